This design comes from an exercise in tuning for small area on the open sky130 flow, not from production work. At most, simulation tests tie the RTL to the original design; equivalence was not proved. Runs are listed by start time; runs that overlapped did not see each other's results, and the first one shown may already differ from the original design. The series may have gaps, and a smaller design here may also do less where the tests do not look. For run 2, only the layout was checked, not whether the RTL still works. Power figures rest on the tool's default switching activity, not on a simulated workload.

--- flow/run.sh ---
#!/bin/bash
# synth_recipe.tcl (not shown) runs the flow's synth.tcl, then flattens the netlist and writes it again
# the make line also repeats each setting of config.mk as NAME=value (left out here)
make -C /OpenROAD-flow-scripts/flow DESIGN_CONFIG=/design/flow/config.mk WORK_HOME=/design/flow/orfs CLKGATE_MAP_FILE= SYNTH_SCRIPT=/design/flow/synth_recipe.tcl finish
--- flow/design.v ---
module nbyn #(parameter x_coord ='d0,parameter y_coord='d0,X=2,Y=2,data_width=32, x_size=1, y_size=1,total_width=(x_size+y_size+data_width),sw_no=X*Y)  
(
input wire clk,
input wire rstn,
input wire i_ready_r,
input wire i_ready_t,
input wire i_valid_l,
input wire i_valid_b,
input wire i_valid_pe,
output wire o_ready_l,
output wire o_ready_b,
output reg  o_ready_pe,
output reg o_valid_r,
output reg o_valid_t,
output reg o_valid_pe,
input wire [total_width-1:0] i_data_l,
input wire [total_width-1:0] i_data_b,
input wire [total_width-1:0] i_data_pe,
output reg [total_width-1:0] o_data_r,
output reg [total_width-1:0] o_data_t,
output reg [total_width-1:0] o_data_pe
);
wire leftToPe;
wire bottomToPe;
wire peTope;
reg  leftToRight;
reg leftToTop;
reg bottomToRight;
reg bottomToTop;
wire peToTop;
wire peToRight;
assign  o_ready_l = 1'b1;
assign  o_ready_b = 1'b1;
assign leftToPe = ((i_data_l[x_size-1:0]==x_coord) & (i_data_l[x_size+y_size-1:x_size]==y_coord) & i_valid_l);
always @(*)
begin
    if(i_valid_l)
    begin
        if(i_data_l[x_size-1:0]!=x_coord)
        begin
            leftToTop = 1'b0;
            leftToRight = 1'b1;
        end
        else if(i_data_l[x_size+y_size-1:x_size]!=y_coord)
        begin
            leftToTop   = 1'b1;
            leftToRight = 1'b0;
        end
        else
        begin
            leftToTop   = 1'b0;
            leftToRight = 1'b0;
        end
    end
    else
    begin
         leftToTop = 1'b0;
         leftToRight = 1'b0;
    end
end
always @(*)
begin
    if(i_valid_b)
    begin
        if(i_data_b[x_size+y_size-1:x_size]!=y_coord)
        begin
            bottomToTop   = 1'b1;
            bottomToRight = 1'b0;
        end
        else if(i_data_b[x_size-1:0]!=x_coord)
        begin
            bottomToTop = 1'b0;
            bottomToRight = 1'b1;
        end
        else
        begin
            bottomToTop   = 1'b0;
            bottomToRight = 1'b0;
        end
    end
    else
    begin
         bottomToTop = 1'b0;
         bottomToRight = 1'b0;
    end
end
assign bottomToPe = ((i_data_b[x_size-1:0]==x_coord) & (i_data_b[x_size+y_size-1:x_size]==y_coord) & i_valid_b);
assign peTope = ((i_data_pe[x_size-1:0]==x_coord) & (i_data_pe[x_size+y_size-1:x_size]==y_coord) & i_valid_pe & o_ready_pe);
assign peToRight = ((i_data_pe[x_size-1:0]!=x_coord) & i_valid_pe & o_ready_pe);
assign peToTop = (~peToRight & (i_data_pe[x_size+y_size-1:x_size]!=y_coord) & i_valid_pe & o_ready_pe);
always @(*)
begin
	if((~leftToRight & ~leftToTop) | (~bottomToTop & ~bottomToRight))
	begin
		o_ready_pe = 1'b1;
	end
	else
	begin
		o_ready_pe = 1'b0;
	end
end
always @(posedge clk)
begin
	if(!rstn)
		o_valid_r <=1'b0;
	if(bottomToRight) 
	begin
		o_data_r  <= i_data_b;
		o_valid_r <= 1'b1;
	end
	else if(leftToTop)
	begin
		if(bottomToTop)
		begin
			o_data_r <= i_data_b;
			o_valid_r <= 1'b1;
		end
		else if(peToTop|peToRight)
		begin
			o_data_r <= i_data_pe;
			o_valid_r <= 1'b1;
		end
		else if(bottomToPe & peTope)
		begin
			o_data_r <= i_data_b;
			o_valid_r <= 1'b1;
		end
		else
			o_valid_r <= 1'b0;
	end
	else if(peToTop)
	begin
		if(bottomToTop)
		begin
			o_data_r  <= i_data_b;
			o_valid_r <= 1'b1;
		end
		else if(leftToRight)
		begin
			o_data_r  <= i_data_l;
			o_valid_r <= 1'b1;
		end
		else if(bottomToPe & leftToPe)
		begin
			o_data_r  <= i_data_l;
			o_valid_r <= 1'b1;
		end
		else
			o_valid_r <= 1'b0;
	end
	else if(leftToPe & bottomToPe)
	begin
		o_data_r  <= i_data_l;
		o_valid_r <= 1'b1;
	end
	else if(leftToPe & peTope)
	begin
		o_data_r <= i_data_l;
		o_valid_r <= 1'b1;
	end
	else if(leftToRight)
	begin
		o_data_r  <= i_data_l;
		o_valid_r <= 1'b1;
	end
	else if(peToRight)
	begin
		o_data_r <=i_data_pe;
		o_valid_r <=1'b1;
	end
	else
	begin
		o_valid_r <=1'b0;
	end
end
always @(posedge clk)
begin
	if(!rstn)
		o_valid_t <= 1'b0;
	else if(bottomToRight) 
	begin
		if(leftToRight|leftToTop)
		begin
			o_data_t <= i_data_l;
			o_valid_t <= 1'b1;
		end
		else if(peToRight|peToTop)  
		begin
			o_data_t <= i_data_pe;
			o_valid_t <= 1'b1;
		end
		else if(leftToPe & peTope)
		begin
			o_data_t <= i_data_l;
			o_valid_t <= 1'b1;
		end
		else
			o_valid_t <= 1'b0;
	end
	else if(leftToTop)
	begin
		o_data_t <= i_data_l;
		o_valid_t <= 1'b1;
	end
	else if(peToTop)
	begin
		o_data_t  <= i_data_pe;
		o_valid_t <= 1'b1;
	end
	else if(leftToRight)
	begin
		if(bottomToTop)
		begin
			o_data_t <= i_data_b;
			o_valid_t <= 1'b1;
		end
		else if(peToRight)
		begin
			o_data_t <= i_data_pe;
			o_valid_t <= 1'b1;
		end
		else if(bottomToPe & peTope)
		begin
			o_data_t <= i_data_b;
			o_valid_t <= 1'b1;
		end
		else
			o_valid_t <= 1'b0;
	end
	else if(leftToPe & bottomToPe) 
	begin
		if(peToRight|peToTop)
		begin
			o_data_t <= i_data_pe;
			o_valid_t <= 1'b1;
		end
		else if(peTope)
		begin
			o_data_t <= i_data_b;
			o_valid_t <= 1'b1;
		end
		else
			o_valid_t <= 1'b0;
	end
	else if(bottomToPe & peTope)
	begin
		o_data_t <= i_data_b;
		o_valid_t <= 1'b1;
	end
	else if(bottomToTop)
	begin
		o_data_t <=i_data_b;
		o_valid_t <=1'b1;
	end
	else if(peToTop)
	begin
		o_data_t <= i_data_pe;
		o_valid_t <= 1'b1;
	end
	else
		o_valid_t <= 1'b0;
end
always @(posedge clk)
begin
	if(!rstn)
		o_valid_pe <= 1'b0; 
	else if(peTope)
	begin
		o_data_pe <= i_data_pe;
		o_valid_pe <=1'b1;
	end
	else if(bottomToPe)
	begin
		o_data_pe  <= i_data_b;
		o_valid_pe <= 1'b1;
	end
	else if(leftToPe)
	begin
		o_data_pe <= i_data_l;
		o_valid_pe <= 1'b1;
	end
	else
		o_valid_pe <=1'b0;
end
endmodule
module openNocTop #(parameter X=2,Y=2,data_width=32, x_size=1, y_size=1,total_width=(x_size+y_size+data_width),sw_no=X*Y)
(
input wire clk,
input wire rstn,
input wire [(X*Y)-1:0] r_valid_pe,
input wire [(total_width*X*Y)-1:0] r_data_pe,
output wire [(X*Y)-1:0] r_ready_pe,
output wire [(X*Y)-1:0] w_valid_pe,
output wire [(total_width*X*Y)-1:0] w_data_pe
);
wire  r_ready_r[X*Y-1:0];
wire  r_ready_t[X*Y-1:0];
wire  r_valid_l[X*Y-1:0];
wire  r_valid_b[X*Y-1:0];
wire  w_ready_l[X*Y-1:0];
wire  w_ready_b[X*Y-1:0];
wire  w_valid_r[X*Y-1:0];
wire  w_valid_t[X*Y-1:0];
wire [total_width-1:0]  w_data_r[X*Y-1:0];
wire [total_width-1:0]  w_data_t[X*Y-1:0];
generate
genvar x, y; 
for (x=0;x<X;x=x+1) begin:xs
   for (y=0; y<Y; y=y+1) begin:ys
      if(x==0 & y==0)
	     begin: instnce
		     nbyn #(.x_coord(x),.y_coord(y),.X(X),.Y(Y),.data_width(data_width), .x_size(x_size), .y_size(y_size),.total_width(total_width))
			   nbyn_instance(
			         .clk(clk), 
			         .rstn(rstn),     
                     .i_ready_r(r_ready_r[(y*X)+x]),    
			         .i_ready_t(r_ready_t[(y*X)+x]), 
					 .i_valid_l(w_valid_r[(y*X)+x+X-1]),
					 .i_valid_b(w_valid_t[(y*X)+x+(Y-1)*X]), 
					 .i_valid_pe(r_valid_pe[x+X*y:x+X*y]),
					 .o_ready_l(r_ready_r[(y*X)+x+X-1]),	 
					 .o_ready_b(r_ready_t[(y*X)+x+(Y-1)*X]), 
                     .o_ready_pe(r_ready_pe[x+X*y:x+X*y]),					 
					 .o_valid_r(w_valid_r[y*X+x]),
					 .o_valid_t(w_valid_t[y*X+x]), 
					 .o_valid_pe(w_valid_pe[x+X*y:x+X*y]),
					 .i_data_l(w_data_r[(y*X)+x+X-1]),	
                     .i_data_b(w_data_t[(y*X)+x+(Y-1)*X]), 
                     .o_data_r(w_data_r[y*X+x]),
                     .o_data_t(w_data_t[y*X+x]), 
					 .i_data_pe(r_data_pe[(total_width*x)+(total_width*X*y)+:total_width]),
					 .o_data_pe(w_data_pe[(total_width*x)+(total_width*X*y)+:total_width])
					 );
		 end
       else if(x!=0 & y==0)
	     begin: instnce
              nbyn #(.x_coord(x),.y_coord(y),.X(X),.Y(Y),.data_width(data_width), .x_size(x_size), .y_size(y_size),.total_width(total_width))
			     nbyn_instance(		  
			         .clk(clk), 
			         .rstn(rstn),     
                     .i_ready_r(r_ready_r[(y*X)+x]),     
			         .i_ready_t(r_ready_t[(y*X)+x]),
					 .i_valid_l(w_valid_r[(y*X)+x-1]),		
					 .i_valid_b(w_valid_t[(y*X)+x+(Y-1)*X]),
					 .i_valid_pe(r_valid_pe[x+X*y:x+X*y]),
					 .o_ready_l(r_ready_r[(y*X)+x-1]),		
					 .o_ready_b(r_ready_t[(y*X)+x+(Y-1)*X]),
					 .o_ready_pe(r_ready_pe[x+X*y:x+X*y]),
					 .o_valid_r(w_valid_r[(y*X)+x]),					  
					 .o_valid_t(w_valid_t[(y*X)+x]),
                     .o_valid_pe(w_valid_pe[x+X*y:x+X*y]),					 
					 .i_data_l(w_data_r[(y*X)+x-1]),			
                     .i_data_b(w_data_t[(y*X)+x+(Y-1)*X]),
                     .o_data_r(w_data_r[(y*X)+x]),
                     .o_data_t(w_data_t[(y*X)+x]),
					 .i_data_pe(r_data_pe[(total_width*x)+(total_width*X*y)+:total_width]),
					 .o_data_pe(w_data_pe[(total_width*x)+(total_width*X*y)+:total_width]));
		 end
      else if(x==0 & y!=0 )
	     begin: instnce
		     nbyn #(.x_coord(x),.y_coord(y),.X(X),.Y(Y),.data_width(data_width), .x_size(x_size), .y_size(y_size),.total_width(total_width))
			    nbyn_instance(
			         .clk(clk),   
			         .rstn(rstn),   
                     .i_ready_r(r_ready_r[(y*X)+x]),     
			         .i_ready_t(r_ready_t[(y*X)+x]),
					 .i_valid_l(w_valid_r[(y*X)+x+X-1]),						  
					 .i_valid_b(w_valid_t[(y*X)+x-X]),
                     .i_valid_pe(r_valid_pe[x+X*y:x+X*y]),					 
					 .o_ready_l(r_ready_r[(y*X)+x+X-1]),						  
					 .o_ready_b(r_ready_t[(y*X)+x-X]),
					 .o_ready_pe(r_ready_pe[x+X*y:x+X*y]),
					 .o_valid_r(w_valid_r[(y*X)+x]),						  
					 .o_valid_t(w_valid_t[(y*X)+x]),
					   .o_valid_pe(w_valid_pe[x+X*y:x+X*y]),	
					 .i_data_l(w_data_r[(y*X)+x+X-1]),						 
                     .i_data_b(w_data_t[(y*X)+x-X]),
                     .o_data_r(w_data_r[(y*X)+x]),
                     .o_data_t(w_data_t[(y*X)+x]),
					 .i_data_pe(r_data_pe[(total_width*x)+(total_width*X*y)+:total_width]),
					 .o_data_pe(w_data_pe[(total_width*x)+(total_width*X*y)+:total_width]))
					 ;
		 end		 
      else if(x!=0 & y!=0)
	     begin: instnce
		     nbyn #(.x_coord(x),.y_coord(y),.X(X),.Y(Y),.data_width(data_width), .x_size(x_size), .y_size(y_size),.total_width(total_width))
			    nbyn_instance(
			         .clk(clk),
			         .rstn(rstn),      
                     .i_ready_r(r_ready_r[(y*X)+x]),     
			         .i_ready_t(r_ready_t[(y*X)+x]),
					 .i_valid_l(w_valid_r[(y*X)+x-1]),						  
					 .i_valid_b(w_valid_t[(y*X)+x-X]),
					 .i_valid_pe(r_valid_pe[x+X*y:x+X*y]),	
					 .o_ready_l(r_ready_r[(y*X)+x-1]),						  
					 .o_ready_b(r_ready_t[(y*X)+x-X]),
					 .o_ready_pe(r_ready_pe[x+X*y:x+X*y]),
					 .o_valid_r(w_valid_r[(y*X)+x]),						  
					 .o_valid_t(w_valid_t[(y*X)+x]),
				     .o_valid_pe(w_valid_pe[x+X*y:x+X*y]),
					 .i_data_l(w_data_r[(y*X)+x-1]),						 
                     .i_data_b(w_data_t[(y*X)+x-X]),
                     .o_data_r(w_data_r[(y*X)+x]),
                     .o_data_t(w_data_t[(y*X)+x]),
					 .i_data_pe(r_data_pe[(total_width*x)+(total_width*X*y)+:total_width]),
					 .o_data_pe(w_data_pe[(total_width*x)+(total_width*X*y)+:total_width]));
		    end
	    end
      end			
endgenerate 
endmodule
--- flow/constraint.sdc ---
create_clock -name core_clock -period 5.0 [get_ports {clk}]
set_input_delay 1.0000 -clock core_clock [delete_from_list [all_inputs] [get_ports {clk}]]
set_output_delay 1.0000 -clock core_clock [all_outputs]
set_load 0.01 [all_outputs]
--- flow/config.mk ---
export PLATFORM = sky130hd
export DESIGN_NAME = openNocTop
export DESIGN_NICKNAME = openNocTop
export VERILOG_FILES = /design/flow/design.v
export SDC_FILE = /design/flow/constraint.sdc
export NUM_CORES = 4
export LEC_CHECK = 0
export CAP_MARGIN = 20
export CORE_MARGIN = 2
export CORE_UTILIZATION = 40
export SLEW_MARGIN = 20
==> results of run 1 <==
[area by class of cell]
cell class                 instances  area, um2
timing repair buffer             373       3550
tap                              873       1090
clock buffer                      67       1380
inverter                          28        105
sequential                       420      12500
fill                            6180      34500
multi-input combinational       2146      13600
antenna                            1       2.50
clock inverter                    27        367
[Yosys cell counts (63+ instances only)]
master     instances
nand2_1          360
nor2_1           280
o221ai_1          98
edfxtp_1         408
a2bb2oi_1         63
o21ai_0          205
clkbuf_1         202
a221o_1           64
a22o_1            75
mux2i_1           94
a22oi_1           98
a21oi_1          111
a31oi_1           83
[power breakdown]
group,leakage (nW),switching [mW],internal [mW]
registers,3.98,2.91,6.69
logic,6.66,7.25,4.61
clock network,0.847,1.61,2.40
total,11.5,11.8,13.7
[logic make-up (layout without fill, tap and decap cells)]
family,count (synthesis),count (layout),share of synthesized area [%]
simple gates,931,931,15.6
other cells,0,1,0
mux,94,94,3.49
flops,420,420,46.3
buf+inv,303,495,4.72
compound gates,1121,1121,29.9
[critical path, cell delays in order, from the launching register on]
cell and delay (ns):
edfxtp_1 0.84, nor2b_1 0.29, or3_1 0.60, clkdlybuf4s50_1 0.55
[per-layer routing]
layer	track usage, %	share of wire [%]	vias up
met2	50.3	43	1964
met3	5.23	11	312
met5	0	0.0073	-
li1	-	-	11500
met1	47.9	40	13000
met4	18.5	6.4	2
[final timing paths]
path,start,endpoint,cells after the start
setup / recovery,flip-flop,r_ready_pe[1],3
hold reg to reg,xs[0].ys[0].instnce.nbyn_instance.o_data_t[22]$_DFFE_PP_,flip-flop,2
hold / removal,xs[0].ys[0].instnce.nbyn_instance.o_data_t[22]$_DFFE_PP_,flip-flop,2
setup reg to reg,flip-flop,xs[0].ys[0].instnce.nbyn_instance.o_data_r[18]$_DFFE_PP_,6
==> flow_metrics.env, run 1 <==
export IMPL_yosysTopAreaCellShare_pct=45.4
export IMPL_synth_top_area_cell="edfxtp_1"
export IMPL_first_pass_iters=7
export IMPL_port_buffers=285
export IMPL_cp_max_fo=14
export IMPL_grt_max_degree=66
export IMPL_cap_violations=0
export IMPL_die_w_um=264
export IMPL_wirelength_mm=123
export IMPL_timing_final_crit_share_pct=78.3
export IMPL_p_leak_nw=11.5
export IMPL_hpwl_mm=85.8
export IMPL_required_ns=4.00
export IMPL_async_flop_share_pct=0
export IMPL_grt_overflow=0
export IMPL_nets=3163
export IMPL_max_freq_mhz=256
export IMPL_dp_slack_ns=0.985
export IMPL_rows=95
export IMPL_design_core_area_um2=67000
export IMPL_drive_gt1_share_pct=7.48
export IMPL_wl_per_cell_um=31.3
export IMPL_cts_sinks=420
export IMPL_vdd_drop_max_uv=360
export IMPL_yosys_top_cells_area="edfxtp_1, nand2_1, nor2_1, o21ai_0, mux2i_1"
export IMPL_synthCells=2869
export IMPL_drtIter0Drc=4401
export IMPL_ant_nets=0
export IMPL_final_cell_mix="edfxtp_1, nand2_1, clkdlybuf4s50_1"
export IMPL_hold_viol_final=0
export IMPL_synth_edff_count=408
export IMPL_slew_headroom_pct=20.0
export IMPL_grt_util_all_layers_pct=34.0
export IMPL_die_y_um=264
export IMPL_crit_type="flip-flop to output port"
export IMPL_antenna_found_initial=3
export IMPL_post_cts_resized=0
export IMPL_cp_arrival_ns=2.91
export IMPL_grt_pass1_wl_mm=175
export IMPL_synth_avg_cell_area_um2=9.41
export IMPL_finalInstanceArea_um2=32600
export IMPL_die_area_um2=69600
export IMPL_postCtsSetupRepairBufs=0
export IMPL_clk_insertion_delay_late_ns=0.62
export IMPL_fin_tns_setup_ns=0
export IMPL_worst_pin_slew_ns=1.20
export IMPL_final_cells=3935
export IMPL_routabilityCongestion=0.949
export IMPL_synthFlopType="edfxtp_1"
export IMPL_final_util_pct=48.6
export IMPL_finalPower_mw=25.5
export IMPL_io_pins=286
export IMPL_h_tree_depth=2
export IMPL_synth_warnings=5
export IMPL_ys_ff_latch=420
export IMPL_synth_distinct_cells=76
export IMPL_p_per_area_nw_per_um2=782
export IMPL_dp_cells=3839
export IMPL_maxSlewViolCount=0
export IMPL_seq_area_frac_synth_pct=46.3
export IMPL_areaGrowthSynthToFinish_pct=20.7
export IMPL_hold_class="flip-flop to flip-flop"
export IMPL_dpl_cell_area_um2=30800
export IMPL_cts_buffer_depth=3
export IMPL_finalSetupViolations=0
export IMPL_ctsHoldBuffers=0
export IMPL_via_count=26800
export IMPL_syn_area_um2=27000
export IMPL_fin_ws_ns=1.09
export IMPL_clock_root_buffer="clkbuf_16"
export IMPL_clk_pin_slew_ns=0.06
export IMPL_rsz0062_at_grt="no"
export IMPL_cts_made_buffers=52
export IMPL_layout_commonest_cell="edfxtp_1"
export IMPL_drcViolationCount=0
export IMPL_outcome="timing/DRC/antenna clean"
export IMPL_end_kind="output port"
export IMPL_r2r_slack_ns=1.45
export IMPL_cts_tree="done"
export IMPL_startpoint_type="flip-flop"
export IMPL_skew_ns=0.0253
export IMPL_vias_per_cell=6.82
export IMPL_holdWs_ns=0.648
export IMPL_start_util_pct=40.3
export IMPL_period_needed_ns=3.91
export IMPL_grt_pass1_vias=24100
==> run 2, diff against run 1 <==
==> flow/design.v (replaced) <==
module nbyn #(parameter x_coord = 0, y_coord = 0, INV_IN = 0, INV_OUT = 0,
              data_width = 32, total_width = data_width + 2)
(
input  wire clk,
input  wire rstn,
input  wire i_valid_l,
input  wire i_valid_b,
input  wire i_valid_pe,
output wire o_ready_pe,
output reg  o_valid_r,
output reg  o_valid_t,
output reg  o_valid_pe,
input  wire [total_width-1:0] i_data_l,
input  wire [total_width-1:0] i_data_b,
input  wire [total_width-1:0] i_data_pe,
output reg  [total_width-1:0] o_data_r,
output reg  [total_width-1:0] o_data_t,
output wire [total_width-1:0] o_data_pe
);
wire [total_width-1:0] dl = INV_IN ? ~i_data_l : i_data_l;
wire [total_width-1:0] db = INV_IN ? ~i_data_b : i_data_b;
wire [total_width-1:0] dp = i_data_pe;
wire lx = dl[0] == x_coord[0];
wire ly = dl[1] == y_coord[0];
wire bx = db[0] == x_coord[0];
wire by = db[1] == y_coord[0];
wire px = dp[0] == x_coord[0];
wire py = dp[1] == y_coord[0];
wire LR = i_valid_l & ~lx;
wire LT = i_valid_l & lx & ~ly;
wire LP = i_valid_l & lx & ly;
wire BT = i_valid_b & ~by;
wire BR = i_valid_b & by & ~bx;
wire BP = i_valid_b & by & bx;
assign o_ready_pe = ~(LR | LT) | ~(BT | BR);
wire pv = i_valid_pe & o_ready_pe;
wire PR = pv & ~px;
wire PT = pv & px & ~py;
wire PP = pv & px & py;
reg [2:0] sr, st, sp;
always @(*) begin
    sr = 3'b000;
    if (BR)
        sr = 3'b001;
    else if (LT) begin
        if (BT)            sr = 3'b001;
        else if (PT | PR)  sr = 3'b100;
        else if (BP & PP)  sr = 3'b001;
    end
    else if (PT) begin
        if (BT)            sr = 3'b001;
        else if (LR)       sr = 3'b010;
        else if (BP & LP)  sr = 3'b010;
    end
    else if (LP & BP)      sr = 3'b010;
    else if (LP & PP)      sr = 3'b010;
    else if (LR)           sr = 3'b010;
    else if (PR)           sr = 3'b100;
end
always @(*) begin
    st = 3'b000;
    if (BR) begin
        if (LR | LT)       st = 3'b010;
        else if (PR | PT)  st = 3'b100;
        else if (LP & PP)  st = 3'b010;
    end
    else if (LT)           st = 3'b010;
    else if (PT)           st = 3'b100;
    else if (LR) begin
        if (BT)            st = 3'b001;
        else if (PR)       st = 3'b100;
        else if (BP & PP)  st = 3'b001;
    end
    else if (LP & BP) begin
        if (PR | PT)       st = 3'b100;
        else if (PP)       st = 3'b001;
    end
    else if (BP & PP)      st = 3'b001;
    else if (BT)           st = 3'b001;
end
always @(*) begin
    sp = 3'b000;
    if (PP)      sp = 3'b100;
    else if (BP) sp = 3'b001;
    else if (LP) sp = 3'b010;
end
wire [total_width-1:0] nr = ({total_width{sr[0]}} & db) | ({total_width{sr[1]}} & dl) | ({total_width{sr[2]}} & dp);
wire [total_width-1:0] nt = ({total_width{st[0]}} & db) | ({total_width{st[1]}} & dl) | ({total_width{st[2]}} & dp);
wire [data_width-1:0]  np = ({data_width{sp[0]}} & db[total_width-1:2]) | ({data_width{sp[1]}} & dl[total_width-1:2]) | ({data_width{sp[2]}} & dp[total_width-1:2]);
reg [data_width-1:0] pe_payload;
assign o_data_pe = {pe_payload, y_coord[0], x_coord[0]};
always @(posedge clk) begin
    o_valid_r  <= |sr;
    o_valid_t  <= rstn & (|st);
    o_valid_pe <= rstn & (|sp);
    o_data_r   <= INV_OUT ? ~nr : nr;
    o_data_t   <= INV_OUT ? ~nt : nt;
    pe_payload <= np;
end
endmodule
module openNocTop #(parameter X=2,Y=2,data_width=32, x_size=1, y_size=1,total_width=(x_size+y_size+data_width),sw_no=X*Y)
(
input wire clk,
input wire rstn,
input wire [(X*Y)-1:0] r_valid_pe,
input wire [(total_width*X*Y)-1:0] r_data_pe,
output wire [(X*Y)-1:0] r_ready_pe,
output wire [(X*Y)-1:0] w_valid_pe,
output wire [(total_width*X*Y)-1:0] w_data_pe
);
wire                   w_valid_r[3:0];
wire                   w_valid_t[3:0];
wire [total_width-1:0] w_data_r[3:0];
wire [total_width-1:0] w_data_t[3:0];
genvar p;
generate
for (p = 0; p < 4; p = p + 1) begin : node
    localparam xc = p % 2;
    localparam yc = p / 2;
    localparam pl = (1 - xc) + 2 * yc;    
    localparam pb = xc + 2 * (1 - yc);    
    localparam inv = (xc + yc) % 2;
    nbyn #(.x_coord(xc), .y_coord(yc), .INV_IN(1 - inv), .INV_OUT(inv),
           .data_width(data_width), .total_width(total_width))
    nbyn_instance (
        .clk(clk),
        .rstn(rstn),
        .i_valid_l(w_valid_r[pl]),
        .i_valid_b(w_valid_t[pb]),
        .i_valid_pe(r_valid_pe[p]),
        .o_ready_pe(r_ready_pe[p]),
        .o_valid_r(w_valid_r[p]),
        .o_valid_t(w_valid_t[p]),
        .o_valid_pe(w_valid_pe[p]),
        .i_data_l(w_data_r[pl]),
        .i_data_b(w_data_t[pb]),
        .i_data_pe(r_data_pe[total_width*p +: total_width]),
        .o_data_r(w_data_r[p]),
        .o_data_t(w_data_t[p]),
        .o_data_pe(w_data_pe[total_width*p +: total_width])
    );
end
endgenerate
endmodule
==> run 2 against run 1 <==
  * Still clean
  * Clock power decreased by 14%
  * Core utilization is 3.2 points higher
  * Fmax up 17%
  * Synthesized area down 40%
  * Via count decreased by 43%
  * Synthesized cell count decreased by 45%
  * Clock-buffer cell count shrank 7
  * Largest cell class is now sequential cells
  * Highest routed layer unchanged
==> flow_metrics.env, run 2 <==
export IMPL_outcome="timing/DRC/antenna clean"
export IMPL_drive_gt1_share_pct=10.2
export IMPL_startpoint_type="flip-flop"
export IMPL_port_buffers=277
export IMPL_routabilityCongestion=0.896
export IMPL_postCtsSetupRepairBufs=0
export IMPL_cts_buffer_depth=3
export IMPL_yosysTopAreaCellShare_pct=50.8
export IMPL_cp_slowest_cell="dfxtp_1"
export IMPL_layout_commonest_cell="dfxtp_1"
export IMPL_maxSlewViolCount=0
export IMPL_final_cell_mix="dfxtp_1, clkdlybuf4s50_1, a222oi_1"
export IMPL_fin_tns_setup_ns=0
export IMPL_skew_ns=0.0262
export IMPL_die_y_um=205
export IMPL_post_cts_resized=0
export IMPL_antenna_found_initial=6
export IMPL_wirelength_mm=66.4
export IMPL_synth_most_common_cell="dfxtp_1"
export IMPL_finalSetupViolations=0
export IMPL_crit_type="flip-flop to output port"
export IMPL_holdWs_ns=0.465
export IMPL_wl_per_cell_um=28.4
export IMPL_design_core_area_um2=39900
export IMPL_p_per_area_nw_per_um2=499
export IMPL_via_count=15200
export IMPL_die_w_um=205
export IMPL_synth_compound_area_share_pct=30.7
export IMPL_fill_cells=3570
export IMPL_clock_root_buffer="clkbuf_16"
export IMPL_synth_xor_area_share_pct=0
export IMPL_async_flop_share_pct=0
export IMPL_nets=1919
export IMPL_largest_registers="node.nbyn_instance.o_data_r x136, node.nbyn_instance.o_data_t x136, node.nbyn_instance.pe_payload x128"
export IMPL_synth_simple_gate_area_share_pct=8.23
export IMPL_finalInstanceArea_um2=20700
export IMPL_synth_avg_cell_area_um2=10.3
export IMPL_drcViolationCount=0
export IMPL_cts_sinks=412
export IMPL_slew_headroom_pct=26.9
export IMPL_ant_nets=0
export IMPL_hpwl_mm=41.6
export IMPL_max_stage_delay_ns=0.59
export IMPL_areaGrowthSynthToFinish_pct=27.4
export IMPL_finalPower_mw=10.3
export IMPL_seq_area_frac_synth_pct=50.8
export IMPL_cap_violations=0
export IMPL_yosys_top_cells_area="dfxtp_1, a222oi_1, a221o_1, o221ai_1, a22oi_1"
export IMPL_ys_ff_latch=412
export IMPL_start_util_pct=40.7
export IMPL_synth_common_cells="dfxtp_1, a222oi_1, nand2_1, nor2_1, inv_1"
export IMPL_end_kind="output port"
export IMPL_grt_max_degree=67
export IMPL_synthMuxAreaShare_pct=2.47
export IMPL_h_tree_depth=2
export IMPL_final_util_pct=51.8
export IMPL_synth_distinct_cells=76
export IMPL_grt_util_all_layers_pct=30.4
export IMPL_timing_final_crit_share_pct=67.1
export IMPL_io_pins=286
export IMPL_ctsHoldBuffers=0
export IMPL_synth_fa_ha_area_share_pct=0
export IMPL_clk_pin_slew_ns=0.07
export IMPL_crit_chain="o211ai_1, or2_2, clkdlybuf4s50_1"
export IMPL_grt_pass1_vias=14900
export IMPL_max_freq_mhz=298
export IMPL_required_ns=4.00
export IMPL_vdd_drop_max_uv=248
export IMPL_grt_overflow=0
export IMPL_dpl_cell_area_um2=19100
export IMPL_synth_top_area_cell="dfxtp_1"
export IMPL_synth_edff_count=0
export IMPL_hold_class="flip-flop to flip-flop"
export IMPL_p_leak_nw=8.03
export IMPL_synthCells=1576
export IMPL_cp_max_fo=10
export IMPL_cp_arrival_ns=2.36
export IMPL_hold_viol_final=0
export IMPL_syn_area_um2=16200
export IMPL_vias_per_cell=6.52
export IMPL_rsz0062_at_grt="no"
export IMPL_synth_top_family_by_area="compound AO/OA/AOI/OAI gates"
export IMPL_cts_tree="done"
export IMPL_rows=73
export IMPL_clk_insertion_delay_late_ns=0.60
export IMPL_worst_pin_slew_ns=1.10
export IMPL_die_area_um2=42200
export IMPL_period_needed_ns=3.36
export IMPL_drtIter0Drc=2644
export IMPL_grt_pass1_wl_mm=94.7
export IMPL_cts_made_buffers=44
export IMPL_synthFlopType="dfxtp_1"
export IMPL_first_pass_iters=9
export IMPL_synth_warnings=5
## run 2: cell count changes after synthesis, moves of 150 or more
cell,before,now
nor2_1,280,82
nand2_1,360,118
dfxtp_1,12,412
clkbuf_1,202,50
edfxtp_1,408,0
o21ai_0,205,55
## run 2: worst paths after layout
path / end / cells after the start / slack [ns] / start
setup reg to reg: node[3].nbyn_instance.o_data_t[16]$_DFF_P_ / 6 / 1.96 / node[2].nbyn_instance.o_valid_r$_DFF_P_
hold reg to reg: node[2].nbyn_instance.o_data_r[8]$_DFF_P_ / 1 / 0.47 / node[0].nbyn_instance.o_data_t[8]$_DFF_P_
setup / recovery: r_ready_pe[3] / 3 / 1.64 / node[2].nbyn_instance.o_valid_r$_DFF_P_
hold / removal: node[2].nbyn_instance.o_data_r[8]$_DFF_P_ / 1 / 0.47 / node[0].nbyn_instance.o_data_t[8]$_DFF_P_
## run 2: metal layers
metal | GRT usage [%] | up-vias | routed length, um
li1 | - | 6510 | -
met1 | 38.6 | 7361 | 25800
met2 | 47.6 | 1161 | 30100
met3 | 8.19 | 198 | 7700
met4 | 15.0 | 4 | 2770
met5 | 0 | - | 26
## run 2: critical path: cells and delay by family, from the launching register on
kind                   cells  cell delay, ns
AND/OR/NAND/NOR            1            0.38
flip-flops                 1            0.59
buffers and inverters      1            0.49
AO/OA/AOI/OAI              1            0.30
## run 2: logic make-up after synthesis
kind of cell	count (synthesis)
compound gates	606
flops	412
simple gates	276
mux	36
buf+inv	244
other cells	2
## run 2: report_power, final
| group | total (mW) | switching [mW] | leakage [nW] | internal (mW) |
|---|---|---|---|---|
| clock network | 3.43 | 1.41 | 0.746 | 2.02 |
| registers | 4.42 | 0.561 | 3.38 | 3.86 |
| logic | 2.46 | 1.52 | 3.90 | 0.943 |
| total | 10.3 | 3.49 | 8.03 | 6.82 |
## run 2: area by class of cell
type                            instances  area, um2  area share, %
Sequential cell                       412       8250           39.9
Tap cell                              525        657           3.18
Antenna cell                            3       7.51         0.0363
Timing Repair Buffer                  312       3070           14.9
Multi-Input combinational cell        926       6880           33.3
Inverter                               81        304           1.47
Clock inverter                         18        249           1.20
Clock buffer                           60       1250           6.05
## run 2: metrics by stage
stage	setup slack [ns]	instances
2_1_floorplan	2.57	1582
3_3_place_gp	1.34	2255
3_5_place_dp	1.26	2255
4_1_cts	1.65	2333
5_1_grt	1.60	2336
6_report	1.64	2337
==> run 3, diff against run 2 <==
--- a/flow/design.v
+++ b/flow/design.v
@@ -20,6 +20,7 @@
 wire [total_width-1:0] dl = INV_IN ? ~i_data_l : i_data_l;
 wire [total_width-1:0] db = INV_IN ? ~i_data_b : i_data_b;
 wire [total_width-1:0] dp = i_data_pe;
+wire [total_width-1:0] rp = INV_IN ? ~i_data_pe : i_data_pe;
 wire lx = dl[0] == x_coord[0];
 wire ly = dl[1] == y_coord[0];
 wire bx = db[0] == x_coord[0];
@@ -84,19 +85,31 @@
     else if (BP) sp = 3'b001;
     else if (LP) sp = 3'b010;
 end
-wire [total_width-1:0] nr = ({total_width{sr[0]}} & db) | ({total_width{sr[1]}} & dl) | ({total_width{sr[2]}} & dp);
-wire [total_width-1:0] nt = ({total_width{st[0]}} & db) | ({total_width{st[1]}} & dl) | ({total_width{st[2]}} & dp);
-wire [data_width-1:0]  np = ({data_width{sp[0]}} & db[total_width-1:2]) | ({data_width{sp[1]}} & dl[total_width-1:2]) | ({data_width{sp[2]}} & dp[total_width-1:2]);
+wire [total_width-1:0] nr, nt;
+wire [data_width-1:0]  np;
+sel3n #(total_width) mux_r (.s(sr), .a(i_data_b), .b(i_data_l), .c(rp), .y(nr));
+sel3n #(total_width) mux_t (.s(st), .a(i_data_b), .b(i_data_l), .c(rp), .y(nt));
+sel3n #(data_width)  mux_p (.s(sp), .a(i_data_b[total_width-1:2]), .b(i_data_l[total_width-1:2]), .c(rp[total_width-1:2]), .y(np));
 reg [data_width-1:0] pe_payload;
-assign o_data_pe = {pe_payload, y_coord[0], x_coord[0]};
+assign o_data_pe = {INV_IN ? pe_payload : ~pe_payload, y_coord[0], x_coord[0]};
 always @(posedge clk) begin
     o_valid_r  <= |sr;
     o_valid_t  <= rstn & (|st);
     o_valid_pe <= rstn & (|sp);
-    o_data_r   <= INV_OUT ? ~nr : nr;
-    o_data_t   <= INV_OUT ? ~nt : nt;
+    o_data_r   <= nr;
+    o_data_t   <= nt;
     pe_payload <= np;
 end
+endmodule
+module sel3n #(parameter W = 1)
+(
+input  wire [2:0]   s,
+input  wire [W-1:0] a,
+input  wire [W-1:0] b,
+input  wire [W-1:0] c,
+output wire [W-1:0] y
+);
+assign y = ~(({W{s[0]}} & a) | ({W{s[1]}} & b) | ({W{s[2]}} & c));
 endmodule
 module openNocTop #(parameter X=2,Y=2,data_width=32, x_size=1, y_size=1,total_width=(x_size+y_size+data_width),sw_no=X*Y)
 (
==> flow/flow/run.sh (new file) <==
#!/bin/bash
# Standard ORFS layout, with the ports buffered by the smallest buffer cell
# instead of ORFS's default choice. Each tool's full output stays in
# orfs/logs; the make output goes to flow_make.log.
set -euo pipefail
bash standard.sh \
  "BUFFER_PORTS_ARGS=-buffer_cell sky130_fd_sc_hd__buf_1" \
  REMOVE_ABC_BUFFERS=1 \
  finish > flow_make.log 2>&1
==> flow/standard.sh (new file) <==
#!/bin/bash
# synth_recipe.tcl (not shown) runs the flow's synth.tcl, then flattens the netlist and writes it again
# the make line also repeats each setting of config.mk as NAME=value (left out here)
make -C /OpenROAD-flow-scripts/flow DESIGN_CONFIG=/design/flow/config.mk WORK_HOME=/design/flow/orfs CLKGATE_MAP_FILE= SYNTH_SCRIPT=/design/flow/synth_recipe.tcl "${@:-finish}"
--- a/flow/config.mk
+++ b/flow/config.mk
@@ -7,5 +7,8 @@
 export LEC_CHECK = 0
 export CAP_MARGIN = 20
 export CORE_MARGIN = 2
-export CORE_UTILIZATION = 40
+export CORE_UTILIZATION = 60
+export CTS_BUF_LIST = sky130_fd_sc_hd__clkbuf_4 sky130_fd_sc_hd__clkbuf_8
 export SLEW_MARGIN = 20
+export SYNTH_HIERARCHICAL = 1
+export SYNTH_MINIMUM_KEEP_SIZE = 0
removed: flow/run.sh
==> run 3 against run 2 <==
  * Synthesized area fell by 6.1%
  * Global-route usage grew 8.3 points
  * First-iteration DRC count up 83%
  * Flip-flop and latch count is the same
  * Combinational power up 57%
  * Power grew 20%
  * Clock-buffer cell count is 33 higher
  * Non-clock buffer count is 6 lower
  * Still clean
  * Sequential share of layout area increased by 8.4 points
==> flow_metrics.env, run 3 <==
export IMPL_multiInputGateArea_um2=5300
export IMPL_period_needed_ns=2.98
export IMPL_holdWs_ns=0.476
export IMPL_fill_cells=2017
export IMPL_synth_avg_cell_area_um2=12.0
export IMPL_rsz0062_at_grt="no"
export IMPL_postCtsSetupRepairBufs=0
export IMPL_ctsHoldBuffers=0
export IMPL_cts_tree="done"
export IMPL_vdd_drop_max_uv=381
export IMPL_cp_num_buf_inv=1
export IMPL_routabilityCongestion=0.901
export IMPL_required_ns=4.00
export IMPL_fin_tns_setup_ns=0
export IMPL_cp_slowest_cell="or4_4"
export IMPL_final_cell_mix="dfxtp_1, a222oi_1, buf_1"
export IMPL_wirelength_mm=54.7
export IMPL_grt_pass1_vias=12900
export IMPL_synth_top_area_cell="dfxtp_1"
export IMPL_hpwl_mm=30.0
export IMPL_cap_violations=0
export IMPL_end_kind="output port"
export IMPL_clk_insertion_delay_late_ns=0.61
export IMPL_die_w_um=163
export IMPL_nets=1638
export IMPL_timing_final_crit_share_pct=59.6
export IMPL_rows=58
export IMPL_yosysTopAreaCellShare_pct=54.1
export IMPL_via_count=13900
export IMPL_largest_registers="node.nbyn_instance.o_data_r x136, node.nbyn_instance.o_data_t x136, node.nbyn_instance.pe_payload x128"
export IMPL_final_cells=1865
export IMPL_finalInstanceArea_um2=17100
export IMPL_synth_common_cells="dfxtp_1, a222oi_1, inv_1, buf_6, buf_2"
export IMPL_wl_per_cell_um=29.3
export IMPL_layout_commonest_cell="dfxtp_1"
export IMPL_slew_headroom_pct=16.7
export IMPL_async_flop_share_pct=0
export IMPL_drtIter0Drc=4826
export IMPL_seq_area_frac_synth_pct=54.1
export IMPL_ys_ff_latch=412
export IMPL_p_leak_nw=6.93
export IMPL_die_y_um=163
export IMPL_cts_sinks=412
export IMPL_clk_pin_slew_ns=0.07
export IMPL_drcViolationCount=0
export IMPL_ant_nets=0
export IMPL_max_stage_delay_ns=0.55
export IMPL_port_buffers=277
export IMPL_die_area_um2=26700
export IMPL_hold_class="flip-flop to flip-flop"
export IMPL_synthFlopType="dfxtp_1"
export IMPL_areaGrowthSynthToFinish_pct=12.1
export IMPL_grt_overflow=0
export IMPL_maxSlewViolCount=0
export IMPL_h_tree_depth=2
export IMPL_synth_edff_count=0
export IMPL_yosys_top_cells_area="dfxtp_1, a222oi_1, buf_6, inv_1, buf_2"
export IMPL_cp_top_family="simple AND/OR/NAND/NOR gates"
export IMPL_p_per_area_nw_per_um2=721
export IMPL_grt_util_all_layers_pct=38.7
export IMPL_max_freq_mhz=336
export IMPL_synth_distinct_cells=68
export IMPL_design_core_area_um2=25000
export IMPL_vias_per_cell=7.45
export IMPL_skew_ns=0.0313
export IMPL_first_pass_iters=14
export IMPL_dpl_cell_area_um2=15800
export IMPL_dp_cells=1761
export IMPL_synthCells=1267
export IMPL_outcome="timing/DRC/antenna clean"
export IMPL_hold_viol_final=0
export IMPL_antenna_found_initial=4
export IMPL_post_cts_resized=0
export IMPL_grt_pass1_wl_mm=77.2
export IMPL_syn_area_um2=15200
export IMPL_drive_gt1_share_pct=11.5
export IMPL_ff_latch_area_um2=8250
export IMPL_synth_most_common_cell="dfxtp_1"
export IMPL_io_pins=286
export IMPL_grt_max_degree=36
export IMPL_cts_made_buffers=61
export IMPL_startpoint_type="flip-flop"
export IMPL_cp_max_fo=8
export IMPL_start_util_pct=60.9
export IMPL_clock_root_buffer="clkbuf_8"
export IMPL_finalSetupViolations=0
export IMPL_cts_buffer_depth=3
export IMPL_finalPower_mw=12.3
export IMPL_worst_pin_slew_ns=1.25
export IMPL_crit_type="flip-flop to output port"
export IMPL_synth_warnings=11
export IMPL_cp_arrival_ns=1.98
export IMPL_crit_chain="nor2b_1, or4_4, buf_1"
[run 3: worst paths after layout]
path                                                     end                                        from  slack, ns  cells past startpoint
hold reg to reg   node[1].nbyn_instance.o_data_r[32]$_DFF_P_  node[0].nbyn_instance.o_data_r[32]$_DFF_P_       0.48                      1
hold / removal    node[1].nbyn_instance.o_data_r[32]$_DFF_P_  node[0].nbyn_instance.o_data_r[32]$_DFF_P_       0.48                      1
setup / recovery                               r_ready_pe[1]   node[3].nbyn_instance.o_data_t[1]$_DFF_P_       2.02                      3
setup reg to reg  node[1].nbyn_instance.o_data_t[32]$_DFF_P_   node[0].nbyn_instance.o_data_r[0]$_DFF_P_       2.17                      6
[run 3: logic make-up after synthesis]
group                  Yosys count  share of synthesized area, %
AOI/OAI and AO/OA              467                          29.9
buffers and inverters          293                          12.1
DFF                            412                          54.1
muxes                            1                        0.0657
other                            6                         0.148
and+or+nand+nor                 88                          3.65
[run 3: power breakdown]
part	total, mW	internal, mW	switching (mW)	leakage [nW]
Sequential	5.68	4.64	1.04	3.43
Combinational	3.85	1.54	2.31	2.84
Clock	2.79	1.53	1.26	0.664
Total	12.3	7.72	4.60	6.93
[run 3: layout make-up]
| type | count | share of cell area [%] |
|---|---|---|
| sequential | 412 | 48.3 |
| multi-input combinational | 564 | 31.0 |
| timing repair buffer | 306 | 7.71 |
| clock buffer | 93 | 6.87 |
| inverter | 151 | 3.32 |
| tap | 330 | 2.42 |
| clock inverter | 7 | 0.388 |
| antenna | 2 | 0.0293 |
[run 3: through the flow]
step	util, %	worst slack [ns]
2_1_floorplan	-	0.622
3_3_place_gp	62.9	1.62
3_5_place_dp	63.1	1.64
4_1_cts	68.0	2.02
5_1_grt	68.2	1.95
6_report	68.3	2.02
[run 3: worst reg2reg max path: stages (launching register included)]
cell and delay [ns]:
dfxtp_1 0.46, nor2b_1 0.37, or4_4 0.23, nand2_1 0.10, nor3_2 0.80, buf_4 0.53, a222oi_1 0.17
[run 3: layer usage]
metal | vias up | global-route usage [%] | part of all wire [%]
li1 | 5782 | - | -
met1 | 6518 | 49.8 | 36
met2 | 1368 | 59.3 | 43
met3 | 216 | 10.7 | 16
met4 | 4 | 20.4 | 5.0
met5 | - | 0.189 | 0.068
==> run 4, diff against run 3 <==
==> flow/flow/run.sh (replaced) <==
#!/bin/bash
# Standard ORFS layout with two changes: the ports are buffered by the
# smallest buffer cell, and the clock tree is built from small clock buffers
# in small clusters, without dummy loads; after global routing, gates off the
# critical paths are downsized (RECOVER_POWER). Each tool's full output stays in
# orfs/logs; the make output goes to flow_make.log.
set -euo pipefail
bash standard.sh \
  "BUFFER_PORTS_ARGS=-buffer_cell sky130_fd_sc_hd__buf_1" \
  REMOVE_ABC_BUFFERS=1 RECOVER_POWER=100 \
  "CTS_ARGS=-sink_clustering_enable -repair_clock_nets -dont_use_dummy_load -buf_list sky130_fd_sc_hd__clkbuf_4 -sink_clustering_size 10 -sink_clustering_max_diameter 50" \
  finish > flow_make.log 2>&1
--- a/flow/config.mk
+++ b/flow/config.mk
@@ -7,8 +7,7 @@
 export LEC_CHECK = 0
 export CAP_MARGIN = 20
 export CORE_MARGIN = 2
-export CORE_UTILIZATION = 60
-export CTS_BUF_LIST = sky130_fd_sc_hd__clkbuf_4 sky130_fd_sc_hd__clkbuf_8
+export CORE_UTILIZATION = 40
 export SLEW_MARGIN = 20
 export SYNTH_HIERARCHICAL = 1
 export SYNTH_MINIMUM_KEEP_SIZE = 0
==> run 4 against run 3 <==
  * The layout now fails its checks (max-capacitance violations, max-slew violations)
  * Clock skew is 0.025 ns higher
  * Clock-buffer cell count is 45 lower
  * Synthesized area stayed put
  * Setup slack worse by 1.2 ns
  * Critical path type is now flip-flop to flip-flop
  * Largest cell class unchanged
  * Largest power group unchanged
==> flow_metrics.env, run 4 <==
export IMPL_outcome="complete, but fails checks"
export IMPL_so_faults="max-capacitance violations, max-slew violations"
export IMPL_synth_fa_ha_area_share_pct=0
export IMPL_max_freq_mhz=240
export IMPL_cp_num_buf_inv=1
export IMPL_rows=71
export IMPL_cp_top_family="compound AO/OA/AOI/OAI gates"
export IMPL_synthMuxAreaShare_pct=0.0657
export IMPL_die_y_um=199
export IMPL_worst_pin_slew_ns=2.88
export IMPL_synth_avg_cell_area_um2=12.0
export IMPL_cap_violations=12
export IMPL_wirelength_mm=59.1
export IMPL_vias_per_cell=6.81
export IMPL_rr_worst_depth=6
export IMPL_synth_top_area_cell="dfxtp_1"
export IMPL_p_per_area_nw_per_um2=673
export IMPL_die_area_um2=39700
export IMPL_cts_sinks=412
export IMPL_skew_ns=0.0567
export IMPL_cts_buffer_depth=3
export IMPL_synth_warnings=11
export IMPL_grt_util_all_layers_pct=28.2
export IMPL_syn_area_um2=15200
export IMPL_ys_ff_latch=412
export IMPL_start_util_pct=40.5
export IMPL_crit_type="flip-flop to flip-flop"
export IMPL_slew_headroom_pct=-92.2
export IMPL_worstHoldPathCells=1
export IMPL_cts_tree="done"
export IMPL_synthFlopType="dfxtp_1"
export IMPL_layout_commonest_cell="dfxtp_1"
export IMPL_grt_pass1_vias=13000
export IMPL_end_kind="flip-flop"
export IMPL_grt_pass1_wl_mm=82.0
export IMPL_routabilityCongestion=0.834
export IMPL_p_leak_nw=6.47
export IMPL_hold_viol_final=0
export IMPL_synth_edff_count=0
export IMPL_maxSlewViolCount=395
export IMPL_largest_registers="node.nbyn_instance.o_data_r x136, node.nbyn_instance.o_data_t x136, node.nbyn_instance.pe_payload x128"
export IMPL_cp_arrival_ns=4.74
export IMPL_drcViolationCount=0
export IMPL_min_from="node[0].nbyn_instance.o_data_t[24]$_DFF_P_"
export IMPL_wl_per_cell_um=29.6
export IMPL_async_flop_share_pct=0
export IMPL_final_cells=1995
export IMPL_r2r_slack_ns=0.83
export IMPL_synth_xor_area_share_pct=0
export IMPL_timing_final_crit_share_pct=83.5
export IMPL_required_ns=5.56
export IMPL_vdd_drop_max_uv=219
export IMPL_design_core_area_um2=37600
export IMPL_synth_simple_gate_area_share_pct=3.65
export IMPL_rsz0062_at_grt="no"
export IMPL_port_buffers=277
export IMPL_finalSetupViolations=0
export IMPL_seq_area_frac_synth_pct=54.1
export IMPL_synth_distinct_cells=68
export IMPL_yosysTopAreaCellShare_pct=54.1
export IMPL_grt_overflow=0
export IMPL_h_tree_depth=2
export IMPL_io_pins=286
export IMPL_die_w_um=199
export IMPL_clk_pin_slew_ns=0.12
export IMPL_via_count=13600
export IMPL_synthCells=1267
export IMPL_areaGrowthSynthToFinish_pct=7.61
export IMPL_clock_root_buffer="clkbuf_4"
export IMPL_nets=1621
export IMPL_antenna_found_initial=7
export IMPL_drive_gt1_share_pct=7.11
export IMPL_synth_top_family_by_area="compound AO/OA/AOI/OAI gates"
export IMPL_drtIter0Drc=4242
export IMPL_startpoint_type="flip-flop"
export IMPL_r2r_end="node[1].nbyn_instance.o_data_r[21]$_DFF_P_"
export IMPL_first_pass_iters=14
export IMPL_final_cell_mix="dfxtp_1, a222oi_1, buf_1"
export IMPL_fin_tns_setup_ns=0
export IMPL_max_stage_delay_ns=2.15
export IMPL_cp_slowest_cell="a21oi_1"
export IMPL_postCtsSetupRepairBufs=0
export IMPL_synth_most_common_cell="dfxtp_1"
export IMPL_dp_cells=1936
export IMPL_holdPathEnd="node[2].nbyn_instance.o_data_r[24]$_DFF_P_"
export IMPL_r2r_start="node[0].nbyn_instance.o_data_r[0]$_DFF_P_"
export IMPL_cts_made_buffers=48
export IMPL_grt_max_degree=36
export IMPL_post_cts_resized=0
export IMPL_synth_common_cells="dfxtp_1, a222oi_1, inv_1, buf_6, buf_2"
export IMPL_clk_insertion_delay_late_ns=0.72
export IMPL_ant_nets=0
export IMPL_synth_compound_area_share_pct=29.9
export IMPL_hpwl_mm=34.0
export IMPL_cp_max_fo=22
export IMPL_yosys_top_cells_area="dfxtp_1, a222oi_1, buf_6, inv_1, buf_2"
export IMPL_hold_class="flip-flop to flip-flop"
export IMPL_ctsHoldBuffers=0
export IMPL_period_needed_ns=4.17
export IMPL_crit_chain="nor2b_1, or4_4, a21boi_0, a21oi_1, buf_4, a222oi_1"
==> run 4: changes by cell type in the layout (fill, tap and decap cells not counted), sizes merged <==
cell / change
bufinv: -1
buf: -9
inv: +2
diode: +5
clkinv: -8
clkbuf: -40
==> run 4: report_power, final <==
| group | leakage, nW | internal [mW] | switching, mW | total (mW) |
|---|---|---|---|---|
| Combinational | 2.82 | 1.54 | 2.31 | 3.86 |
| Sequential | 3.43 | 4.64 | 1.04 | 5.68 |
| Clock | 0.221 | 0.441 | 1.06 | 1.50 |
| Total | 6.47 | 6.62 | 4.42 | 11.0 |
==> run 4: cell type report <==
class                      instances  area (um2)
fill                            3681       21200
sequential                       412        8250
multi-input combinational        564        5240
timing repair buffer             302        1320
tap                              511         639
inverter                         151         567
clock buffer                      48         360
antenna                            7        17.5
==> run 4: worst max-delay path by stage <==
stage	slack [ns]	from	cells past startpoint	end
after detailed placement	1.45	r_data_pe[68]	6	node[2].nbyn_instance.pe_payload[25]$_DFF_P_
after floorplan	0.62	r_valid_pe[0]	4	node[0].nbyn_instance.pe_payload[0]$_DFF_P_
after CTS	1.87	node[3].nbyn_instance.o_data_t[1]$_DFF_P_	3	r_ready_pe[1]
after global placement	1.55	r_data_pe[68]	6	node[2].nbyn_instance.pe_payload[30]$_DFF_P_
final	0.83	node[0].nbyn_instance.o_data_r[0]$_DFF_P_	6	node[1].nbyn_instance.o_data_r[21]$_DFF_P_
after global routing	0.91	node[0].nbyn_instance.o_data_r[0]$_DFF_P_	6	node[1].nbyn_instance.o_data_r[21]$_DFF_P_
==> run 4: cell families after synthesis <==
| kind of cell | after synthesis |
|---|---|
| flops | 412 |
| mux | 1 |
| buf+inv | 293 |
| other cells | 6 |
| simple gates | 88 |
| compound gates | 467 |
==> run 4: metal layers <==
metal / up-vias / global-route usage, % / wire, um
li1: 5728 / - / -
met1: 6561 / 37.1 / 22400
met2: 1135 / 45.3 / 26800
met3: 153 / 5.28 / 7860
met4: 2 / 12.1 / 2010
met5: - / 0 / 9
==> run 4: metrics by stage <==
step / hold WS, ns / worst slack, ns / util [%] / cell area (um2) / power [mW]
floorplan: 0.444 / 0.622 / - / 14000 / 7.67
finish: 0.462 / 0.826 / 43.6 / 16400 / 11.0
CTS: 0.461 / 1.87 / 43.5 / 16400 / 10.9
global route: 0.460 / 0.913 / 43.6 / 16400 / 11.5
global placement: 0.455 / 1.55 / 42.4 / 15900 / 9.32
detailed placement: 0.463 / 1.45 / 42.6 / 16000 / 9.39
==> run 5, diff against run 4 <==
==> flow/flow/run.sh (replaced) <==
#!/bin/bash
# Standard ORFS layout with two changes: the ports are buffered by the
# smallest buffer cell, and the clock tree is built from small clock buffers
# in small clusters, without dummy loads. Each tool's full output stays in
# orfs/logs; the make output goes to flow_make.log.
set -euo pipefail
bash standard.sh \
  "BUFFER_PORTS_ARGS=-buffer_cell sky130_fd_sc_hd__buf_1" \
  REMOVE_ABC_BUFFERS=1 \
  "CTS_ARGS=-sink_clustering_enable -repair_clock_nets -dont_use_dummy_load -buf_list sky130_fd_sc_hd__clkbuf_4 -sink_clustering_size 10 -sink_clustering_max_diameter 50" \
  finish > flow_make.log 2>&1
--- a/flow/config.mk
+++ b/flow/config.mk
@@ -7,7 +7,7 @@
 export LEC_CHECK = 0
 export CAP_MARGIN = 20
 export CORE_MARGIN = 2
-export CORE_UTILIZATION = 40
+export CORE_UTILIZATION = 50
 export SLEW_MARGIN = 20
 export SYNTH_HIERARCHICAL = 1
 export SYNTH_MINIMUM_KEEP_SIZE = 0
==> run 5 against run 4 <==
  * The run now finishes clean
  * Core utilization is 11 points higher
  * Synthesized area stayed put
  * Power is 0.50% lower
  * Highest routed layer unchanged
==> flow_metrics.env, run 5 <==
export IMPL_die_y_um=179
export IMPL_areaGrowthSynthToFinish_pct=6.97
export IMPL_syn_area_um2=15200
export IMPL_clock_power_share_pct=13.5
export IMPL_r2r_start="node[3].nbyn_instance.o_data_r[0]$_DFF_P_"
export IMPL_final_cell_mix="dfxtp_1, a222oi_1, buf_1"
export IMPL_vdd_drop_max_uv=306
export IMPL_die_area_um2=31900
export IMPL_largest_registers="node.nbyn_instance.o_data_r x136, node.nbyn_instance.o_data_t x136, node.nbyn_instance.pe_payload x128"
export IMPL_clk_pin_slew_ns=0.10
export IMPL_postCtsSetupRepairBufs=0
export IMPL_wirelength_mm=55.7
export IMPL_timing_final_crit_share_pct=60.8
export IMPL_ant_nets=0
export IMPL_p_switching_mw=4.37
export IMPL_synth_common_cells="dfxtp_1, a222oi_1, inv_1, buf_6, buf_2"
export IMPL_synth_top_area_cell="dfxtp_1"
export IMPL_cp_max_fo=33
export IMPL_grt_max_degree=36
export IMPL_max_freq_mhz=329
export IMPL_wl_per_cell_um=29.8
export IMPL_slew_headroom_pct=17.0
export IMPL_worst_pin_slew_ns=1.24
export IMPL_finalPower_mw=11.0
export IMPL_dp_slack_ns=1.60
export IMPL_cp_arrival_ns=3.48
export IMPL_r2r_end="node[2].nbyn_instance.pe_payload[18]$_DFF_P_"
export IMPL_async_flop_share_pct=0
export IMPL_finalSetupViolations=0
export IMPL_dp_cells=1817
export IMPL_ctsHoldBuffers=0
export IMPL_cts_tree="done"
export IMPL_h_tree_depth=2
export IMPL_synth_most_common_cell="dfxtp_1"
export IMPL_finalInstanceArea_um2=16300
export IMPL_layout_commonest_cell="dfxtp_1"
export IMPL_end_kind="flip-flop"
export IMPL_cts_made_buffers=48
export IMPL_hold_class="flip-flop to flip-flop"
export IMPL_grt_overflow=0
export IMPL_via_count=13600
export IMPL_final_cells=1871
export IMPL_clk_insertion_delay_late_ns=0.73
export IMPL_seq_area_frac_synth_pct=54.1
export IMPL_drtIter0Drc=4105
export IMPL_vias_per_cell=7.28
export IMPL_crit_start="node[3].nbyn_instance.o_data_r[0]$_DFF_P_"
export IMPL_final_util_pct=54.7
export IMPL_synth_avg_cell_area_um2=12.0
export IMPL_comb_power_share_pct=34.9
export IMPL_synthCells=1267
export IMPL_drcViolationCount=0
export IMPL_internal_power_mw=6.61
export IMPL_rows=63
export IMPL_rr_worst_depth=6
export IMPL_synth_warnings=11
export IMPL_p_leak_nw=6.49
export IMPL_hpwl_mm=30.7
export IMPL_startpoint_type="flip-flop"
export IMPL_rsz0062_at_grt="no"
export IMPL_first_pass_iters=15
export IMPL_synth_distinct_cells=68
export IMPL_cts_buffer_depth=3
export IMPL_fin_tns_setup_ns=0
export IMPL_cts_sinks=412
export IMPL_maxSlewViolCount=0
export IMPL_ys_ff_latch=412
export IMPL_port_buffers=277
export IMPL_dpl_cell_area_um2=15800
export IMPL_synthFlopType="dfxtp_1"
export IMPL_grt_pass1_vias=12900
export IMPL_hold_viol_final=0
export IMPL_holdWs_ns=0.412
export IMPL_io_pins=286
export IMPL_required_ns=5.44
export IMPL_p_per_area_nw_per_um2=674
export IMPL_skew_ns=0.0996
export IMPL_r2r_slack_ns=1.96
export IMPL_endpoint="node[2].nbyn_instance.pe_payload[18]$_DFF_P_"
export IMPL_period_needed_ns=3.04
export IMPL_antenna_found_initial=4
export IMPL_outcome="timing/DRC/antenna clean"
export IMPL_start_util_pct=51.1
export IMPL_yosys_top_cells_area="dfxtp_1, a222oi_1, buf_6, inv_1, buf_2"
export IMPL_drive_gt1_share_pct=8.32
export IMPL_nets=1622
export IMPL_grt_util_all_layers_pct=33.4
export IMPL_synth_edff_count=0
export IMPL_routabilityCongestion=0.882
export IMPL_grt_pass1_wl_mm=78.8
export IMPL_sequentialPowerShare_pct=51.6
export IMPL_post_cts_resized=0
export IMPL_die_w_um=179
export IMPL_design_core_area_um2=29800
export IMPL_cap_violations=0
export IMPL_p_sw_share_pct=39.8
export IMPL_clock_root_buffer="clkbuf_4"
export IMPL_fin_ws_ns=1.96
export IMPL_yosysTopAreaCellShare_pct=54.1
export IMPL_crit_type="flip-flop to flip-flop"
export IMPL_fill_cells=2714
==> run 5: changes by cell type in the layout (fill, tap and decap cells not counted), sizes merged <==
cell / delta
buf: +6
clkbuf: -5
clkinv: +2
diode: -4
inv: -2
==> run 5: worst min-delay path by stage <==
stage,startpoint,endpoint,slack [ns],depth (start not counted)
after global placement,node[1].nbyn_instance.o_data_r[32]$_DFF_P_,node[0].nbyn_instance.pe_payload[30]$_DFF_P_,0.46,1
final,node[2].nbyn_instance.o_data_r[20]$_DFF_P_,node[3].nbyn_instance.o_data_t[20]$_DFF_P_,0.41,1
after global routing,node[2].nbyn_instance.o_data_r[20]$_DFF_P_,node[3].nbyn_instance.o_data_t[20]$_DFF_P_,0.45,1
after floorplan,node[1].nbyn_instance.o_data_r[32]$_DFF_P_,node[0].nbyn_instance.o_data_r[32]$_DFF_P_,0.44,1
after CTS,node[2].nbyn_instance.o_data_r[20]$_DFF_P_,node[3].nbyn_instance.o_data_t[20]$_DFF_P_,0.41,1
after detailed placement,node[3].nbyn_instance.o_data_r[32]$_DFF_P_,node[2].nbyn_instance.o_data_t[32]$_DFF_P_,0.46,1
==> run 5: power by group through the flow <==
stage          combinational, mW  sequential [mW]  clock, mW
6_report                    3.83             5.67       1.48
5_1_grt                     4.05             5.78       1.62
4_1_cts                     3.69             5.60       1.50
3_5_place_dp                3.67             5.65          0
3_3_place_gp                3.63             5.68          0
2_1_floorplan               2.23             5.44          0
==> run 5: cell families (layout without fill, tap and decap cells) <==
group	Yosys count	count (layout)	synth area share (%)
AOI/OAI and AO/OA	467	467	29.9
DFF	412	412	54.1
buffers and inverters	293	502	12.1
and+or+nand+nor	88	88	3.65
other	6	11	0.148
muxes	1	1	0.0657
==> run 5: layer usage <==
layer  share of wire, %  vias to the layer above  GRT usage, %
li1                   -                     5731             -
met2                 45                     1229          52.3
met3                 14                      144          7.74
met4                3.6                        2          15.4
met1                 37                     6515          43.8
met5              0.034                        -             0
==> run 5: cell type report <==
cell class	instances	area [um2]	area share, %
Sequential cell	412	8250	50.6
Multi-Input combinational cell	564	5310	32.6
Timing Repair Buffer	303	1320	8.07
Inverter	151	567	3.48
Tap cell	390	488	2.99
Clock buffer	48	360	2.21
Antenna cell	3	7.51	0.0461
==> run 5: critical path, cell delays in order, from the launching register on <==
cell and delay (ns):
dfxtp_1 0.52, nand2b_2 0.22, nand4_1 0.19, nand2_1 0.17
inv_2 0.37, nor2_4 1.08, a222oi_1 0.26
==> run 6, diff against run 5 <==
--- a/flow/design.v
+++ b/flow/design.v
@@ -1,4 +1,4 @@
-module nbyn #(parameter x_coord = 0, y_coord = 0, INV_IN = 0, INV_OUT = 0,
+module nbyn #(parameter x_coord = 0, y_coord = 0, INV_IN = 0,
               data_width = 32, total_width = data_width + 2)
 (
 input  wire clk,
@@ -38,58 +38,25 @@
 wire PR = pv & ~px;
 wire PT = pv & px & ~py;
 wire PP = pv & px & py;
-reg [2:0] sr, st, sp;
-always @(*) begin
-    sr = 3'b000;
-    if (BR)
-        sr = 3'b001;
-    else if (LT) begin
-        if (BT)            sr = 3'b001;
-        else if (PT | PR)  sr = 3'b100;
-        else if (BP & PP)  sr = 3'b001;
-    end
-    else if (PT) begin
-        if (BT)            sr = 3'b001;
-        else if (LR)       sr = 3'b010;
-        else if (BP & LP)  sr = 3'b010;
-    end
-    else if (LP & BP)      sr = 3'b010;
-    else if (LP & PP)      sr = 3'b010;
-    else if (LR)           sr = 3'b010;
-    else if (PR)           sr = 3'b100;
-end
-always @(*) begin
-    st = 3'b000;
-    if (BR) begin
-        if (LR | LT)       st = 3'b010;
-        else if (PR | PT)  st = 3'b100;
-        else if (LP & PP)  st = 3'b010;
-    end
-    else if (LT)           st = 3'b010;
-    else if (PT)           st = 3'b100;
-    else if (LR) begin
-        if (BT)            st = 3'b001;
-        else if (PR)       st = 3'b100;
-        else if (BP & PP)  st = 3'b001;
-    end
-    else if (LP & BP) begin
-        if (PR | PT)       st = 3'b100;
-        else if (PP)       st = 3'b001;
-    end
-    else if (BP & PP)      st = 3'b001;
-    else if (BT)           st = 3'b001;
-end
-always @(*) begin
-    sp = 3'b000;
-    if (PP)      sp = 3'b100;
-    else if (BP) sp = 3'b001;
-    else if (LP) sp = 3'b010;
-end
+wire lR = LR | (LP & (PP | BP));    
+wire bT = BT | (BP & PP);           
+wire r_b = BR | (bT & (LT | PT));
+wire r_l = ~BR & lR;
+wire r_p = (PR & ~BR & ~lR) | (PT & LT);
+wire t_l = LT | (lR & BR);
+wire t_p = (PT & ~LT) | (PR & (BR | lR));
+wire t_b = bT & ~LT & ~PT;
+wire [2:0] sr = {r_p, r_l, r_b};
+wire [2:0] st = {t_p, t_l, t_b};
+wire [2:0] sp = {PP, LP, BP};
+wire [2:0] dr = {~(r_b | r_l), r_l, r_b};
+wire [2:0] dt = {t_p, t_l, ~(t_l | t_p)};
+wire [2:0] dq = {PP, ~PP & ~BP, ~PP & BP};
 wire [total_width-1:0] nr, nt;
 wire [data_width-1:0]  np;
-sel3n #(total_width) mux_r (.s(sr), .a(i_data_b), .b(i_data_l), .c(rp), .y(nr));
-sel3n #(total_width) mux_t (.s(st), .a(i_data_b), .b(i_data_l), .c(rp), .y(nt));
-sel3n #(data_width)  mux_p (.s(sp), .a(i_data_b[total_width-1:2]), .b(i_data_l[total_width-1:2]), .c(rp[total_width-1:2]), .y(np));
+sel3n #(total_width) mux_r (.s(dr), .a(i_data_b), .b(i_data_l), .c(rp), .y(nr));
+sel3n #(total_width) mux_t (.s(dt), .a(i_data_b), .b(i_data_l), .c(rp), .y(nt));
+sel3n #(data_width)  mux_p (.s(dq), .a(i_data_b[total_width-1:2]), .b(i_data_l[total_width-1:2]), .c(rp[total_width-1:2]), .y(np));
 reg [data_width-1:0] pe_payload;
 assign o_data_pe = {INV_IN ? pe_payload : ~pe_payload, y_coord[0], x_coord[0]};
 always @(posedge clk) begin
@@ -133,7 +100,7 @@
     localparam pl = (1 - xc) + 2 * yc;    
     localparam pb = xc + 2 * (1 - yc);    
     localparam inv = (xc + yc) % 2;
-    nbyn #(.x_coord(xc), .y_coord(yc), .INV_IN(1 - inv), .INV_OUT(inv),
+    nbyn #(.x_coord(xc), .y_coord(yc), .INV_IN(1 - inv),
            .data_width(data_width), .total_width(total_width))
     nbyn_instance (
         .clk(clk),
==> flow/flow/run.sh (replaced) <==
#!/bin/bash
# Standard ORFS layout with three changes after the standard synthesis:
# the ports are buffered by the smallest buffer cell; the clock tree is built
# from small clock buffers in small clusters, without dummy loads; and the
# repair steps may not use the cells listed in flow/dont_use.txt (the
# platform's own don't-use cells plus the high-drive logic and buffer cells),
# so that they buffer heavy nets with small buffers instead of upsizing.
# Each tool's full output stays in orfs/logs; the make output goes to
# flow_synth.log and flow_make.log.
set -euo pipefail
bash standard.sh synth > flow_synth.log 2>&1
dont_use=$(grep -v '^#' flow/dont_use.txt | tr '\n' ' ')
bash standard.sh \
  "BUFFER_PORTS_ARGS=-buffer_cell sky130_fd_sc_hd__buf_1" \
  REMOVE_ABC_BUFFERS=1 \
  "DONT_USE_CELLS=$dont_use" \
  "CTS_ARGS=-sink_clustering_enable -repair_clock_nets -dont_use_dummy_load -buf_list sky130_fd_sc_hd__clkbuf_4 -sink_clustering_size 10 -sink_clustering_max_diameter 50" \
  finish > flow_make.log 2>&1
==> flow/flow/dont_use.txt (new file) <==
# Cells the layout steps after synthesis may not use: the platform's own
# don't-use list, then every logic and buffer cell of drive 2 or more
# except buf_2, buf_4 and the clock buffers and flip-flops.
sky130_fd_sc_hd__probe_p_8
sky130_fd_sc_hd__probec_p_8
sky130_fd_sc_hd__lpflow_bleeder_1
sky130_fd_sc_hd__lpflow_clkbufkapwr_1
sky130_fd_sc_hd__lpflow_clkbufkapwr_16
sky130_fd_sc_hd__lpflow_clkbufkapwr_2
sky130_fd_sc_hd__lpflow_clkbufkapwr_4
sky130_fd_sc_hd__lpflow_clkbufkapwr_8
sky130_fd_sc_hd__lpflow_clkinvkapwr_1
sky130_fd_sc_hd__lpflow_clkinvkapwr_16
sky130_fd_sc_hd__lpflow_clkinvkapwr_2
sky130_fd_sc_hd__lpflow_clkinvkapwr_4
sky130_fd_sc_hd__lpflow_clkinvkapwr_8
sky130_fd_sc_hd__lpflow_decapkapwr_12
sky130_fd_sc_hd__lpflow_decapkapwr_3
sky130_fd_sc_hd__lpflow_decapkapwr_4
sky130_fd_sc_hd__lpflow_decapkapwr_6
sky130_fd_sc_hd__lpflow_decapkapwr_8
sky130_fd_sc_hd__lpflow_inputiso0n_1
sky130_fd_sc_hd__lpflow_inputiso0p_1
sky130_fd_sc_hd__lpflow_inputiso1n_1
sky130_fd_sc_hd__lpflow_inputiso1p_1
sky130_fd_sc_hd__lpflow_inputisolatch_1
sky130_fd_sc_hd__lpflow_isobufsrc_1
sky130_fd_sc_hd__lpflow_isobufsrc_16
sky130_fd_sc_hd__lpflow_isobufsrc_2
sky130_fd_sc_hd__lpflow_isobufsrc_4
sky130_fd_sc_hd__lpflow_isobufsrc_8
sky130_fd_sc_hd__lpflow_isobufsrckapwr_16
sky130_fd_sc_hd__lpflow_lsbuf_lh_hl_isowell_tap_1
sky130_fd_sc_hd__lpflow_lsbuf_lh_hl_isowell_tap_2
sky130_fd_sc_hd__lpflow_lsbuf_lh_hl_isowell_tap_4
sky130_fd_sc_hd__lpflow_lsbuf_lh_isowell_4
sky130_fd_sc_hd__lpflow_lsbuf_lh_isowell_tap_1
sky130_fd_sc_hd__lpflow_lsbuf_lh_isowell_tap_2
sky130_fd_sc_hd__lpflow_lsbuf_lh_isowell_tap_4
sky130_fd_sc_hd__fill_1
sky130_fd_sc_hd__fill_2
sky130_fd_sc_hd__fill_4
sky130_fd_sc_hd__fill_8
sky130_fd_sc_hd__a2111o_4
sky130_fd_sc_hd__a2111oi_4
sky130_fd_sc_hd__a211o_4
sky130_fd_sc_hd__a211oi_4
sky130_fd_sc_hd__a21bo_4
sky130_fd_sc_hd__a21boi_4
sky130_fd_sc_hd__a21o_4
sky130_fd_sc_hd__a21oi_4
sky130_fd_sc_hd__a221o_4
sky130_fd_sc_hd__a221oi_4
sky130_fd_sc_hd__a22o_4
sky130_fd_sc_hd__a22oi_4
sky130_fd_sc_hd__a2bb2o_4
sky130_fd_sc_hd__a2bb2oi_4
sky130_fd_sc_hd__a311o_4
sky130_fd_sc_hd__a311oi_4
sky130_fd_sc_hd__a31o_4
sky130_fd_sc_hd__a31oi_4
sky130_fd_sc_hd__a32o_4
sky130_fd_sc_hd__a32oi_4
sky130_fd_sc_hd__a41o_4
sky130_fd_sc_hd__a41oi_4
sky130_fd_sc_hd__and2_4
sky130_fd_sc_hd__and2b_4
sky130_fd_sc_hd__and3_4
sky130_fd_sc_hd__and3b_4
sky130_fd_sc_hd__and4_4
sky130_fd_sc_hd__and4b_4
sky130_fd_sc_hd__and4bb_4
sky130_fd_sc_hd__buf_12
sky130_fd_sc_hd__buf_16
sky130_fd_sc_hd__buf_6
sky130_fd_sc_hd__buf_8
sky130_fd_sc_hd__bufbuf_16
sky130_fd_sc_hd__bufbuf_8
sky130_fd_sc_hd__bufinv_16
sky130_fd_sc_hd__bufinv_8
sky130_fd_sc_hd__clkinv_16
sky130_fd_sc_hd__clkinv_4
sky130_fd_sc_hd__clkinv_8
sky130_fd_sc_hd__clkinvlp_4
sky130_fd_sc_hd__dfrtp_4
sky130_fd_sc_hd__dfstp_4
sky130_fd_sc_hd__dlclkp_4
sky130_fd_sc_hd__dlrtn_4
sky130_fd_sc_hd__dlrtp_4
sky130_fd_sc_hd__dlxtn_4
sky130_fd_sc_hd__ebufn_4
sky130_fd_sc_hd__ebufn_8
sky130_fd_sc_hd__einvn_4
sky130_fd_sc_hd__einvn_8
sky130_fd_sc_hd__einvp_4
sky130_fd_sc_hd__einvp_8
sky130_fd_sc_hd__fa_4
sky130_fd_sc_hd__ha_4
sky130_fd_sc_hd__inv_12
sky130_fd_sc_hd__inv_16
sky130_fd_sc_hd__inv_4
sky130_fd_sc_hd__inv_6
sky130_fd_sc_hd__inv_8
sky130_fd_sc_hd__maj3_4
sky130_fd_sc_hd__mux2_4
sky130_fd_sc_hd__mux2_8
sky130_fd_sc_hd__mux2i_4
sky130_fd_sc_hd__mux4_4
sky130_fd_sc_hd__nand2_4
sky130_fd_sc_hd__nand2_8
sky130_fd_sc_hd__nand2b_4
sky130_fd_sc_hd__nand3_4
sky130_fd_sc_hd__nand3b_4
sky130_fd_sc_hd__nand4_4
sky130_fd_sc_hd__nand4b_4
sky130_fd_sc_hd__nand4bb_4
sky130_fd_sc_hd__nor2_4
sky130_fd_sc_hd__nor2_8
sky130_fd_sc_hd__nor2b_4
sky130_fd_sc_hd__nor3_4
sky130_fd_sc_hd__nor3b_4
sky130_fd_sc_hd__nor4_4
sky130_fd_sc_hd__nor4b_4
sky130_fd_sc_hd__nor4bb_4
sky130_fd_sc_hd__o2111a_4
sky130_fd_sc_hd__o2111ai_4
sky130_fd_sc_hd__o211a_4
sky130_fd_sc_hd__o211ai_4
sky130_fd_sc_hd__o21a_4
sky130_fd_sc_hd__o21ai_4
sky130_fd_sc_hd__o21ba_4
sky130_fd_sc_hd__o21bai_4
sky130_fd_sc_hd__o221a_4
sky130_fd_sc_hd__o221ai_4
sky130_fd_sc_hd__o22a_4
sky130_fd_sc_hd__o22ai_4
sky130_fd_sc_hd__o2bb2a_4
sky130_fd_sc_hd__o2bb2ai_4
sky130_fd_sc_hd__o311a_4
sky130_fd_sc_hd__o311ai_4
sky130_fd_sc_hd__o31a_4
sky130_fd_sc_hd__o31ai_4
sky130_fd_sc_hd__o32a_4
sky130_fd_sc_hd__o32ai_4
sky130_fd_sc_hd__o41a_4
sky130_fd_sc_hd__o41ai_4
sky130_fd_sc_hd__or2_4
sky130_fd_sc_hd__or2b_4
sky130_fd_sc_hd__or3_4
sky130_fd_sc_hd__or3b_4
sky130_fd_sc_hd__or4_4
sky130_fd_sc_hd__or4b_4
sky130_fd_sc_hd__or4bb_4
sky130_fd_sc_hd__probe_p_8
sky130_fd_sc_hd__probec_p_8
sky130_fd_sc_hd__sdfrtp_4
sky130_fd_sc_hd__sdfstp_4
sky130_fd_sc_hd__sdfxtp_4
sky130_fd_sc_hd__sdlclkp_4
sky130_fd_sc_hd__sedfxtp_4
sky130_fd_sc_hd__xnor2_4
sky130_fd_sc_hd__xnor3_4
sky130_fd_sc_hd__xor2_4
sky130_fd_sc_hd__xor3_4
sky130_fd_sc_hd__a2111o_2
sky130_fd_sc_hd__a2111oi_2
sky130_fd_sc_hd__a211o_2
sky130_fd_sc_hd__a211oi_2
sky130_fd_sc_hd__a21bo_2
sky130_fd_sc_hd__a21boi_2
sky130_fd_sc_hd__a21o_2
sky130_fd_sc_hd__a21oi_2
sky130_fd_sc_hd__a221o_2
sky130_fd_sc_hd__a221oi_2
sky130_fd_sc_hd__a22o_2
sky130_fd_sc_hd__a22oi_2
sky130_fd_sc_hd__a2bb2o_2
sky130_fd_sc_hd__a2bb2oi_2
sky130_fd_sc_hd__a311o_2
sky130_fd_sc_hd__a311oi_2
sky130_fd_sc_hd__a31o_2
sky130_fd_sc_hd__a31oi_2
sky130_fd_sc_hd__a32o_2
sky130_fd_sc_hd__a32oi_2
sky130_fd_sc_hd__a41o_2
sky130_fd_sc_hd__a41oi_2
sky130_fd_sc_hd__and2_2
sky130_fd_sc_hd__and2b_2
sky130_fd_sc_hd__and3_2
sky130_fd_sc_hd__and3b_2
sky130_fd_sc_hd__and4_2
sky130_fd_sc_hd__and4b_2
sky130_fd_sc_hd__and4bb_2
sky130_fd_sc_hd__clkdlybuf4s15_2
sky130_fd_sc_hd__clkdlybuf4s18_2
sky130_fd_sc_hd__clkdlybuf4s25_2
sky130_fd_sc_hd__clkdlybuf4s50_2
sky130_fd_sc_hd__clkinv_2
sky130_fd_sc_hd__clkinvlp_2
sky130_fd_sc_hd__dfbbn_2
sky130_fd_sc_hd__dfrbp_2
sky130_fd_sc_hd__dfrtp_2
sky130_fd_sc_hd__dfsbp_2
sky130_fd_sc_hd__dfstp_2
sky130_fd_sc_hd__dfxbp_2
sky130_fd_sc_hd__dlclkp_2
sky130_fd_sc_hd__dlrbn_2
sky130_fd_sc_hd__dlrbp_2
sky130_fd_sc_hd__dlrtn_2
sky130_fd_sc_hd__dlrtp_2
sky130_fd_sc_hd__dlxbn_2
sky130_fd_sc_hd__dlxtn_2
sky130_fd_sc_hd__ebufn_2
sky130_fd_sc_hd__einvn_2
sky130_fd_sc_hd__einvp_2
sky130_fd_sc_hd__fa_2
sky130_fd_sc_hd__ha_2
sky130_fd_sc_hd__inv_2
sky130_fd_sc_hd__maj3_2
sky130_fd_sc_hd__mux2_2
sky130_fd_sc_hd__mux2i_2
sky130_fd_sc_hd__mux4_2
sky130_fd_sc_hd__nand2_2
sky130_fd_sc_hd__nand2b_2
sky130_fd_sc_hd__nand3_2
sky130_fd_sc_hd__nand3b_2
sky130_fd_sc_hd__nand4_2
sky130_fd_sc_hd__nand4b_2
sky130_fd_sc_hd__nand4bb_2
sky130_fd_sc_hd__nor2_2
sky130_fd_sc_hd__nor2b_2
sky130_fd_sc_hd__nor3_2
sky130_fd_sc_hd__nor3b_2
sky130_fd_sc_hd__nor4_2
sky130_fd_sc_hd__nor4b_2
sky130_fd_sc_hd__nor4bb_2
sky130_fd_sc_hd__o2111a_2
sky130_fd_sc_hd__o2111ai_2
sky130_fd_sc_hd__o211a_2
sky130_fd_sc_hd__o211ai_2
sky130_fd_sc_hd__o21a_2
sky130_fd_sc_hd__o21ai_2
sky130_fd_sc_hd__o21ba_2
sky130_fd_sc_hd__o21bai_2
sky130_fd_sc_hd__o221a_2
sky130_fd_sc_hd__o221ai_2
sky130_fd_sc_hd__o22a_2
sky130_fd_sc_hd__o22ai_2
sky130_fd_sc_hd__o2bb2a_2
sky130_fd_sc_hd__o2bb2ai_2
sky130_fd_sc_hd__o311a_2
sky130_fd_sc_hd__o311ai_2
sky130_fd_sc_hd__o31a_2
sky130_fd_sc_hd__o31ai_2
sky130_fd_sc_hd__o32a_2
sky130_fd_sc_hd__o32ai_2
sky130_fd_sc_hd__o41a_2
sky130_fd_sc_hd__o41ai_2
sky130_fd_sc_hd__or2_2
sky130_fd_sc_hd__or2b_2
sky130_fd_sc_hd__or3_2
sky130_fd_sc_hd__or3b_2
sky130_fd_sc_hd__or4_2
sky130_fd_sc_hd__or4b_2
sky130_fd_sc_hd__or4bb_2
sky130_fd_sc_hd__sdfbbn_2
sky130_fd_sc_hd__sdfrbp_2
sky130_fd_sc_hd__sdfrtp_2
sky130_fd_sc_hd__sdfsbp_2
sky130_fd_sc_hd__sdfstp_2
sky130_fd_sc_hd__sdfxbp_2
sky130_fd_sc_hd__sdfxtp_2
sky130_fd_sc_hd__sdlclkp_2
sky130_fd_sc_hd__sedfxbp_2
sky130_fd_sc_hd__sedfxtp_2
sky130_fd_sc_hd__xnor2_2
sky130_fd_sc_hd__xnor3_2
sky130_fd_sc_hd__xor2_2
sky130_fd_sc_hd__xor3_2
--- a/flow/config.mk
+++ b/flow/config.mk
@@ -7,7 +7,7 @@
 export LEC_CHECK = 0
 export CAP_MARGIN = 20
 export CORE_MARGIN = 2
-export CORE_UTILIZATION = 50
+export CORE_UTILIZATION = 45
 export SLEW_MARGIN = 20
 export SYNTH_HIERARCHICAL = 1
 export SYNTH_MINIMUM_KEEP_SIZE = 0
==> run 6 against run 5 <==
  * Critical path depth up 1
  * Clock skew is 0.035 ns lower
  * Fmax fell by 4.3%
  * Final area decreased by 0.99%
  * Global-route usage decreased by 3.7 points
  * Clock-buffer cell count unchanged
  * Sequential share of layout area grew 0.51 points
  * Combinational power increased by 35%
  * Die area increased by 11%
  * Critical path type unchanged
  * Largest cell class unchanged
==> flow_metrics.env, run 6 <==
export IMPL_port_buffers=277
export IMPL_synth_top_area_cell="dfxtp_1"
export IMPL_yosys_top_cells_area="dfxtp_1, a222oi_1, buf_6, inv_1, buf_2"
export IMPL_crit_type="flip-flop to flip-flop"
export IMPL_r2r_slack_ns=1.82
export IMPL_synth_avg_cell_area_um2=12.0
export IMPL_grt_overflow=0
export IMPL_synth_common_cells="dfxtp_1, a222oi_1, inv_1, buf_6, buf_2"
export IMPL_antenna_found_initial=2
export IMPL_startpoint_type="flip-flop"
export IMPL_post_cts_resized=0
export IMPL_synth_most_common_cell="dfxtp_1"
export IMPL_postCtsSetupRepairBufs=0
export IMPL_via_count=13600
export IMPL_cts_buffer_depth=3
export IMPL_yosysTopAreaCellShare_pct=54.3
export IMPL_drive_gt1_share_pct=6.59
export IMPL_rsz0062_at_grt="no"
export IMPL_final_cell_mix="dfxtp_1, a222oi_1, buf_1"
export IMPL_rr_worst_depth=7
export IMPL_timing_final_crit_share_pct=63.5
export IMPL_required_ns=5.58
export IMPL_nets=1647
export IMPL_clock_root_buffer="clkbuf_4"
export IMPL_holdPathEnd="node[3].nbyn_instance.o_data_t[32]$_DFF_P_"
export IMPL_end_kind="flip-flop"
export IMPL_r2r_end="node[2].nbyn_instance.o_data_r[22]$_DFF_P_"
export IMPL_layout_commonest_cell="dfxtp_1"
export IMPL_vias_per_cell=6.94
export IMPL_fill_cells=3230
export IMPL_vdd_drop_max_uv=557
export IMPL_fin_tns_setup_ns=0
export IMPL_hold_class="flip-flop to flip-flop"
export IMPL_finalSetupViolations=0
export IMPL_ys_ff_latch=412
export IMPL_synthCells=1269
export IMPL_maxSlewViolCount=0
export IMPL_first_pass_iters=13
export IMPL_wl_per_cell_um=28.3
export IMPL_outcome="timing/DRC/antenna clean"
export IMPL_ff_latch_area_um2=8250
export IMPL_synth_warnings=11
export IMPL_routabilityCongestion=0.901
export IMPL_worstHoldPathCells=1
export IMPL_cp_max_fo=18
export IMPL_worst_pin_slew_ns=1.22
export IMPL_rows=67
export IMPL_largest_registers="node.nbyn_instance.o_data_r x136, node.nbyn_instance.o_data_t x136, node.nbyn_instance.pe_payload x128"
export IMPL_finalPower_mw=13.2
export IMPL_period_needed_ns=3.18
export IMPL_cts_sinks=412
export IMPL_h_tree_depth=2
export IMPL_synth_distinct_cells=65
export IMPL_clk_pin_slew_ns=0.11
export IMPL_grt_pass1_vias=13000
export IMPL_ctsHoldBuffers=0
export IMPL_synthFlopType="dfxtp_1"
export IMPL_syn_area_um2=15200
export IMPL_cts_tree="done"
export IMPL_start_util_pct=45.6
export IMPL_cts_made_buffers=48
export IMPL_async_flop_share_pct=0
export IMPL_die_y_um=188
export IMPL_design_core_area_um2=33400
export IMPL_synth_edff_count=0
export IMPL_areaGrowthSynthToFinish_pct=6.17
export IMPL_multiInputGateArea_um2=5130
export IMPL_min_from="node[2].nbyn_instance.o_data_r[32]$_DFF_P_"
export IMPL_die_area_um2=35300
export IMPL_die_w_um=188
export IMPL_io_pins=286
export IMPL_ant_nets=0
export IMPL_grt_max_degree=36
export IMPL_hpwl_mm=34.1
export IMPL_drtIter0Drc=4032
export IMPL_clk_insertion_delay_late_ns=0.72
export IMPL_skew_ns=0.0651
export IMPL_wirelength_mm=55.4
export IMPL_p_leak_nw=6.38
export IMPL_slew_headroom_pct=18.2
export IMPL_grt_pass1_wl_mm=79.9
export IMPL_cp_arrival_ns=3.76
export IMPL_p_per_area_nw_per_um2=816
export IMPL_drcViolationCount=0
export IMPL_max_freq_mhz=315
export IMPL_seq_area_frac_synth_pct=54.3
export IMPL_r2r_start="node[0].nbyn_instance.o_data_t[0]$_DFF_P_"
export IMPL_grt_util_all_layers_pct=29.7
export IMPL_hold_viol_final=0
export IMPL_cap_violations=0
export IMPL_holdWs_ns=0.478
-- run 6: layout make-up --
| type | instances | share of cell area [%] |
|---|---|---|
| antenna | 2 | 0.0310 |
| clock buffer | 48 | 2.23 |
| inverter | 145 | 3.37 |
| multi-input combinational | 571 | 31.8 |
| sequential | 412 | 51.1 |
| tap | 448 | 3.47 |
| timing repair buffer | 327 | 7.97 |
-- run 6: per-layer routing --
| metal | global-route usage, % | up-vias | wire [um] |
|---|---|---|---|
| met1 | 40.1 | 6457 | 21100 |
| met4 | 12.2 | 0 | 1930 |
| met3 | 6.79 | 153 | 7760 |
| met2 | 46.1 | 1184 | 24600 |
| met5 | 0 | - | 0 |
| li1 | - | 5765 | - |
-- run 6: worst max-delay path by stage --
stage	startpoint	to	slack, ns	depth (start not counted)
detailed placement	r_data_pe[68]	node[2].nbyn_instance.o_data_t[10]$_DFF_P_	1.45	8
global route	node[0].nbyn_instance.o_data_t[0]$_DFF_P_	node[2].nbyn_instance.o_data_r[13]$_DFF_P_	1.68	7
CTS	node[0].nbyn_instance.o_data_t[0]$_DFF_P_	node[2].nbyn_instance.o_data_r[22]$_DFF_P_	1.96	7
floorplan	r_data_pe[68]	node[2].nbyn_instance.o_data_t[32]$_DFF_P_	0.87	6
global placement	r_data_pe[68]	node[2].nbyn_instance.o_data_t[10]$_DFF_P_	1.46	8
finish	node[0].nbyn_instance.o_data_t[0]$_DFF_P_	node[2].nbyn_instance.o_data_r[22]$_DFF_P_	1.82	7
-- run 6: power breakdown --
| group | internal [mW] | leakage (nW) | total, mW | switching [mW] |
|---|---|---|---|---|
| clock network | 0.441 | 0.221 | 1.49 | 1.05 |
| logic | 1.99 | 2.68 | 5.18 | 3.19 |
| registers | 5.14 | 3.48 | 6.51 | 1.37 |
| total | 7.57 | 6.38 | 13.2 | 5.61 |
-- run 6: critical path, cell delays in order, from the launching register on --
cell and delay, ns:
dfxtp_1 0.56, nor2b_4 0.09, o31ai_1 0.36, a21oi_1 0.14, o21ai_2 0.16, clkinv_1 0.59, buf_1 0.64, a222oi_1 0.48
-- run 6: logic make-up (layout without fill, tap and decap cells) --
logic type	count (synthesis)	in the layout	synth area share (%)
AND/OR/NAND/NOR	100	100	3.90
buffers and inverters	288	520	12.0
adder cells (fa/ha/maj)	1	1	0.0741
AO/OA/AOI/OAI	462	462	29.6
other	6	10	0.148
flip-flops	412	412	54.3
-- run 6: stage by stage --
step	instance area, um2	instances	util, %	setup slack (ns)
floorplan	13900	1128	-	0.871
global placement	15800	1901	47.2	1.46
detailed placement	15800	1901	47.2	1.45
CTS	16100	1949	48.3	1.96
global route	16100	1953	48.4	1.68
finish	16100	1953	48.4	1.82
==> run 7, diff against run 6 <==
--- a/flow/design.v
+++ b/flow/design.v
@@ -51,7 +51,8 @@
 wire [2:0] sp = {PP, LP, BP};
 wire [2:0] dr = {~(r_b | r_l), r_l, r_b};
 wire [2:0] dt = {t_p, t_l, ~(t_l | t_p)};
-wire [2:0] dq = {PP, ~PP & ~BP, ~PP & BP};
+wire pself = i_valid_pe & px & py;
+wire [2:0] dq = {pself, ~pself & ~BP, ~pself & BP};
 wire [total_width-1:0] nr, nt;
 wire [data_width-1:0]  np;
 sel3n #(total_width) mux_r (.s(dr), .a(i_data_b), .b(i_data_l), .c(rp), .y(nr));
==> run 7 against run 6 <==
  * Critical path depth fell by 1
  * Critical path type is now input port to flip-flop
  * Highest routed layer unchanged
  * Global-route usage grew 0.16 points
  * Sequential power hardly changed
  * First-iteration DRC count shrank 0.97%
  * Worst hold slack worse by 0.068 ns
  * Via count up 1.0%
  * Clock skew rose by 0.050 ns
  * Clock power about the same
==> flow_metrics.env, run 7 <==
export IMPL_r2r_start="node[2].nbyn_instance.o_data_t[0]$_DFF_P_"
export IMPL_slew_headroom_pct=29.8
export IMPL_syn_area_um2=15200
export IMPL_cts_sinks=412
export IMPL_drive_gt1_share_pct=7.40
export IMPL_holdPathEnd="node[3].nbyn_instance.o_data_r[29]$_DFF_P_"
export IMPL_synth_common_cells="dfxtp_1, a222oi_1, inv_1, buf_6, buf_2"
export IMPL_grt_overflow=0
export IMPL_max_freq_mhz=301
export IMPL_synth_edff_count=0
export IMPL_p_per_area_nw_per_um2=822
export IMPL_grt_pass1_vias=13300
export IMPL_antenna_found_initial=4
export IMPL_clk_insertion_delay_late_ns=0.74
export IMPL_grt_pass1_wl_mm=80.8
export IMPL_clk_pin_slew_ns=0.11
export IMPL_outcome="timing/DRC/antenna clean"
export IMPL_h_tree_depth=2
export IMPL_ant_nets=0
export IMPL_finalInstanceArea_um2=16100
export IMPL_synthFlopType="dfxtp_1"
export IMPL_drcViolationCount=0
export IMPL_rsz0062_at_grt="no"
export IMPL_startpoint_type="input port"
export IMPL_finalPower_mw=13.3
export IMPL_drtIter0Drc=3993
export IMPL_synth_avg_cell_area_um2=12.0
export IMPL_rows=67
export IMPL_routabilityCongestion=0.848
export IMPL_via_count=13700
export IMPL_final_cells=1952
export IMPL_wl_per_cell_um=28.4
export IMPL_clock_root_buffer="clkbuf_4"
export IMPL_skew_ns=0.115
export IMPL_end_kind="flip-flop"
export IMPL_p_leak_nw=6.37
export IMPL_async_flop_share_pct=0
export IMPL_ys_ff_latch=412
export IMPL_timing_final_crit_share_pct=66.4
export IMPL_seq_area_frac_synth_pct=54.3
export IMPL_largest_registers="node.nbyn_instance.o_data_r x136, node.nbyn_instance.o_data_t x136, node.nbyn_instance.pe_payload x128"
export IMPL_final_cell_mix="dfxtp_1, a222oi_1, buf_1"
export IMPL_synth_distinct_cells=61
export IMPL_hold_viol_final=0
export IMPL_postCtsSetupRepairBufs=0
export IMPL_fin_ws_ns=1.68
export IMPL_die_area_um2=35200
export IMPL_post_cts_resized=0
export IMPL_wirelength_mm=55.5
export IMPL_dpl_cell_area_um2=15700
export IMPL_cp_max_fo=16
export IMPL_rr_worst_depth=6
export IMPL_cts_buffer_depth=3
export IMPL_hold_class="flip-flop to flip-flop"
export IMPL_start_util_pct=45.5
export IMPL_vdd_drop_max_uv=336
export IMPL_synth_top_area_cell="dfxtp_1"
export IMPL_die_y_um=188
export IMPL_period_needed_ns=3.32
export IMPL_port_buffers=277
export IMPL_worstHoldPathCells=1
export IMPL_maxSlewViolCount=0
export IMPL_synth_warnings=11
export IMPL_design_core_area_um2=33400
export IMPL_fill_cells=3171
export IMPL_dp_slack_ns=1.19
export IMPL_synthCells=1269
export IMPL_first_pass_iters=17
export IMPL_dp_cells=1897
export IMPL_required_ns=5.52
export IMPL_fin_tns_setup_ns=0
export IMPL_r2r_slack_ns=2.03
export IMPL_die_w_um=188
export IMPL_ctsHoldBuffers=0
export IMPL_nets=1644
export IMPL_cp_arrival_ns=3.84
export IMPL_grt_util_all_layers_pct=29.9
export IMPL_yosysTopAreaCellShare_pct=54.3
export IMPL_min_from="node[1].nbyn_instance.o_data_t[29]$_DFF_P_"
export IMPL_cts_made_buffers=50
export IMPL_io_pins=286
export IMPL_cts_tree="done"
export IMPL_vias_per_cell=7.02
export IMPL_synth_most_common_cell="dfxtp_1"
export IMPL_yosys_top_cells_area="dfxtp_1, a222oi_1, buf_6, inv_1, buf_2"
export IMPL_worst_pin_slew_ns=1.05
export IMPL_r2r_end="node[0].nbyn_instance.o_data_t[2]$_DFF_P_"
export IMPL_areaGrowthSynthToFinish_pct=6.15
export IMPL_hpwl_mm=34.5
export IMPL_finalSetupViolations=0
export IMPL_grt_max_degree=38
export IMPL_layout_commonest_cell="dfxtp_1"
export IMPL_cap_violations=0
export IMPL_crit_type="input port to flip-flop"
==> run 7: cell count changes in the layout (fill, tap and decap cells not counted), sizes merged, moves of 4 or more <==
cell	before	now
buf	325	321
nand2	19	24
nor2	24	14
o211ai	2	6
o31a	4	0
==> run 7: through the flow <==
stage / hold WS (ns) / util (%)
2_1_floorplan: 0.444 / -
3_3_place_gp: 0.464 / 47.2
3_5_place_dp: 0.467 / 47.2
4_1_cts: 0.423 / 48.3
5_1_grt: 0.424 / 48.3
6_report: 0.410 / 48.3
==> run 7: worst max-delay path, stage by stage <==
cell and delay, ns:
buf_1 0.22, nand3b_1 0.21, clkinv_1 0.62, a21oi_1 1.08
buf_2 0.53, a222oi_1 0.16
==> run 7: how the worst max path moves through the flow <==
| stage | startpoint | end | slack [ns] | cells after the start |
|---|---|---|---|---|
| floorplan | r_valid_pe[3] | node[3].nbyn_instance.o_data_t[0]$_DFF_P_ | 1.06 | 5 |
| global placement | r_data_pe[35] | node[1].nbyn_instance.pe_payload[9]$_DFF_P_ | 1.28 | 6 |
| detailed placement | r_data_pe[35] | node[1].nbyn_instance.pe_payload[19]$_DFF_P_ | 1.19 | 6 |
| CTS | r_data_pe[35] | node[1].nbyn_instance.pe_payload[29]$_DFF_P_ | 1.93 | 6 |
| global route | r_data_pe[35] | node[1].nbyn_instance.pe_payload[27]$_DFF_P_ | 1.75 | 6 |
| finish | r_data_pe[35] | node[1].nbyn_instance.pe_payload[29]$_DFF_P_ | 1.68 | 6 |
==> run 7: layout make-up <==
class | instances | area [um2] | share of cell area (%)
flip-flops and latches | 412 | 8250 | 51.1
multi-input cells | 572 | 5120 | 31.8
repair buffers | 321 | 1260 | 7.84
well taps | 448 | 561 | 3.48
inverters | 145 | 544 | 3.37
clock buffers | 50 | 375 | 2.33
diodes | 4 | 10.0 | 0.0621
==> run 7: cell families after synthesis <==
family                 Yosys count  synth area share (%)
buffers and inverters          287                  12.0
DFF                            412                  54.3
and+or+nand+nor                 98                  3.96
other                            6                 0.148
AOI/OAI and AO/OA              466                  29.6
==> run 7: power breakdown <==
group | switching (mW) | leakage, nW | internal [mW]
clock network | 1.05 | 0.230 | 0.458
logic | 3.24 | 2.67 | 2.03
registers | 1.33 | 3.48 | 5.15
total | 5.62 | 6.37 | 7.63
==> run 7: metal layers <==
layer | vias up | routed length (um) | GRT usage [%]
li1 | 5784 | - | -
met1 | 6579 | 21100 | 39.6
met2 | 1195 | 25000 | 46.9
met3 | 141 | 7390 | 6.78
met4 | 0 | 1970 | 13.0
met5 | - | 0 | 0
==> run 8, diff against run 7 <==
==> flow/flow/run.sh (replaced) <==
#!/bin/bash
# Standard ORFS layout with four changes after the standard synthesis:
# after floorplanning, flow/downsize.tcl sets every combinational cell to
# drive strength 1; the ports are buffered by the smallest buffer cell; the
# clock tree is built from small clock buffers in small clusters, without
# dummy loads; and the repair steps may not use the cells listed in
# flow/dont_use.txt (the platform's own don't-use cells plus the high-drive
# logic and buffer cells), so that they buffer heavy nets with small buffers
# instead of upsizing.
# Each tool's full output stays in orfs/logs; the make output goes to
# flow_synth.log and flow_make.log.
set -euo pipefail
bash standard.sh synth > flow_synth.log 2>&1
dont_use=$(grep -v '^#' flow/dont_use.txt | tr '\n' ' ')
bash standard.sh \
  "BUFFER_PORTS_ARGS=-buffer_cell sky130_fd_sc_hd__buf_1" \
  REMOVE_ABC_BUFFERS=1 \
  "POST_FLOORPLAN_TCL=$PWD/flow/downsize.tcl" \
  "DONT_USE_CELLS=$dont_use" \
  "CTS_ARGS=-sink_clustering_enable -repair_clock_nets -dont_use_dummy_load -buf_list sky130_fd_sc_hd__clkbuf_4 -sink_clustering_size 10 -sink_clustering_max_diameter 50" \
  finish > flow_make.log 2>&1
==> flow/flow/downsize.tcl (new file) <==
# Downsize every combinational cell that synthesis gave a drive strength
# above 1 to its drive-1 variant; the placement repair then buffers any net
# that needs more drive.
set n 0
foreach inst [get_cells *] {
  set m [get_property $inst ref_name]
  if {![regexp {^(sky130_fd_sc_hd__[a-z0-9]+)_([0-9]+)$} $m -> base sz]} { continue }
  if {$sz <= 1 || [regexp {df|dl|clk|conb|tap|fill|decap|diode} $base]} { continue }
  set cand [get_lib_cells -quiet */${base}_1]
  if {$cand == ""} { continue }
  if {[get_property $cand dont_use]} { continue }
  replace_cell $inst $cand
  incr n
}
puts "downsized $n cells"
==> run 8 against run 7 <==
  * Final cell count is 0.41% lower
  * Via count is 2.1% lower
  * Sequential share of layout area is 0.43 points higher
  * Core utilization is 0.40 points lower
  * Die area stayed put
  * Critical path depth stayed put
  * Global-route usage is 0.67 points lower
  * Routed wire length is 0.91% lower
  * Final area is 0.83% lower
==> flow_metrics.env, run 8 <==
export IMPL_p_leak_nw=6.34
export IMPL_io_pins=286
export IMPL_clk_pin_slew_ns=0.12
export IMPL_hold_class="flip-flop to flip-flop"
export IMPL_finalSetupViolations=0
export IMPL_synth_top_area_cell="dfxtp_1"
export IMPL_ys_ff_latch=412
export IMPL_p_per_area_nw_per_um2=822
export IMPL_first_pass_iters=14
export IMPL_antenna_found_initial=2
export IMPL_cp_arrival_ns=3.81
export IMPL_largest_registers="node.nbyn_instance.o_data_r x136, node.nbyn_instance.o_data_t x136, node.nbyn_instance.pe_payload x128"
export IMPL_startpoint_type="flip-flop"
export IMPL_cp_max_fo=19
export IMPL_yosys_top_cells_area="dfxtp_1, a222oi_1, buf_6, inv_1, buf_2"
export IMPL_h_tree_depth=2
export IMPL_internal_power_mw=7.58
export IMPL_cts_sinks=412
export IMPL_nets=1639
export IMPL_rsz0062_at_grt="no"
export IMPL_layout_commonest_cell="dfxtp_1"
export IMPL_grt_max_degree=36
export IMPL_postCtsSetupRepairBufs=0
export IMPL_final_util_pct=47.9
export IMPL_top_layer_used="met5"
export IMPL_design_core_area_um2=33400
export IMPL_timing_final_crit_share_pct=65.6
export IMPL_synth_edff_count=0
export IMPL_synth_most_common_cell="dfxtp_1"
export IMPL_ctsHoldBuffers=0
export IMPL_fin_tns_setup_ns=0
export IMPL_die_area_um2=35200
export IMPL_end_kind="flip-flop"
export IMPL_cp_top_family="simple AND/OR/NAND/NOR gates"
export IMPL_required_ns=5.53
export IMPL_die_w_um=188
export IMPL_wirelength_mm=55.0
export IMPL_grt_overflow=0
export IMPL_hold_viol_final=0
export IMPL_post_cts_resized=0
export IMPL_synth_common_cells="dfxtp_1, a222oi_1, inv_1, buf_6, buf_2"
export IMPL_die_y_um=188
export IMPL_synth_warnings=11
export IMPL_drtIter0Drc=3884
export IMPL_fill_cells=3229
export IMPL_async_flop_share_pct=0
export IMPL_synthFlopType="dfxtp_1"
export IMPL_synth_distinct_cells=61
export IMPL_wl_met2_mm=25.1
export IMPL_p_switching_mw=5.56
export IMPL_crit_chain="and2_1, a31oi_1, a21boi_1, and2_1, buf_1, a222oi_1"
export IMPL_seq_area_frac_synth_pct=54.3
export IMPL_p_sw_share_pct=42.3
export IMPL_worst_pin_slew_ns=1.24
export IMPL_drcViolationCount=0
export IMPL_synth_avg_cell_area_um2=12.0
export IMPL_clock_power_share_pct=11.3
export IMPL_grt_pass1_wl_mm=78.3
export IMPL_max_stage_delay_ns=1.01
export IMPL_cp_num_buf_inv=1
export IMPL_synthCells=1269
export IMPL_via_count=13400
export IMPL_wl_per_cell_um=28.3
export IMPL_skew_ns=0.0798
export IMPL_drive_gt1_share_pct=5.48
export IMPL_cts_made_buffers=48
export IMPL_period_needed_ns=3.28
export IMPL_clock_root_buffer="clkbuf_4"
export IMPL_grt_util_all_layers_pct=29.2
export IMPL_outcome="timing/DRC/antenna clean"
export IMPL_maxSlewViolCount=0
export IMPL_cts_buffer_depth=3
export IMPL_sequentialPowerShare_pct=49.1
export IMPL_cts_tree="done"
export IMPL_grt_pass1_vias=13000
export IMPL_clk_insertion_delay_late_ns=0.72
export IMPL_vdd_drop_max_uv=339
export IMPL_syn_area_um2=15200
export IMPL_port_buffers=277
export IMPL_rows=67
export IMPL_final_cell_mix="dfxtp_1, a222oi_1, buf_1"
export IMPL_start_util_pct=45.5
export IMPL_cap_violations=0
export IMPL_max_freq_mhz=305
export IMPL_ant_nets=0
export IMPL_yosysTopAreaCellShare_pct=54.3
export IMPL_hpwl_mm=32.9
export IMPL_cp_slowest_cell="and2_1"
export IMPL_areaGrowthSynthToFinish_pct=5.27
export IMPL_routabilityCongestion=0.850
export IMPL_vias_per_cell=6.90
export IMPL_crit_path_frequent_cell="and2_1"
export IMPL_wl_met1_mm=21.1
export IMPL_comb_power_share_pct=39.6
export IMPL_slew_headroom_pct=17.6
export IMPL_wl_met3_mm=6.86
export IMPL_crit_type="flip-flop to flip-flop"
## run 8: logic make-up after synthesis
group	count (synthesis)	share of synthesized area, %
compound gates	466	29.6
flops	412	54.3
buf+inv	287	12.0
simple gates	98	3.96
other cells	6	0.148
## run 8: power by group through the flow
stage,clock network (mW),registers (mW),logic (mW)
floorplan,0,6.19,3.06
global route,1.63,6.60,5.48
finish,1.49,6.45,5.21
global placement,0,6.43,5.02
CTS,1.50,6.37,5.07
detailed placement,0,6.42,5.04
## run 8: per-layer routing
layer	global-route usage (%)	vias to the layer above
met3	5.32	141
li1	-	5763
met1	38.4	6408
met2	47.1	1092
met5	0	-
met4	12.9	2
## run 8: final cells by class
class | instances | area, um2 | area share (%)
multi-input combinational | 572 | 5030 | 31.4
clock buffer | 48 | 360 | 2.25
timing repair buffer | 318 | 1250 | 7.82
sequential | 412 | 8250 | 51.6
antenna | 1 | 2.50 | 0.0156
tap | 448 | 561 | 3.50
inverter | 145 | 544 | 3.40
## run 8: final timing paths
| kind | start | end | slack (ns) | cells after the start |
|---|---|---|---|---|
| max | node[1].nbyn_instance.o_valid_r$_DFF_P_ | node[0].nbyn_instance.o_data_t[17]$_DFF_P_ | 1.72 | 6 |
| min | node[3].nbyn_instance.o_data_r[13]$_DFF_P_ | node[2].nbyn_instance.o_data_r[13]$_DFF_P_ | 0.45 | 1 |
| max reg2reg | node[1].nbyn_instance.o_valid_r$_DFF_P_ | node[0].nbyn_instance.o_data_t[17]$_DFF_P_ | 1.72 | 6 |
| min reg2reg | node[3].nbyn_instance.o_data_r[13]$_DFF_P_ | node[2].nbyn_instance.o_data_r[13]$_DFF_P_ | 0.45 | 1 |
## run 8: metrics by stage
| stage | instance area (um2) | power [mW] | setup slack [ns] | cells | hold WS (ns) |
|---|---|---|---|---|---|
| after floorplan | 13900 | 9.25 | 1.06 | 1129 | 0.444 |
| after global placement | 15600 | 11.4 | 1.29 | 1895 | 0.459 |
| after detailed placement | 15600 | 11.5 | 1.29 | 1895 | 0.464 |
| after CTS | 16000 | 12.9 | 1.87 | 1943 | 0.429 |
| after global routing | 16000 | 13.7 | 1.52 | 1944 | 0.422 |
| final | 16000 | 13.1 | 1.72 | 1944 | 0.447 |

[what the ideal ports hide]
The results above use ideal ports. As a check the final layouts listed here were re-extracted and re-timed, cells and wires unchanged. Step 1: set_driving_cell puts a clkbuf_16 on clk and a buf_2 on each other input, an assumption about the parent block. Step 2 adds t to the input delays and takes it off the output delays; t is the mean of the earliest and latest rising clock arrival at the registers after step 1. Input paths then give back, and output paths get back, about the clock's delay inside the block. a / b / c = no drivers / after step 1 / after step 2; a / b = the first two.
run	t (ns)	setup WS [ns]	hold WS [ns]	clock arrival spread, ns	worst slew at a driven data input, ns
run 1	0.667	1.087 / 1.026 / 0.886	0.648 / 0.648 / 0.648	0.027 / 0.027	0.07
run 2	0.646	1.643 / 1.586 / 1.152	0.465 / 0.465 / 0.465	0.029 / 0.028	0.09
run 3	0.645	2.022 / 1.975 / 1.487	0.476 / 0.476 / 0.476	0.032 / 0.032	0.10
run 4	0.742	0.826 / 0.826 / 0.120	0.462 / 0.463 / 0.463	0.061 / 0.061	0.10
run 5	0.728	1.959 / 1.937 / 1.455	0.412 / 0.412 / 0.412	0.109 / 0.109	0.09
run 6	0.735	1.823 / 1.823 / 1.312	0.478 / 0.478 / 0.478	0.065 / 0.066	0.09
run 7	0.719	1.681 / 1.706 / 0.988	0.410 / 0.410 / 0.410	0.141 / 0.141	0.10
run 8	0.728	1.722 / 1.722 / 1.123	0.447 / 0.447 / 0.447	0.080 / 0.080	0.09
The setup slack of run 4, which loses most, moves by 0.000 ns with the drivers and by -0.706 ns with both steps.
